This design comes from an exercise in tuning for small area on the open sky130 flow, not from production work.
In this exercise RTL edits were held to simulation tests only and were not proved equivalent to the original.
The runs stand in the order in which they began. Some may have run side by side, so a run need not build on the results above it, and the first need not be the original design.
The series may have gaps, and a smaller design here may also do less where the tests do not look.
The clock cells of runs 6 and 7 come from the design's own scripts or RTL, not from TritonCTS.
No driver is modelled on the clock port, so clock power and skew are understated where the tree is cut down; a real chip needs a root buffer or a tree.
Power is estimated from default activity; no workload was simulated.

### flow/run.sh
#!/bin/bash
# synth_recipe.tcl (not shown) runs the flow's synth.tcl, then flattens the netlist and writes it again
# the make line also repeats each setting of config.mk as NAME=value (left out here)
make -C /OpenROAD-flow-scripts/flow DESIGN_CONFIG=/design/flow/config.mk WORK_HOME=/design/flow/orfs CLKGATE_MAP_FILE= SYNTH_SCRIPT=/design/flow/synth_recipe.tcl finish
### flow/config.mk
export PLATFORM = sky130hd
export DESIGN_NAME = instrument_main
export DESIGN_NICKNAME = instrument_main
export VERILOG_FILES = /design/flow/design.v
export SDC_FILE = /design/flow/constraint.sdc
export NUM_CORES = 4
export LEC_CHECK = 0
export CAP_MARGIN = 20
export CORE_MARGIN = 2
export CORE_UTILIZATION = 40
export SLEW_MARGIN = 20
### flow/constraint.sdc
create_clock -name core_clock -period 10.0 [get_ports {clk}]
set_input_delay 2.0000 -clock core_clock [delete_from_list [all_inputs] [get_ports {clk}]]
set_output_delay 2.0000 -clock core_clock [all_outputs]
set_load 0.01 [all_outputs]
### flow/design.v
module async_receiver(clk, rst, RxD, RxD_data_ready, RxD_data, RxD_endofpacket, RxD_idle);
input clk, rst, RxD;
output RxD_data_ready;   
output [7:0] RxD_data;
parameter ClkFrequency = 50000000;  
parameter Baud = 115200;
output RxD_endofpacket;   
output RxD_idle;   
parameter Baud8 = Baud*8;
parameter Baud8GeneratorAccWidth = 16;
wire [Baud8GeneratorAccWidth:0] Baud8GeneratorInc = ((Baud8<<(Baud8GeneratorAccWidth-7))+(ClkFrequency>>8))/(ClkFrequency>>7);
reg [Baud8GeneratorAccWidth:0] Baud8GeneratorAcc;
always @(posedge clk) if(rst) Baud8GeneratorAcc <= 0; else Baud8GeneratorAcc <= Baud8GeneratorAcc[Baud8GeneratorAccWidth-1:0] + Baud8GeneratorInc;
wire Baud8Tick = Baud8GeneratorAcc[Baud8GeneratorAccWidth];
reg [1:0] RxD_sync_inv;
always @(posedge clk) if(rst) RxD_sync_inv <= 2'b00; else if(Baud8Tick) RxD_sync_inv <= {RxD_sync_inv[0], ~RxD};
reg [1:0] RxD_cnt_inv;
reg RxD_bit_inv;
always @(posedge clk)
if(rst)
begin
	RxD_cnt_inv <= 2'b00;
	RxD_bit_inv <= 1'b0;
end
else
if(Baud8Tick)
begin
	if( RxD_sync_inv[1] && RxD_cnt_inv!=2'b11) RxD_cnt_inv <= RxD_cnt_inv + 2'h1;
	else 
	if(~RxD_sync_inv[1] && RxD_cnt_inv!=2'b00) RxD_cnt_inv <= RxD_cnt_inv - 2'h1;
	if(RxD_cnt_inv==2'b00) RxD_bit_inv <= 1'b0;
	else
	if(RxD_cnt_inv==2'b11) RxD_bit_inv <= 1'b1;
end
reg [3:0] state;
reg [3:0] bit_spacing;
wire next_bit = (bit_spacing==4'd10);
always @(posedge clk)
if(rst)
	bit_spacing <= 4'b0000;
else
if(state==0)
	bit_spacing <= 4'b0000;
else
if(Baud8Tick)
	bit_spacing <= {bit_spacing[2:0] + 4'b0001} | {bit_spacing[3], 3'b000};
always @(posedge clk)
if(rst)
	state <= 4'b0000;
else
if(Baud8Tick)
case(state)
	4'b0000: if(RxD_bit_inv) state <= 4'b1000;   
	4'b1000: if(next_bit) state <= 4'b1001;   
	4'b1001: if(next_bit) state <= 4'b1010;   
	4'b1010: if(next_bit) state <= 4'b1011;   
	4'b1011: if(next_bit) state <= 4'b1100;   
	4'b1100: if(next_bit) state <= 4'b1101;   
	4'b1101: if(next_bit) state <= 4'b1110;   
	4'b1110: if(next_bit) state <= 4'b1111;   
	4'b1111: if(next_bit) state <= 4'b0001;   
	4'b0001: if(next_bit) state <= 4'b0000;   
	default: state <= 4'b0000;
endcase
reg [7:0] RxD_data;
always @(posedge clk)
if(rst) RxD_data <= 8'h00; else
if(Baud8Tick && next_bit && state[3]) RxD_data <= {~RxD_bit_inv, RxD_data[7:1]};
reg RxD_data_ready, RxD_data_error;
always @(posedge clk)
if(rst)
begin
	RxD_data_ready <= 1'b0;
	RxD_data_error <= 1'b0;
end
else
begin
	RxD_data_ready <= (Baud8Tick && next_bit && state==4'b0001 && ~RxD_bit_inv);   
	RxD_data_error <= (Baud8Tick && next_bit && state==4'b0001 &&  RxD_bit_inv);   
end
reg [4:0] gap_count;
always @(posedge clk) if (rst) gap_count<=5'h00; else if (state!=0) gap_count<=5'h00; else if(Baud8Tick & ~gap_count[4]) gap_count <= gap_count + 5'h01;
assign RxD_idle = gap_count[4];
reg RxD_endofpacket; always @(posedge clk) if (rst) RxD_endofpacket <= 1'b0; else RxD_endofpacket <= Baud8Tick & (gap_count==5'h0F);
endmodule
`timescale 1ns / 1ps
module strum_bar(
    input clk,
    input rst,
    input [2:0] inst,
    output reg strum_b,
    output reg strum_g,
	 output reg drum_foot
    );
reg [29:0] slw_clk_0;
reg [29:0] slw_clk_1;
reg [29:0] slw_clk_foot;
always@(posedge clk)
if (rst)
begin
	strum_g <= 0;
	strum_b <= 0;
	drum_foot <= 0;
	slw_clk_0 = 0;
	slw_clk_1 = 0;
	slw_clk_foot = 0;
end
else
begin
	if(strum_g != inst[0])	
	begin	
		if(slw_clk_0 < 1)   
			slw_clk_0 = slw_clk_0 + 1; 
		else
			begin
				strum_g <= inst[0];
				slw_clk_0 = 0;
			end
	end
	if(strum_b != inst[1])
	begin
		if(slw_clk_1 < 1)
			slw_clk_1 = slw_clk_1 + 1;
		else
			begin
				strum_b <= inst[1];
				slw_clk_1 = 0;
			end
	end
	if(drum_foot != inst[2])
	begin
		if(slw_clk_foot <= 1)   
			slw_clk_foot = slw_clk_foot + 1; 
		else
			begin
				drum_foot <= inst[2];
				slw_clk_foot = 0;
			end
	end
end
endmodule
`timescale 1ns / 1ps
module LCD(
    input clk,
    input rst,
	 input [3:0] an0,
	 input [3:0] an1,
	 input [3:0] an2,
	 input [3:0] an3,
    output reg [7:0] CATHODE,
    output reg [3:0] ANODE
    );
reg [29:0] slw_clk;
reg [1:0] i;
always@(posedge clk)
if (rst)
begin
	slw_clk = 0;
	i = 0;
	CATHODE = 0;
	ANODE = 0;
end
else
begin
	if(slw_clk <= 50000)
	   slw_clk = slw_clk + 1;
	else
	   begin
		slw_clk = 0;
		case(i)
		2'b0:ANODE = 4'b0111;
		2'b1:ANODE = 4'b1011;
		2'b10:ANODE = 4'b1101;
		2'b11:ANODE = 4'b1110;
		endcase
		case(i)
		2'b0:begin
			  case(an0)
			  4'h0:CATHODE = 8'b11000000; 
			  4'h1:CATHODE = 8'b10000111; 
			  4'h2:CATHODE = 8'b10100100; 
			  4'h3:CATHODE = 8'b10110000; 
			  4'h4:CATHODE = 8'b10001100; 
			  endcase
			  end
		2'b1:begin
			  case(an1)
			  4'h0:CATHODE = 8'b11000000; 
			  4'h1:CATHODE = 8'b11111001; 
			  4'h2:CATHODE = 8'b10000110; 
			  4'h3:CATHODE = 8'b11000111; 
			  4'h4:CATHODE = 8'b11000111; 
			  endcase
			  end	
		2'b10:begin
			  case(an2)
			  4'h0:CATHODE = 8'b11000000; 
			  4'h1:CATHODE = 8'b11111001; 
			  4'h2:CATHODE = 8'b10001000; 
			  4'h3:CATHODE = 8'b10010010; 
			  4'h4:CATHODE = 8'b10011001; 
			  endcase
			  end
		2'b11:begin
			  case(an3)
			  4'h0:CATHODE = 8'b11000000; 
			  4'h1:CATHODE = 8'b10010001; 
			  4'h2:CATHODE = 8'b10100100; 
			  4'h3:CATHODE = 8'b10110000; 
			  4'h4:CATHODE = 8'b10000111; 
			  endcase
			  end
		endcase
		i = i + 1;
		end
end
endmodule
`timescale 1ns / 1ps
module instrument_main(
    input clk,
    input rst,
	 input [2:0] btn,
	 input RxD,
	 input [7:0] sw,
    output reg [4:0] bass,
    output reg [3:0] drum,
	 output reg [4:0] guitar,
	 output strum_g,
	 output strum_b,
	 output drum_foot,
	 output reg [7:0] leds,
	 output [7:0] CATHODE,
	 output [3:0] ANODE
    );
wire RxD_data_ready;
wire [7:0] RxD_data;
reg [2:0] inst;
reg [3:0] state_LED;
reg [29:0] slw_clk;
reg [29:0] slw_clk_foot;
reg leds_on;
reg [3:0] an0;
reg [3:0] an1;
reg [3:0] an2;
reg [3:0] an3;
async_receiver receiver(.clk(clk),.rst(rst),.RxD(RxD), .RxD_data_ready(RxD_data_ready), .RxD_data(RxD_data));
strum_bar strum(.clk(clk),.rst(rst),.inst(inst),.strum_b(strum_b),.strum_g(strum_g),.drum_foot(drum_foot));
LCD display(.clk(clk),.rst(rst),.an0(an0),.an1(an1),.an2(an2),.an3(an3),.CATHODE(CATHODE),.ANODE(ANODE));
always@(posedge clk)
if (rst)
begin
	slw_clk = 0;
	leds_on = 0;
	state_LED = 0;
	inst <= 0;
	bass = 0;
	drum = 0;
	guitar = 0;
	leds = 0;
	an0 <= 0;
	an1 <= 0;
	an2 <= 0;
	an3 <= 0;
end
else
begin
	if(slw_clk <= 2700000)
		slw_clk = slw_clk + 1;
	else
		begin
		slw_clk = 0;
		leds_on = ~leds_on;
		state_LED = state_LED + 1;
		end
	if (sw[7] == 1)
	begin
		leds[7] = 0;
		an0 <= 1;
		an1 <= 2;
		an2 <= 3;
		an3 <= 4;
		case(btn)
		3'b100:	begin
					bass = sw[4:0];
					if(sw[4:0] > 0)
						inst[1] <= 1;
					else
						inst[1] <= 0;
					end
		3'b010:	begin
					drum = sw[4:1];
					inst[2] <= sw[5];
					end
		3'b001:	begin
					guitar = sw[4:0];
					if(sw[4:0] > 0)
						inst[0] <= 1;
					else
						inst[0] <= 0;
					end
		default: begin
					bass = 0;
					inst <= 0;
					drum = 0;
					guitar = 0;
					end
		endcase
	end
	else
	begin
		an0 <= 4;
		an1 <= 3;
		an2 <= 2;
		an3 <= 1;
		if (RxD_data_ready)
		begin 
			leds[7] = ~leds[7];
			case(RxD_data[2:0])
			3'b001:	begin 
						bass = RxD_data[7:3];
						if(RxD_data[7:3] > 0)
							inst[1] <= 1;
						else
							inst[1] <= 0;
						end 
			3'b010:	begin
							drum = RxD_data[6:3]; 
							if(RxD_data[7] == 1)  
								inst[2] <= 1;
							else
								inst[2] <= 0;
						end
			3'b100:	begin 
						guitar = RxD_data[7:3];
						if(RxD_data[7:3] > 0)
							inst[0] <= 1;
						else
							inst[0] <= 0;
						end 
			endcase
		end 
	end
	leds[6:0] = 0;
	case(btn)
	3'b100:begin
			 leds[4:0] = bass;
			 leds[5] = strum_b;
			 leds[6] = 0;
			 end
	3'b010:begin
			 leds[4:1] = drum;
			 leds[5] = drum_foot;
			 leds[6] = 0;
			 end
	3'b001:begin
			 leds[4:0] = guitar;
			 leds[5] = strum_g;
			 leds[6] = 0;
			 end
	default:
		    begin
			 if(leds_on == 1)
			 begin
				case(state_LED)
				4'h0:	begin
						leds[6:0] = 7'b1000000;
						end
				4'h1:	begin
						leds[6:0] = 7'b1100000;
						end
				4'h2:	begin
						leds[6:0] = 7'b0110000;
						end
				4'h3:	begin
						leds[6:0] = 7'b0011000;
						end
				4'h4:	begin
						leds[6:0] = 7'b0001100;
						end
				4'h5:	begin
						leds[6:0] = 7'b0000110;
						end
				4'h6:	begin
						leds[6:0] = 7'b0000011;
						end
				4'h7:	begin
						leds[6:0] = 7'b0000001;
						end
				4'h8:	begin
						leds[6:0] = 7'b0000000;
						end
				4'h9:	begin
						leds[6:0] = 7'b0000001;
						end
				4'hA:	begin
						leds[6:0] = 7'b0000011;
						end
				4'hB:	begin
						leds[6:0] = 7'b0000110;
						end
				4'hC:	begin
						leds[6:0] = 7'b0001100;
						end
				4'hD:	begin
						leds[6:0] = 7'b0011000;
						end
				4'hE:	begin
						leds[6:0] = 7'b0110000;
						end
				4'hF:	begin
						leds[6:0] = 7'b1100000;
						end
				endcase
			end
			end
	endcase
end
endmodule
==> results of run 1 <==
## registers in the layout (all words and copies together) (netlist names), 14 cells and up
name and count:
display.slw_clk 30, slw_clk 30, strum.slw_clk_foot 30, strum.slw_clk_1 30, receiver.Baud8GeneratorAcc 14, strum.slw_clk_0 30
## power groups by stage
stage | sequential (mW) | combinational (mW) | clock [mW]
6_report | 0.983 | 0.133 | 1.00
5_1_grt | 0.986 | 0.150 | 1.07
4_1_cts | 0.983 | 0.134 | 1.03
3_5_place_dp | 1.00 | 0.133 | 0
3_3_place_gp | 1.00 | 0.132 | 0
2_1_floorplan | 1.00 | 0.0883 | 0
## area by class of cell
class | count | area [um2] | share of cell area (%)
Clock inverter | 12 | 146 | 1.20
Sequential cell | 236 | 4720 | 38.7
Tap cell | 335 | 419 | 3.44
Timing Repair Buffer | 55 | 531 | 4.35
Multi-Input combinational cell | 899 | 5480 | 44.9
Clock buffer | 37 | 773 | 6.34
Inverter | 33 | 124 | 1.02
## per-stage QoR
| step | power (mW) | area, um2 | utilization (%) | hold WS (ns) | instances |
|---|---|---|---|---|---|
| 2_1_floorplan | 1.09 | 10500 | - | 0.426 | 1213 |
| 3_3_place_gp | 1.13 | 11300 | 43.6 | 0.442 | 1558 |
| 3_5_place_dp | 1.14 | 11300 | 43.6 | 0.449 | 1558 |
| 4_1_cts | 2.15 | 12200 | 47.2 | 0.462 | 1607 |
| 5_1_grt | 2.21 | 12200 | 47.2 | 0.494 | 1607 |
| 6_report | 2.12 | 12200 | 47.2 | 0.458 | 1607 |
## logic make-up (layout without fill, tap and decap cells)
| logic type | Yosys count | after routing |
|---|---|---|
| flops | 236 | 236 |
| simple gates | 523 | 523 |
| compound gates | 208 | 208 |
| buf+inv | 78 | 137 |
| mux | 27 | 27 |
| fa+ha+maj | 35 | 35 |
| xor+xnor | 84 | 84 |
| other cells | 1 | 22 |
## worst max-delay path, stage by stage
cell and delay, ns:
clkdlybuf4s50_1 0.85, nor3b_2 0.62, buf_4 0.30, nand2_1 0.06, o21ai_0 0.07, mux2i_1 0.12, o2bb2a_1 0.31, o32a_1 0.22
o22ai_1 0.17
## path summary, 6_finish.rpt
check / startpoint / end / slack (ns) / cells after the start
worst max-delay path: btn[1] / leds[2] / 5.71 / 9
worst min-delay path: receiver.Baud8GeneratorAcc[3] / receiver.Baud8GeneratorAcc[3] / 0.46 / 1
worst max register to register: slw_clk[17] / leds[3] / 7.15 / 11
worst min register to register: receiver.Baud8GeneratorAcc[3] / receiver.Baud8GeneratorAcc[3] / 0.46 / 1
## cell usage after synthesis (all sizes together), types with 4 or more instances
master	n	area share (%)
a221oi	6	0.56
xor2	46	3.9
nand4	25	1.5
nor2b	8	0.48
and4	11	0.92
dfxtp	236	45
clkbuf	39	1.6
nand2	77	2.8
inv	33	1.2
nand3	41	2.0
a22oi	11	0.79
ha	35	4.2
o211ai	5	0.36
nor3	22	1.1
mux2i	20	2.0
nor4b	5	0.48
a41oi	6	0.50
nor4	32	2.1
or4	4	0.36
mux2	7	0.75
nor2	224	8.0
o21ai	36	1.8
o22ai	4	0.24
xnor2	38	3.2
a21oi	68	3.3
and3	33	2.0
a211oi	9	0.65
buf	6	0.34
nand2b	8	0.48
and2	14	0.84
nor3b	4	0.34
a31oi	24	1.5
a22o	6	0.50
## per-layer routing
metal,vias up,GRT usage [%],part of all wire [%],wire length [um]
li1,4296,-,-,-
met3,25,2.50,3.9,858
met2,124,27.2,46,10100
met5,-,0,0,0
met1,3907,21.6,49,10700
met4,0,3.76,1.4,312
==> metrics.md, run 1 <==
| Metric | Value |
|---|---|
| Status | finished clean |
| Via density | 5.20 |
| Syn Inst Count | 1192 |
| Crit end category | flop |
| Part of the power in registers | 46.4% |
| Post-CTS Hold Buffers | 0 |
| PortBufs | 49 |
| Post-synth EDFFs | 0 |
| Max IR drop VDD | 0.129 mV |
| Synthesized flop and latch total | 236 |
| Nets@finish | 1301 |
| CTS tree | yes |
| Longest Clk Path Bufs | 3 |
| Slew of the pin with the lowest slew margin | 1.06 ns |
| Clk root buf | clkbuf_16 |
| YS warnings | 4 |
| Fill cell count | 2542 |
| Avg WL per Cell | 13.7 um |
| Via Count | 8352 |
| CP required | 10.44 ns |
| Vias in the first global route | 7615 |
| Starting density of the core | 40.4% |
| GPL Wtd Cong | 0.788 |
| Hold Fails Final Rpt | 0 |
| Gr ovfl total | 0 |
| Final worst slack | 5.71 ns |
| Remaining DRCs | 0 |
| Final WL | 22000 um |
| Most frequent cells in the layout | 236 x dfxtp_1, 224 x nor2_1, 76 x nand2_1 |
| Total track usage | 16.1% |
| Leakage power | 4.50 nW |
| Sw Share | 22.7% |
| Clk Latency, worst-skew pair | 0.52 ns |
| Sw power | 480 uW |
| Internal power | 1.64 mW |
| Clk slew on worst S/H paths | 0.06 ns |
| Power Dens Cells | 174 nW/um2 |
| Layout area overhead | 16.7% |
| Diode count | 0 |
| I/O pin count | 51 |
| Max Freq | 233 MHz |
| Postcts setup bufs | 0 |
| CP max FO | 15 |
| First-pass DRT Iterations | 5 |
| Detail Route Antenna Nets | 0 |
| Compound-gate portion of the synthesized area | 13.1% |
| First-pass GRT wire length | 36600 um |
| Largest net degree at the start of global routing | 74 |
| Clk sinks | 236 |
| FFs w/ async S/R, synth | 0% |
| Share of cells above drive strength 1 | 7.00% |
| Mean Syn Cell Area | 8.76 um2 |
| H-tree levels | 1 |
| Post-Synth Simple-Gate Area | 24.5% |
| Slew Limit Fails | 0 |
| RSZ-0062 raised after global routing | false |
| Core footprint | 25800 um2 |
| Synthesized cell area | 10400 um2 |
| Headroom to the max-slew limit | 29.1% |
| Post-CTS Resized | 0 |
| DP Worst Slack | 5.19 ns |
| Mux share of post-synthesis cell area | 2.71% |
| Adder-cell share of the synthesized area | 4.19% |
| Setup Skew | 0.0125 ns |
| Worst Hold Class | flop to flop |
| Initial antenna violation count | 0 |
| Synth Area in XOR/XNOR | 7.12% |
| Final setup TNS | 0 ns |
| # rows | 59 |
| Power share of the clock group | 47.3% |
| Width of the die | 166 um |
| Startpoint Class | input pin |
| Max-cap viol count | 0 |
| Die Area | 27400 um2 |
| Minimum clock period | 4.29 ns |
| Final Setup Violations | 0 |
| TritonCTS Buffers | 27 |
| Combinational power share | 6.3% |
| Final period util | 42.9% |
| Commonest non-fill, non-tap cell in the layout | dfxtp_1 |
| CP arrival | 4.73 ns |
| CP Class | input pin to flop |
| Sequential area share after synthesis | 45.2% |
| Hpwl dp | 14900 um |
| Ys flop type | dfxtp_1 |
| Unique masters post-synth | 77 |
| Die Ht | 166 um |
| Largest family of logic cells by synthesized area | simple AND/OR/NAND/NOR gates |
| 1st-iter DRT viols | 548 |
==> run 2: changes to the inputs <==
==> flow/design.v (replaced) <==
module async_receiver(clk, rst, RxD, RxD_data_ready, RxD_data);
input clk, rst, RxD;
output RxD_data_ready;    
output [7:0] RxD_data;
reg [12:0] acc;
reg tick;
always @(posedge clk)
if (rst) {tick, acc} <= 14'd0;
else {tick, acc} <= {1'b0, acc} + 14'd151;
reg [1:0] sync_inv;
reg [1:0] cnt_inv;
reg bit_inv;
always @(posedge clk)
if (rst) begin
	sync_inv <= 2'b00;
	cnt_inv <= 2'b00;
	bit_inv <= 1'b0;
end else if (tick) begin
	sync_inv <= {sync_inv[0], ~RxD};
	if ( sync_inv[1] && cnt_inv != 2'b11) cnt_inv <= cnt_inv + 2'h1;
	else if (~sync_inv[1] && cnt_inv != 2'b00) cnt_inv <= cnt_inv - 2'h1;
	if (cnt_inv == 2'b00) bit_inv <= 1'b0;
	else if (cnt_inv == 2'b11) bit_inv <= 1'b1;
end
reg [6:0] pos;
wire sample = tick && (pos[2:0] == 3'b111) && (pos[6:3] != 4'd0);
wire stop_sample = sample && pos[6] && pos[3];
assign RxD_data_ready = pos[6] && pos[4];
always @(posedge clk)
if (rst)
	pos <= 7'd0;
else if (RxD_data_ready)
	pos <= 7'd0;
else if (tick) begin
	if (pos == 7'd0)
		pos <= bit_inv ? 7'd5 : 7'd0;
	else if (stop_sample && bit_inv)
		pos <= 7'd0;
	else
		pos <= pos + 7'd1;
end
reg [7:0] RxD_data;
always @(posedge clk)
if (sample && !stop_sample) RxD_data <= {~bit_inv, RxD_data[7:1]};
endmodule
module strum_bar(
    input clk,
    input rst,
    input [2:0] inst,
    output reg strum_b,
    output reg strum_g,
    output reg drum_foot
    );
reg cnt_0;
reg cnt_1;
reg [1:0] cnt_foot;
wire diff_g = strum_g != inst[0];
wire diff_b = strum_b != inst[1];
wire diff_f = drum_foot != inst[2];
always @(posedge clk)
if (rst) begin
	strum_g <= 1'b0;
	strum_b <= 1'b0;
	drum_foot <= 1'b0;
	cnt_0 <= 1'b0;
	cnt_1 <= 1'b0;
	cnt_foot <= 2'd0;
end else begin
	if (diff_g) begin
		cnt_0 <= ~cnt_0;
		if (cnt_0) strum_g <= inst[0];
	end
	if (diff_b) begin
		cnt_1 <= ~cnt_1;
		if (cnt_1) strum_b <= inst[1];
	end
	if (diff_f) begin
		if (cnt_foot[1]) begin
			drum_foot <= inst[2];
			cnt_foot <= 2'd0;
		end else
			cnt_foot <= cnt_foot + 2'd1;
	end
end
endmodule
module LCD(
    input clk,
    input rst,
    input mode,
    output reg [7:0] CATHODE,
    output reg [3:0] ANODE
    );
reg [15:0] lf;
wire step = (lf == 16'h521E);
always @(posedge clk)
if (rst || step) lf <= 16'd0;
else lf <= {lf[14:0], ~(lf[15] ^ lf[14] ^ lf[12] ^ lf[3])};
reg started;     
reg [1:0] i;     
reg mode_lat;    
always @(posedge clk)
if (rst) begin
	started <= 1'b0;
	i <= 2'd0;
end else if (step) begin
	started <= 1'b1;
	i <= i + 2'd1;
end
always @(posedge clk)
if (step) mode_lat <= mode;
wire [1:0] d = i - 2'd1;    
always @(*) begin
	ANODE = 4'b0000;
	CATHODE = 8'b00000000;
	if (started) begin
		case (d)
		2'd0: ANODE = 4'b0111;
		2'd1: ANODE = 4'b1011;
		2'd2: ANODE = 4'b1101;
		default: ANODE = 4'b1110;
		endcase
		case ({mode_lat, d})
		3'b100: CATHODE = 8'b10000111;  
		3'b101: CATHODE = 8'b10000110;  
		3'b110: CATHODE = 8'b10010010;  
		3'b111: CATHODE = 8'b10000111;  
		3'b000: CATHODE = 8'b10001100;  
		3'b001: CATHODE = 8'b11000111;  
		3'b010: CATHODE = 8'b10001000;  
		default: CATHODE = 8'b10010001;  
		endcase
	end
end
endmodule
module instrument_main(
    input clk,
    input rst,
    input [2:0] btn,
    input RxD,
    input [7:0] sw,
    output reg [4:0] bass,
    output reg [3:0] drum,
    output reg [4:0] guitar,
    output strum_g,
    output strum_b,
    output drum_foot,
    output [7:0] leds,
    output [7:0] CATHODE,
    output [3:0] ANODE
    );
wire RxD_data_ready;
wire [7:0] RxD_data;
reg foot_req;    
reg mode_q;      
wire [2:0] inst = {foot_req, |bass, |guitar};
reg led7;
reg [6:0] led_low;
assign leds = {led7, led_low};
async_receiver receiver(.clk(clk), .rst(rst), .RxD(RxD), .RxD_data_ready(RxD_data_ready), .RxD_data(RxD_data));
strum_bar strum(.clk(clk), .rst(rst), .inst(inst), .strum_b(strum_b), .strum_g(strum_g), .drum_foot(drum_foot));
LCD display(.clk(clk), .rst(rst), .mode(mode_q), .CATHODE(CATHODE), .ANODE(ANODE));
reg [21:0] lf;
wire step = (lf == 22'h29E031);
always @(posedge clk)
if (rst || step) lf <= 22'd0;
else lf <= {lf[20:0], ~(lf[21] ^ lf[20])};
reg [3:0] state_LED;    
always @(posedge clk)
if (rst) state_LED <= 4'd0;
else if (step) state_LED <= state_LED + 4'd1;
always @(posedge clk)
mode_q <= sw[7];
wire b_bass   = btn == 3'b100;
wire b_drum   = btn == 3'b010;
wire b_guitar = btn == 3'b001;
wire b_none   = !(b_bass || b_drum || b_guitar);
wire manual = sw[7];
wire rx_bass   = RxD_data_ready && RxD_data[2:0] == 3'b001;
wire rx_drum   = RxD_data_ready && RxD_data[2:0] == 3'b010;
wire rx_guitar = RxD_data_ready && RxD_data[2:0] == 3'b100;
always @(posedge clk)
if (rst) begin
	bass <= 5'd0;
	drum <= 4'd0;
	guitar <= 5'd0;
	foot_req <= 1'b0;
	led7 <= 1'b0;
end else if (manual) begin
	led7 <= 1'b0;
	if (b_bass) bass <= sw[4:0];
	if (b_drum) begin
		drum <= sw[4:1];
		foot_req <= sw[5];
	end
	if (b_guitar) guitar <= sw[4:0];
	if (b_none) begin
		bass <= 5'd0;
		drum <= 4'd0;
		guitar <= 5'd0;
		foot_req <= 1'b0;
	end
end else begin
	if (RxD_data_ready) led7 <= ~led7;
	if (rx_bass) bass <= RxD_data[7:3];
	if (rx_drum) begin
		drum <= RxD_data[6:3];
		foot_req <= RxD_data[7];
	end
	if (rx_guitar) guitar <= RxD_data[7:3];
end
localparam SEL_NONE = 2'd0, SEL_BASS = 2'd1, SEL_DRUM = 2'd2, SEL_GUITAR = 2'd3;
reg [1:0] sel;
reg sel_strum;
always @(posedge clk)
if (rst) begin
	sel <= SEL_NONE;
	sel_strum <= 1'b0;
end else begin
	sel <= b_bass ? SEL_BASS : b_drum ? SEL_DRUM : b_guitar ? SEL_GUITAR : SEL_NONE;
	sel_strum <= (b_bass && strum_b) || (b_drum && drum_foot) || (b_guitar && strum_g);
end
wire [1:0] pos = state_LED[3] ? ~state_LED[2:1] : state_LED[2:1];
always @(*) begin
	case (sel)
	SEL_BASS:   led_low = {1'b0, sel_strum, bass};
	SEL_DRUM:   led_low = {1'b0, sel_strum, drum, 1'b0};
	SEL_GUITAR: led_low = {1'b0, sel_strum, guitar};
	default:
		if (!state_LED[0]) led_low = 7'b0000000;
		else case (pos)
		2'd0: led_low = 7'b1100000;
		2'd1: led_low = 7'b0011000;
		2'd2: led_low = 7'b0000110;
		default: led_low = 7'b0000001;
		endcase
	endcase
end
endmodule
==> run 2 against run 1 <==
Effect of this change:
- clock power decreased by 64%
- fmax increased by 0.55%
- critical path depth decreased by 5
- final cell count decreased by 57%
- power decreased by 56%
- die area decreased by 54%
- setup slack improved by 0.024 ns
- first-iteration DRC count decreased by 73%
- largest cell class is now flip-flops and latches
==> metrics.md, run 2 <==
| Metric | Value |
|---|---|
| Status | finished clean |
| Postcts setup bufs | 0 |
| Worst hold slack | 0.427 ns |
| Clk root buf | clkbuf_16 |
| CP max FO | 11 |
| Via density | 5.12 |
| Crit end category | output pin |
| Hpwl dp | 6400 um |
| Count leader, synth | dfxtp_1 |
| Via Count | 3507 |
| Clk Latency, worst-skew pair | 0.34 ns |
| PortBufs | 48 |
| Largest net degree at the start of global routing | 66 |
| CP required | 8.00 ns |
| Number of flip-flops in the largest register | 22 |
| Diode count | 0 |
| CTS tree | yes |
| Gr ovfl total | 0 |
| Commonest non-fill, non-tap cell in the layout | dfxtp_1 |
| Synth area leaders | dfxtp_1 42%, edfxtp_1 5.8%, ha_1 4.6% |
| Critical path's largest stage delay | 0.55 ns |
| # rows | 39 |
| TritonCTS Buffers | 9 |
| Synthesized flop and latch total | 107 |
| Final period util | 42.6% |
| Final instance area | 5530 um2 |
| Worst path slowest cell | clkdlybuf4s50_1 |
| Setup Skew | 0.00726 ns |
| Syn Inst Count | 502 |
| Post-synth EDFFs | 9 |
| Initial antenna violation count | 0 |
| Unique masters post-synth | 51 |
| RSZ-0062 raised after global routing | false |
| Worst Hold Class | flop to flop |
| GPL Wtd Cong | 0.830 |
| Max Freq | 235 MHz |
| Share of cells above drive strength 1 | 4.24% |
| First-pass DRT Iterations | 4 |
| Width of the die | 112 um |
| Die Area | 12500 um2 |
| Power Dens Cells | 169 nW/um2 |
| Startpoint Class | flop |
| Layout area overhead | 18.6% |
| H-tree levels | 3 |
| R2R depth | 4 |
| Detail Route Antenna Nets | 0 |
| YS warnings | 4 |
| Sequential area share after synthesis | 47.9% |
| Ys flop type | dfxtp_1 |
| Synthesized cell area | 4660 um2 |
| Slew Limit Fails | 0 |
| Post-CTS Hold Buffers | 0 |
| Area after DPL | 5220 um2 |
| Final WL | 8770 um |
| Nets@finish | 568 |
| Area leader, netlist | dfxtp_1 |
| Min-Delay Path Depth | 0 |
| Max IR drop VDD | 0.107 mV |
| Die Ht | 112 um |
| Final design utilization | 48.5% |
| Longest Clk Path Bufs | 2 |
| Total track usage | 14.6% |
| Minimum clock period | 4.26 ns |
| I/O pin count | 51 |
| Clk slew on worst S/H paths | 0.07 ns |
| Leakage power | 2.01 nW |
| Vias in the first global route | 3341 |
| Mean Syn Cell Area | 9.29 um2 |
| CP arrival | 2.26 ns |
| Fill cell count | 1110 |
| Starting density of the core | 40.9% |
| Post-CTS Resized | 0 |
| Path length in cells of the critical path | 4 |
| Headroom to the max-slew limit | 37.0% |
| CP Class | flop to output pin |
| FFs w/ async S/R, synth | 0% |
| Worst path buffer plus inverter count | 1 |
| Core footprint | 11400 um2 |
| Top post-synthesis cells by count | 98 x dfxtp_1, 43 x nor2_1, 40 x a21oi_1 |
| Max-cap viol count | 0 |
| Family with the most delay on the worst path | buffers and inverters |
| Largest Register | lf |
| Final Setup Violations | 0 |
| Slew of the pin with the lowest slew margin | 0.945 ns |
| Remaining DRCs | 0 |
| Final setup TNS | 0 ns |
| Most frequent cells in the layout | 98 x dfxtp_1, 47 x clkdlybuf4s50_1, 43 x nor2_1 |
| Hold Fails Final Rpt | 0 |
| Critical-path cell list | or3b_2 -> a21oi_1 -> a221o_1 -> clkdlybuf4s50_1 |
| Avg WL per Cell | 12.8 um |
| 1st-iter DRT viols | 149 |
| Post-synth top area share | 42.1% |
| First-pass GRT wire length | 15200 um |
| Clk sinks | 107 |
==> run 2: cells by family (layout without fill, tap and decap cells) <==
group                      after synthesis  count (layout)  synth area share (%)
adders and majority gates               17              17                  4.56
AOI/OAI and AO/OA                      106             106                  14.5
xor gates and xnor gates                20              20                  3.76
muxes                                   10              10                  2.20
buffers and inverters                   56              96                  4.77
other                                    1               1                0.0804
DFF                                    107             107                  47.9
and+or+nand+nor                        185             185                  22.3
==> run 2: cell type report <==
type / count / area (um2) / area share, %
clock buffers: 10 / 229 / 4.14
clock inverters: 6 / 80.1 / 1.45
inverters: 31 / 116 / 2.10
multi-input cells: 339 / 2210 / 40.0
flip-flops and latches: 107 / 2230 / 40.3
well taps: 143 / 179 / 3.23
repair buffers: 49 / 483 / 8.73
==> run 2: power breakdown <==
group / switching [mW] / leakage, nW / internal, mW / total (mW)
sequential: 0.0214 / 0.879 / 0.452 / 0.473
combinational: 0.0476 / 0.985 / 0.0508 / 0.0984
clock: 0.146 / 0.149 / 0.217 / 0.363
==> run 2: path summary, 6_finish.rpt <==
path / startpoint / to / slack, ns
setup / recovery: state_LED[1] / leds[3] / 5.74
hold / removal: mode_q / display.mode_lat / 0.43
setup reg to reg: lf[1] / state_LED[3] / 7.92
hold reg to reg: mode_q / display.mode_lat / 0.43
==> run 2: metal layers <==
layer	track usage (%)	vias up	part of all wire [%]
met5	0	-	0
met4	4.31	0	1.4
met3	3.76	9	4.8
met2	24.2	60	46
met1	19.0	1606	48
li1	-	1832	-
==> run 2: through the flow <==
step           cells  worst slack, ns  power (mW)
4_1_cts          685             5.74       0.945
2_1_floorplan    502             6.59       0.544
3_5_place_dp     669             5.79       0.582
6_report         685             5.74       0.935
5_1_grt          685             5.54       0.977
3_3_place_gp     669             5.84       0.579
==> run 3: changes to the inputs <==
--- a/flow/design.v
+++ b/flow/design.v
@@ -5,7 +5,22 @@
 reg [12:0] acc;
 reg tick;
+wire [13:0] c;    
+assign c[0] = 1'b0;
+assign c[1] = acc[0];
+assign c[2] = acc[1] | c[1];
+assign c[3] = acc[2] | c[2];
+assign c[4] = acc[3] & c[3];
+assign c[5] = acc[4] | c[4];
+assign c[6] = acc[5] & c[5];
+assign c[7] = acc[6] & c[6];
+assign c[8] = acc[7] | c[7];
+genvar g;
+generate for (g = 8; g < 13; g = g + 1) begin : inc
+	assign c[g+1] = acc[g] & c[g];
+end endgenerate
+wire [12:0] acc_next = acc ^ c[12:0] ^ 13'b0_0000_1001_0111;
 always @(posedge clk)
 if (rst) {tick, acc} <= 14'd0;
-else {tick, acc} <= {1'b0, acc} + 14'd151;
+else {tick, acc} <= {c[13], acc_next};
 reg [1:0] sync_inv;
 reg [1:0] cnt_inv;
@@ -27,4 +42,10 @@
 wire stop_sample = sample && pos[6] && pos[3];
 assign RxD_data_ready = pos[6] && pos[4];
+wire [7:0] pc;    
+assign pc[0] = 1'b1;
+generate for (g = 0; g < 7; g = g + 1) begin : pinc
+	assign pc[g+1] = &pos[g:0];
+end endgenerate
+wire [6:0] pos_inc = pos ^ pc[6:0];
 always @(posedge clk)
 if (rst)
@@ -38,5 +59,5 @@
 		pos <= 7'd0;
 	else
-		pos <= pos + 7'd1;
+		pos <= pos_inc;
 end
 reg [7:0] RxD_data;
@@ -52,10 +73,10 @@
     output reg drum_foot
     );
-reg cnt_0;
-reg cnt_1;
-reg [1:0] cnt_foot;
-wire diff_g = strum_g != inst[0];
-wire diff_b = strum_b != inst[1];
-wire diff_f = drum_foot != inst[2];
+reg c_g;
+reg c_b;
+reg [1:0] c_f;
+function maj(input a, input b, input c);
+	maj = (a & b) | (a & c) | (b & c);
+endfunction
 always @(posedge clk)
 if (rst) begin
@@ -63,23 +84,15 @@
 	strum_b <= 1'b0;
 	drum_foot <= 1'b0;
-	cnt_0 <= 1'b0;
-	cnt_1 <= 1'b0;
-	cnt_foot <= 2'd0;
+	c_g <= 1'b0;
+	c_b <= 1'b0;
+	c_f <= 2'b00;
 end else begin
-	if (diff_g) begin
-		cnt_0 <= ~cnt_0;
-		if (cnt_0) strum_g <= inst[0];
-	end
-	if (diff_b) begin
-		cnt_1 <= ~cnt_1;
-		if (cnt_1) strum_b <= inst[1];
-	end
-	if (diff_f) begin
-		if (cnt_foot[1]) begin
-			drum_foot <= inst[2];
-			cnt_foot <= 2'd0;
-		end else
-			cnt_foot <= cnt_foot + 2'd1;
-	end
+	strum_g <= maj(strum_g, c_g, inst[0]);
+	c_g <= maj(c_g, inst[0], ~strum_g);
+	strum_b <= maj(strum_b, c_b, inst[1]);
+	c_b <= maj(c_b, inst[1], ~strum_b);
+	drum_foot <= maj(drum_foot, c_f[1], inst[2]);
+	c_f[1] <= maj(c_f[1], c_f[0], inst[2]);
+	c_f[0] <= maj(c_f[0], inst[2], ~drum_foot);
 end
 endmodule
@@ -91,41 +104,42 @@
     output reg [3:0] ANODE
     );
-reg [15:0] lf;
-wire step = (lf == 16'h521E);
-always @(posedge clk)
-if (rst || step) lf <= 16'd0;
-else lf <= {lf[14:0], ~(lf[15] ^ lf[14] ^ lf[12] ^ lf[3])};
+localparam [15:0] POL = 16'hAAAA;
+reg [15:0] lf_q;
+wire [15:0] lf = lf_q ^ POL;
+wire step = (lf == 16'h142C);
+wire [15:0] lf_next = (rst || step) ? 16'd0 : {lf[14:0], ~(lf[15] ^ lf[6])};
+always @(posedge clk)
+lf_q <= lf_next ^ POL;
 reg started;     
-reg [1:0] i;     
+reg [1:0] dg;    
 reg mode_lat;    
 always @(posedge clk)
 if (rst) begin
 	started <= 1'b0;
-	i <= 2'd0;
+	dg <= 2'b10;
 end else if (step) begin
 	started <= 1'b1;
-	i <= i + 2'd1;
+	dg <= {dg[0], ~dg[1]};
 end
 always @(posedge clk)
 if (step) mode_lat <= mode;
-wire [1:0] d = i - 2'd1;    
 always @(*) begin
 	ANODE = 4'b0000;
 	CATHODE = 8'b00000000;
 	if (started) begin
-		case (d)
-		2'd0: ANODE = 4'b0111;
-		2'd1: ANODE = 4'b1011;
-		2'd2: ANODE = 4'b1101;
+		case (dg)
+		2'b00: ANODE = 4'b0111;
+		2'b01: ANODE = 4'b1011;
+		2'b11: ANODE = 4'b1101;
 		default: ANODE = 4'b1110;
 		endcase
-		case ({mode_lat, d})
+		case ({mode_lat, dg})
 		3'b100: CATHODE = 8'b10000111;  
 		3'b101: CATHODE = 8'b10000110;  
-		3'b110: CATHODE = 8'b10010010;  
-		3'b111: CATHODE = 8'b10000111;  
+		3'b111: CATHODE = 8'b10010010;  
+		3'b110: CATHODE = 8'b10000111;  
 		3'b000: CATHODE = 8'b10001100;  
 		3'b001: CATHODE = 8'b11000111;  
-		3'b010: CATHODE = 8'b10001000;  
+		3'b011: CATHODE = 8'b10001000;  
 		default: CATHODE = 8'b10010001;  
 		endcase
@@ -160,9 +174,10 @@
 strum_bar strum(.clk(clk), .rst(rst), .inst(inst), .strum_b(strum_b), .strum_g(strum_g), .drum_foot(drum_foot));
 LCD display(.clk(clk), .rst(rst), .mode(mode_q), .CATHODE(CATHODE), .ANODE(ANODE));
-reg [21:0] lf;
+localparam [21:0] POL = 22'h2AAAAA;
+reg [21:0] lf_q;
+wire [21:0] lf = lf_q ^ POL;
 wire step = (lf == 22'h29E031);
 always @(posedge clk)
-if (rst || step) lf <= 22'd0;
-else lf <= {lf[20:0], ~(lf[21] ^ lf[20])};
+lf_q <= ((rst || step) ? 22'd0 : {lf[20:0], ~(lf[21] ^ lf[20])}) ^ POL;
 reg [3:0] state_LED;    
 always @(posedge clk)
@@ -179,34 +194,22 @@
 wire rx_drum   = RxD_data_ready && RxD_data[2:0] == 3'b010;
 wire rx_guitar = RxD_data_ready && RxD_data[2:0] == 3'b100;
-always @(posedge clk)
-if (rst) begin
-	bass <= 5'd0;
-	drum <= 4'd0;
-	guitar <= 5'd0;
-	foot_req <= 1'b0;
-	led7 <= 1'b0;
-end else if (manual) begin
-	led7 <= 1'b0;
-	if (b_bass) bass <= sw[4:0];
-	if (b_drum) begin
-		drum <= sw[4:1];
-		foot_req <= sw[5];
+wire clr = rst || (manual && b_none);
+wire [4:0] v5 = clr ? 5'd0 : manual ? sw[4:0] : RxD_data[7:3];
+wire [3:0] v4 = clr ? 4'd0 : manual ? sw[4:1] : RxD_data[6:3];
+wire vf = clr ? 1'b0 : manual ? sw[5] : RxD_data[7];
+wire ld_bass   = clr || (manual ? b_bass : rx_bass);
+wire ld_drum   = clr || (manual ? b_drum : rx_drum);
+wire ld_guitar = clr || (manual ? b_guitar : rx_guitar);
+always @(posedge clk) begin
+	if (ld_bass) bass <= v5;
+	if (ld_drum) begin
+		drum <= v4;
+		foot_req <= vf;
 	end
-	if (b_guitar) guitar <= sw[4:0];
-	if (b_none) begin
-		bass <= 5'd0;
-		drum <= 4'd0;
-		guitar <= 5'd0;
-		foot_req <= 1'b0;
-	end
-end else begin
-	if (RxD_data_ready) led7 <= ~led7;
-	if (rx_bass) bass <= RxD_data[7:3];
-	if (rx_drum) begin
-		drum <= RxD_data[6:3];
-		foot_req <= RxD_data[7];
-	end
-	if (rx_guitar) guitar <= RxD_data[7:3];
-end
+	if (ld_guitar) guitar <= v5;
+end
+always @(posedge clk)
+if (rst || manual) led7 <= 1'b0;
+else if (RxD_data_ready) led7 <= ~led7;
 localparam SEL_NONE = 2'd0, SEL_BASS = 2'd1, SEL_DRUM = 2'd2, SEL_GUITAR = 2'd3;
 reg [1:0] sel;
==> flow/flow/run.sh (new file) <==
#!/bin/bash
# Own layout flow: the standard ORFS flow (standard.sh: the standard
# synthesis, floorplan, power grid and tap cells unchanged) with two settings
# changed through ORFS's own variables:
#  - every input and output port still gets a buffer, but the smallest one
#    (buf_1) instead of the resizer's default pick (clkdlybuf4s50_1);
#  - the clock tree uses clkbuf_8 buffers and no dummy loads.
# make's full output goes to flow_make.log here; ORFS writes each step's log
# under orfs/logs/.
set -euo pipefail
export BUFFER_PORTS_ARGS="-buffer_cell sky130_fd_sc_hd__buf_1"
export CTS_ARGS="-sink_clustering_enable -repair_clock_nets -dont_use_dummy_load -buf_list sky130_fd_sc_hd__clkbuf_8"
bash standard.sh finish > flow_make.log 2>&1
==> flow/standard.sh (new file) <==
#!/bin/bash
# synth_recipe.tcl (not shown) runs the flow's synth.tcl, then flattens the netlist and writes it again
# the make line also repeats each setting of config.mk as NAME=value (left out here)
make -C /OpenROAD-flow-scripts/flow DESIGN_CONFIG=/design/flow/config.mk WORK_HOME=/design/flow/orfs CLKGATE_MAP_FILE= SYNTH_SCRIPT=/design/flow/synth_recipe.tcl "${@:-finish}"
removed: flow/run.sh
==> run 3 against run 2 <==
Effect of this change:
- combinational power fell by 42%
- setup slack improved by 0.27 ns
- power fell by 22%
- still clean on timing, DRC and antenna
- final cell count down 13%
- clock skew increased by 0.011 ns
- critical path type unchanged
- die area down 7.0%
- critical path depth unchanged
- highest routed layer unchanged
==> metrics.md, run 3 <==
| Metric | Value |
|---|---|
| Status | finished clean |
| Width of the die | 108 um |
| Post-CTS Hold Buffers | 0 |
| Max IR drop VDD | 0.0769 mV |
| Gr ovfl total | 0 |
| Vias in the first global route | 2863 |
| First-pass GRT wire length | 12900 um |
| Via Count | 2982 |
| Max Freq | 250 MHz |
| Minimum clock period | 4.00 ns |
| Leakage power | 1.79 nW |
| Remaining DRCs | 0 |
| Count leader, synth | dfxtp_1 |
| Clk Latency, worst-skew pair | 0.36 ns |
| CP Class | flop to output pin |
| Worst flop-to-flop path startpoint | receiver.acc[0] |
| Nets@finish | 498 |
| CP arrival | 2.00 ns |
| Unique masters post-synth | 50 |
| CTS tree | yes |
| Ys flop type | dfxtp_1 |
| Headroom to the max-slew limit | 48.1% |
| FFs w/ async S/R, synth | 0% |
| Hold Fails Final Rpt | 0 |
| RSZ-0062 raised after global routing | false |
| Largest net degree at the start of global routing | 51 |
| Area leader, netlist | dfxtp_1 |
| Synth area leaders | dfxtp_1 38%, edfxtp_1 17%, ha_1 5.8% |
| Total track usage | 14.0% |
| Post-synth EDFFs | 24 |
| CP required | 8.00 ns |
| Hpwl dp | 5380 um |
| Clk root buf | clkbuf_8 |
| Post-synth top area share | 38.4% |
| GPL Wtd Cong | 0.817 |
| Most frequent cells in the layout | 83 x dfxtp_1, 54 x nor2_1, 47 x buf_1 |
| Core footprint | 10400 um2 |
| Synthesized cell area | 4320 um2 |
| Sequential area share after synthesis | 55.1% |
| Power Dens Cells | 156 nW/um2 |
| Slew of the pin with the lowest slew margin | 0.779 ns |
| Final Setup Violations | 0 |
| Postcts setup bufs | 0 |
| Detail Route Antenna Nets | 0 |
| Share of cells above drive strength 1 | 4.98% |
| Syn Inst Count | 426 |
| Min-delay src | lf_q[0] |
| CP max FO | 11 |
| Top post-synthesis cells by count | 83 x dfxtp_1, 54 x nor2_1, 38 x nand2_1 |
| Startpoint Class | flop |
| Final setup TNS | 0 ns |
| CP startpoint | state_LED[1] |
| Commonest non-fill, non-tap cell in the layout | dfxtp_1 |
| Largest Register | lf_q |
| Layout area overhead | 9.03% |
| Final period util | 40.0% |
| Die Area | 11700 um2 |
| Longest Clk Path Bufs | 2 |
| Starting density of the core | 41.5% |
| Mean Syn Cell Area | 10.2 um2 |
| # rows | 37 |
| Avg WL per Cell | 12.5 um |
| Finished Layout Cells | 598 |
| Crit end category | output pin |
| Setup Skew | 0.0182 ns |
| I/O pin count | 51 |
| Clk sinks | 107 |
| Diode count | 0 |
| YS warnings | 4 |
| Final WL | 7480 um |
| Slew Limit Fails | 0 |
| Placed cell count | 589 |
| PortBufs | 48 |
| Max-cap viol count | 0 |
| Worst Hold Class | flop to flop |
| Die Ht | 108 um |
| Number of flip-flops in the largest register | 22 |
| Initial antenna violation count | 0 |
| H-tree levels | 3 |
| Via density | 4.99 |
| First-pass DRT Iterations | 4 |
| Clk slew on worst S/H paths | 0.09 ns |
| 1st-iter DRT viols | 135 |
| TritonCTS Buffers | 9 |
| Post-CTS Resized | 0 |
| Synthesized flop and latch total | 107 |
run 3: cell count changes in the layout (fill, tap and decap cells not counted), sizes merged, moves of 15 or more:
cell,delta
clkdlybuf4s50,-47
buf,+46
and2,-29
a21oi,-16
dfxtp,-15
edfxtp,+15
nand2,+15
run 3: routing by layer:
layer  routed length [um]  vias to the layer above  global-route usage, %
li1                     -                     1517                      -
met1                 3520                     1419                   16.9
met2                 3540                       33                   23.0
met3                  259                       13                   4.16
met4                  151                        0                   6.59
met5                    0                        -                      0
run 3: stage by stage:
step	area [um2]	util, %	hold slack, ns	power (mW)	worst slack, ns
3_3_place_gp	4590	44.0	0.358	0.538	6.36
3_5_place_dp	4590	44.0	0.364	0.540	6.35
2_1_floorplan	4320	-	0.353	0.522	6.66
6_report	4710	45.3	0.370	0.734	6.00
5_1_grt	4710	45.3	0.397	0.772	5.90
4_1_cts	4710	45.2	0.380	0.746	6.00
run 3: report_power, final:
group	switching (mW)	internal, mW
combinational	0.0323	0.0249
sequential	0.0112	0.461
clock	0.124	0.0811
total	0.167	0.567
run 3: cell type report:
class,instances,area (um2)
clock buffer,9,124
fill,992,5700
inverter,24,90.1
sequential,107,2380
tap,136,170
timing repair buffer,49,189
multi-input combinational,273,1760
run 3: kinds of logic after synthesis:
kind of cell / count (synthesis) / synth area share, %
simple gates: 165 / 20.1
other cells: 1 / 0.0867
xor+xnor: 11 / 2.23
compound gates: 63 / 9.12
fa+ha+maj: 22 / 6.25
flops: 107 / 55.1
buf+inv: 46 / 4.34
mux: 11 / 2.75
run 3: final timing paths:
path	end	slack [ns]	cells after the start
setup / recovery	leds[4]	6.00	4
hold / removal	lf_q[1]	0.37	1
setup reg to reg	receiver.acc[12]	7.01	19
hold reg to reg	lf_q[1]	0.37	1
run 3: worst max-delay path, stage by stage, from the launching register on:
cell and delay, ns:
dfxtp_1 0.51, or3b_2 0.48, a21oi_1 0.34, a221o_1 0.17, buf_1 0.15
==> run 4: changes to the inputs <==
--- a/flow/design.v
+++ b/flow/design.v
@@ -212,30 +212,32 @@
 if (rst || manual) led7 <= 1'b0;
 else if (RxD_data_ready) led7 <= ~led7;
-localparam SEL_NONE = 2'd0, SEL_BASS = 2'd1, SEL_DRUM = 2'd2, SEL_GUITAR = 2'd3;
-reg [1:0] sel;
+reg sel_b, sel_d, sel_g;
 reg sel_strum;
 always @(posedge clk)
 if (rst) begin
-	sel <= SEL_NONE;
+	sel_b <= 1'b0;
+	sel_d <= 1'b0;
+	sel_g <= 1'b0;
 	sel_strum <= 1'b0;
 end else begin
-	sel <= b_bass ? SEL_BASS : b_drum ? SEL_DRUM : b_guitar ? SEL_GUITAR : SEL_NONE;
+	sel_b <= b_bass;
+	sel_d <= b_drum;
+	sel_g <= b_guitar;
 	sel_strum <= (b_bass && strum_b) || (b_drum && drum_foot) || (b_guitar && strum_g);
 end
+wire anim = !(sel_b || sel_d || sel_g) && state_LED[0];
 wire [1:0] pos = state_LED[3] ? ~state_LED[2:1] : state_LED[2:1];
+wire a0 = anim && pos == 2'd0;
+wire a1 = anim && pos == 2'd1;
+wire a2 = anim && pos == 2'd2;
+wire a3 = anim && pos == 2'd3;
 always @(*) begin
-	case (sel)
-	SEL_BASS:   led_low = {1'b0, sel_strum, bass};
-	SEL_DRUM:   led_low = {1'b0, sel_strum, drum, 1'b0};
-	SEL_GUITAR: led_low = {1'b0, sel_strum, guitar};
-	default:
-		if (!state_LED[0]) led_low = 7'b0000000;
-		else case (pos)
-		2'd0: led_low = 7'b1100000;
-		2'd1: led_low = 7'b0011000;
-		2'd2: led_low = 7'b0000110;
-		default: led_low = 7'b0000001;
-		endcase
-	endcase
-end
-endmodule
+	led_low[6] = a0;
+	led_low[5] = sel_strum | a0;
+	led_low[4] = (sel_b & bass[4]) | (sel_d & drum[3]) | (sel_g & guitar[4]) | a1;
+	led_low[3] = (sel_b & bass[3]) | (sel_d & drum[2]) | (sel_g & guitar[3]) | a1;
+	led_low[2] = (sel_b & bass[2]) | (sel_d & drum[1]) | (sel_g & guitar[2]) | a2;
+	led_low[1] = (sel_b & bass[1]) | (sel_d & drum[0]) | (sel_g & guitar[1]) | a2;
+	led_low[0] = (sel_b & bass[0]) | (sel_g & guitar[0]) | a3;
+end
+endmodule
==> flow/flow/run.sh (replaced) <==
#!/bin/bash
# Own layout flow: the standard ORFS flow (standard.sh) with these changes:
#  - synthesis: flow/synth.tcl (the standard synthesis with an area-oriented
#    combinational mapping; registers unchanged);
#  - every input and output port still gets a buffer, but the smallest one
#    (buf_1) instead of the resizer's default pick (clkdlybuf4s50_1);
#  - the clock tree uses clkbuf_8 buffers and no dummy loads.
# Floorplan, power grid, tap cells, placement, routing are the standard ones.
# make's full output goes to flow_make.log here; ORFS writes each step's log
# under orfs/logs/.
set -euo pipefail
here=$(pwd)
flowdir=$(cd "$(dirname "$0")" && pwd)
sed "s|SYNTH_SCRIPT=[^ ]*|SYNTH_SCRIPT=$flowdir/synth.tcl|" standard.sh > own_standard.sh
grep -q "SYNTH_SCRIPT=$flowdir/synth.tcl" own_standard.sh
export BUFFER_PORTS_ARGS="-buffer_cell sky130_fd_sc_hd__buf_1"
export CTS_ARGS="-sink_clustering_enable -repair_clock_nets -dont_use_dummy_load -buf_list sky130_fd_sc_hd__clkbuf_8"
bash own_standard.sh finish > "$here/flow_make.log" 2>&1
==> flow/flow/area.abc (new file) <==
strash
dch -f
map -a
strash
dch -f
map -a
strash
dch -f
map -a
topo
==> flow/flow/synth.tcl (new file) <==
# The standard synthesis (synth_recipe.tcl: ORFS's synth.tcl without Yosys's fsm
# and share passes, then flattened and renamed the same way), with two changes
# to the combinational mapping only:
#  - no extract_fa: adders stay plain logic for ABC instead of ha/fa cells;
#  - ABC maps for area (area.abc here) instead of ORFS's delay-driven script.
# Registers are mapped by the same dfflibmap step, so they keep their names
# and cell types.
set my_flow_dir [file dirname [file normalize [info script]]]
proc synth {args} { yosys synth -nofsm -noshare {*}$args }
proc extract_fa {args} { puts "bench own flow: extract_fa skipped" }
proc abc {args} {
  set i [lsearch -exact $args -script]
  if {$i >= 0} { lset args [expr {$i + 1}] [file join $::my_flow_dir area.abc] }
  puts "bench own flow: abc $args"
  yosys abc {*}$args
}
source $::env(SCRIPTS_DIR)/synth.tcl
# left out here: clear keep_hierarchy, flatten, clean up, hide names made inside functions, write 1_2_yosys.v
==> run 4 against run 3 <==
Effect of this change:
- still clean on timing, DRC and antenna
- first-iteration DRC count down 16%
- clock-buffer cell count unchanged
- die area down 9.9%
- combinational power down 26%
- critical path depth up 2
- wire length down 6.1%
- synthesized cell count up 1.6%
- clock skew up 0.023 ns
- critical path type is now input pin to flop
- largest power group unchanged
==> metrics.md, run 4 <==
| Metric | Value |
|---|---|
| Clk Latency, worst-skew pair | 0.37 ns |
| I/O pin count | 51 |
| Post-CTS Resized | 0 |
| First-pass GRT wire length | 11700 um |
| Critical-path cell list | buf_1 -> buf_4 -> clkinv_1 -> a21oi_1 -> a41oi_1 -> o21ai_0 |
| Total track usage | 14.1% |
| Gr ovfl total | 0 |
| Min-Delay Path Depth | 1 |
| CP required | 9.97 ns |
| Via Count | 2919 |
| Share of cells above drive strength 1 | 3.08% |
| Synthesized flop and latch total | 108 |
| Count leader, synth | dfxtp_1 |
| Layout area overhead | 11.4% |
| RSZ-0062 raised after global routing | false |
| Clk root buf | clkbuf_8 |
| CTS tree | yes |
| Final setup TNS | 0 ns |
| Post-CTS Hold Buffers | 0 |
| Slew Limit Fails | 0 |
| Worst Hold Class | flop to flop |
| Hold Fails Final Rpt | 0 |
| Mean Syn Cell Area | 8.96 um2 |
| Slew of the pin with the lowest slew margin | 0.981 ns |
| Synthesized cell area | 3880 um2 |
| PortBufs | 48 |
| 1st-iter DRT viols | 113 |
| Final Setup Violations | 0 |
| YS warnings | 4 |
| Remaining DRCs | 0 |
| Post-synth top area share | 43.4% |
| Largest net degree at the start of global routing | 22 |
| Max-cap viol count | 0 |
| Die Area | 10500 um2 |
| # rows | 35 |
| Placed cell count | 607 |
| Total power | 717 uW |
| Postcts setup bufs | 0 |
| Final period util | 40.8% |
| Status | finished clean |
| Longest Clk Path Bufs | 2 |
| Width of the die | 102 um |
| Worst hold slack | 0.374 ns |
| Commonest non-fill, non-tap cell in the layout | dfxtp_1 |
| Family with the most delay on the worst path | compound AO/OA/AOI/OAI gates |
| H-tree levels | 3 |
| First-pass DRT Iterations | 4 |
| Diode count | 0 |
| Worst path slowest cell | a21oi_1 |
| Die Ht | 102 um |
| Fill cell count | 913 |
| FFs w/ async S/R, synth | 0% |
| Sequential area share after synthesis | 61.9% |
| R2R depth | 6 |
| Post-synth EDFFs | 24 |
| Vias in the first global route | 2640 |
| Number of flip-flops in the largest register | 22 |
| Power Dens Cells | 166 nW/um2 |
| Startpoint Class | input pin |
| Starting density of the core | 41.6% |
| Worst path buffer plus inverter count | 3 |
| Max Freq | 245 MHz |
| Setup Skew | 0.0407 ns |
| Final WL | 7020 um |
| Crit end category | flop |
| Via density | 4.74 |
| Final worst slack | 5.92 ns |
| Syn Inst Count | 433 |
| GPL Wtd Cong | 0.796 |
| CP max FO | 21 |
| Largest Register | lf_q |
| Nets@finish | 503 |
| Headroom to the max-slew limit | 34.1% |
| Clk slew on worst S/H paths | 0.09 ns |
| Synth area leaders | dfxtp_1 43%, edfxtp_1 19%, nor2_1 6.8% |
| Critical path's largest stage delay | 0.81 ns |
| DP Worst Slack | 5.53 ns |
| Detail Route Antenna Nets | 0 |
| Avg WL per Cell | 11.4 um |
| Finished Layout Cells | 616 |
| Clk sinks | 108 |
| Top post-synthesis cells by count | 84 x dfxtp_1, 70 x nor2_1, 67 x nand2_1 |
| TritonCTS Buffers | 9 |
| Unique masters post-synth | 24 |
| Path length in cells of the critical path | 6 |
| Initial antenna violation count | 0 |
| Hpwl dp | 5220 um |
| CP arrival | 4.05 ns |
| Ys flop type | dfxtp_1 |
| Most frequent cells in the layout | 84 x dfxtp_1, 70 x nor2_1, 67 x nand2_1 |
| Area leader, netlist | dfxtp_1 |
| Leakage power | 1.52 nW |
| Max IR drop VDD | 0.0899 mV |
| Core footprint | 9330 um2 |
| Minimum clock period | 4.08 ns |
| CP Class | input pin to flop |
==> run 4: cell types whose count changed after synthesis, sizes merged, moves of 10 or more <==
cell | before | now
clkbuf | 16 | 0
ha | 20 | 0
nand3 | 4 | 14
a21oi | 24 | 41
nor2 | 54 | 70
inv | 24 | 0
nand2 | 38 | 67
nand2b | 10 | 0
nor3 | 5 | 15
clkinv | 0 | 50
o21ai | 14 | 30
nor2b | 14 | 0
==> run 4: cells by family after synthesis <==
kind of cell / count (synthesis) / share of synthesized area (%)
and+or+nand+nor: 178 / 19.0
DFF: 108 / 61.9
AOI/OAI and AO/OA: 91 / 13.1
buffers and inverters: 54 / 5.61
xor gates and xnor gates: 1 / 0.226
other: 1 / 0.0967
==> run 4: cell type report <==
type	count	area [um2]	share of cell area [%]
Clock buffer	9	124	2.87
Inverter	50	188	4.34
Multi-Input combinational cell	271	1260	29.1
Sequential cell	108	2400	55.6
Tap cell	129	161	3.73
Timing Repair Buffer	49	188	4.34
==> run 4: path summary, 6_finish.rpt <==
kind                                     from              endpoint  slack, ns
worst max-delay path                      rst               bass[2]       5.92
worst min-delay path                  lf_q[0]               lf_q[1]       0.37
worst max register to register  receiver.tick  receiver.RxD_data[0]       7.19
worst min register to register        lf_q[0]               lf_q[1]       0.37
==> run 4: per-layer routing <==
metal  track usage, %  vias up  share of wire [%]
met4             3.49        0               0.54
met2             22.5       42                 46
met1             18.7     1323                 50
met3             4.31        4                3.7
li1                 -     1550                  -
met5                0        -                  0
==> run 4: per-stage QoR <==
stage / instance area, um2 / utilization [%]
2_1_floorplan: 3880 / -
3_3_place_gp: 4200 / 45.0
3_5_place_dp: 4200 / 45.0
4_1_cts: 4320 / 46.3
5_1_grt: 4320 / 46.3
6_report: 4320 / 46.3
==> run 4: power breakdown <==
part	total, mW	switching [mW]	internal (mW)	leakage, nW
clock	0.202	0.121	0.0812	0.0647
combinational	0.0422	0.0287	0.0135	0.525
sequential	0.472	0.0107	0.461	0.926
==> run 5: changes to the inputs <==
==> flow/flow/area.abc (replaced) <==
strash
&get -n
&st
&dch
&nf -R 1000 -p -F 8 -A 8
&put
strash
&get -n
&st
&dch
&nf -R 1000 -p -F 8 -A 8
&put
strash
&get -n
&st
&dch
&nf -R 1000 -p -F 8 -A 8
&put
strash
&get -n
&st
&dch
&nf -R 1000 -p -F 8 -A 8
&put
strash
&get -n
&st
&dch
&nf -R 1000 -p -F 8 -A 8
&put
topo
==> run 5 against run 4 <==
Effect of this change:
- via count shrank 4.7%
- worst hold slack got worse by 0.011 ns
- sequential power about the same
- non-clock buffer count unchanged
- die area is 2.1% lower
- still clean
==> metrics.md, run 5 <==
| Metric | Value |
|---|---|
| Clk root buf | clkbuf_8 |
| CP max FO | 45 |
| Starting density of the core | 41.0% |
| Remaining DRCs | 0 |
| Family with the most delay on the worst path | simple AND/OR/NAND/NOR gates |
| Crit end category | flop |
| Die Ht | 101 um |
| Max IR drop VDD | 0.0882 mV |
| Detail Route Antenna Nets | 0 |
| FF-to-FF setup slack | 7.59 ns |
| Post-synth top area share | 44.3% |
| CP Class | input pin to flop |
| Path length in cells of the critical path | 6 |
| Final WL | 6860 um |
| Unique masters post-synth | 33 |
| Largest net degree at the start of global routing | 46 |
| Headroom to the max-slew limit | 41.5% |
| Worst flop-to-flop path startpoint | receiver.acc[1] |
| Power share of the clock group | 27.9% |
| Total power | 722 uW |
| Longest Clk Path Bufs | 2 |
| Mean Syn Cell Area | 10.0 um2 |
| Status | finished clean |
| Sequential area share after synthesis | 63.3% |
| Number of flip-flops in the largest register | 22 |
| Post-synth EDFFs | 24 |
| Syn Inst Count | 378 |
| Diode count | 0 |
| Total track usage | 14.4% |
| Synthesized cell area | 3790 um2 |
| Minimum clock period | 3.88 ns |
| Post-CTS Resized | 0 |
| Met3 WL post-DR | 300 um |
| Clk sinks | 108 |
| CP startpoint | rst |
| Die Area | 10300 um2 |
| Slew Limit Fails | 0 |
| Area leader, netlist | dfxtp_1 |
| Setup Skew | 0.0252 ns |
| CP arrival | 3.87 ns |
| Max-cap viol count | 0 |
| Most frequent cells in the layout | 84 x dfxtp_1, 60 x nand2_1, 56 x nor2_1 |
| Combinational power share | 6.3% |
| Final period util | 38.8% |
| Share of cells above drive strength 1 | 2.55% |
| PortBufs | 48 |
| Power Dens Cells | 170 nW/um2 |
| H-tree levels | 3 |
| First-pass GRT wire length | 11700 um |
| Internal power | 560 uW |
| Hold Fails Final Rpt | 0 |
| Worst path buffer plus inverter count | 2 |
| Postcts setup bufs | 0 |
| Gr ovfl total | 0 |
| Worst Hold Class | flop to flop |
| Synthesized flop and latch total | 108 |
| Vias in the first global route | 2590 |
| Width of the die | 101 um |
| # rows | 35 |
| Worst path slowest cell | nor4b_1 |
| CP required | 9.99 ns |
| Largest Register | lf_q |
| Count leader, synth | dfxtp_1 |
| Critical Path End | guitar[3] |
| Initial antenna violation count | 0 |
| Clk Latency, worst-skew pair | 0.35 ns |
| Avg WL per Cell | 12.2 um |
| Ys flop type | dfxtp_1 |
| YS warnings | 4 |
| Final setup TNS | 0 ns |
| Final Setup Violations | 0 |
| Nets@finish | 448 |
| Synth area leaders | dfxtp_1 44%, edfxtp_1 19%, nand2_1 5.9% |
| First-pass DRT Iterations | 5 |
| Leakage power | 1.52 nW |
| Part of the power in registers | 65.9% |
| Critical path's largest stage delay | 0.65 ns |
| Post-CTS Hold Buffers | 0 |
| R2R depth | 10 |
| Met2 Routed Length | 3070 um |
| Sw power | 162 uW |
| Max Freq | 258 MHz |
| Layout area overhead | 11.7% |
| RSZ-0062 raised after global routing | false |
| Hpwl dp | 4870 um |
| Core footprint | 9240 um2 |
| FFs w/ async S/R, synth | 0% |
| Highest metal used | met4 |
| 1st-iter DRT viols | 104 |
| Metal1 wirelength | 3340 um |
| CTS tree | yes |
| Via density | 4.96 |
| Top post-synthesis cells by count | 84 x dfxtp_1, 60 x nand2_1, 56 x nor2_1 |
| Capturing point of the worst reg2reg path | receiver.acc[12] |
| Clk slew on worst S/H paths | 0.10 ns |
| Via Count | 2783 |
| Slew of the pin with the lowest slew margin | 0.870 ns |
| TritonCTS Buffers | 9 |
| Sw Share | 22.5% |
| Commonest non-fill, non-tap cell in the layout | dfxtp_1 |
| I/O pin count | 51 |
| GPL Wtd Cong | 0.820 |
| Startpoint Class | input pin |
| Critical-path cell list | clkbuf_2 -> buf_4 -> nor4b_1 -> nor2_1 -> a21oi_1 -> o21ai_0 |
-- run 5: cell count changes in the layout (fill, tap and decap cells not counted), sizes merged, moves of 6 or more --
cell,before,now
nor3,15,24
and2,1,7
clkinv,50,4
xor2,0,6
nand2,67,60
nand3,14,3
a21oi,41,34
o21ai,30,7
nor2,70,56
a22oi,8,2
-- run 5: final cells by class --
class,count,area (um2)
Inverter,4,15.0
Clock buffer,9,124
Timing Repair Buffer,49,189
Fill cell,885,5000
Sequential cell,108,2400
Tap cell,129,161
Multi-Input combinational cell,262,1350
-- run 5: through the flow --
| stage | hold slack, ns | std cells | setup slack [ns] | instance area, um2 | util (%) |
|---|---|---|---|---|---|
| finish | 0.363 | 561 | 6.12 | 4240 | 45.8 |
| CTS | 0.370 | 561 | 6.09 | 4240 | 45.8 |
| detailed placement | 0.367 | 552 | 5.75 | 4110 | 44.5 |
| global placement | 0.359 | 552 | 5.77 | 4110 | 44.5 |
| global route | 0.380 | 561 | 5.91 | 4240 | 45.8 |
| floorplan | 0.353 | 378 | 6.72 | 3790 | - |
-- run 5: cell families (layout without fill, tap and decap cells) --
| logic type | count (synthesis) | count (layout) | share of synthesized area, % |
|---|---|---|---|
| buffers and inverters | 8 | 62 | 1.19 |
| other | 1 | 1 | 0.0989 |
| flip-flops | 108 | 108 | 63.3 |
| AND/OR/NAND/NOR | 185 | 185 | 22.4 |
| XOR/XNOR | 12 | 12 | 2.77 |
| multiplexers | 1 | 1 | 0.264 |
| AO/OA/AOI/OAI | 63 | 63 | 9.90 |
-- run 5: worst min path at each step --
stage	end	cells after the start	slack, ns	start
4_1_cts	display.lf_q[9]	1	0.37	display.lf_q[8]
5_1_grt	display.lf_q[9]	1	0.38	display.lf_q[8]
2_1_floorplan	display.lf_q[15]	1	0.35	display.lf_q[14]
3_5_place_dp	display.lf_q[5]	1	0.37	display.lf_q[4]
3_3_place_gp	lf_q[3]	1	0.36	lf_q[2]
6_report	display.lf_q[9]	1	0.36	display.lf_q[8]
-- run 5: routing by layer --
layer | global-route usage [%] | vias up
li1 | - | 1434
met3 | 4.90 | 15
met1 | 19.4 | 1281
met5 | 0 | -
met4 | 4.78 | 0
met2 | 21.8 | 53
-- run 5: power by group through the flow --
stage / combinational [mW] / sequential [mW] / clock [mW]
global route: 0.0526 / 0.478 / 0.227
finish: 0.0452 / 0.475 / 0.201
global placement: 0.0446 / 0.485 / 0
detailed placement: 0.0456 / 0.485 / 0
floorplan: 0.0260 / 0.485 / 0
CTS: 0.0459 / 0.475 / 0.210
==> run 6: changes to the inputs <==
--- a/flow/flow/run.sh
+++ b/flow/flow/run.sh
@@ -5,5 +5,7 @@
 #  - every input and output port still gets a buffer, but the smallest one
 #    (buf_1) instead of the resizer's default pick (clkdlybuf4s50_1);
-#  - the clock tree uses clkbuf_8 buffers and no dummy loads.
+#  - the clock tree: the clock port drives four clkbuf_16 buffers, each
+#    feeding one cluster of registers (flow/clock_tree.tcl, in place of
+#    TritonCTS).
 # Floorplan, power grid, tap cells, placement, routing are the standard ones.
 # make's full output goes to flow_make.log here; ORFS writes each step's log
@@ -15,4 +17,4 @@
 grep -q "SYNTH_SCRIPT=$flowdir/synth.tcl" own_standard.sh
 export BUFFER_PORTS_ARGS="-buffer_cell sky130_fd_sc_hd__buf_1"
-export CTS_ARGS="-sink_clustering_enable -repair_clock_nets -dont_use_dummy_load -buf_list sky130_fd_sc_hd__clkbuf_8"
+export PRE_CTS_TCL="$flowdir/clock_tree.tcl"
 bash own_standard.sh finish > "$here/flow_make.log" 2>&1
==> flow/flow/clock_tree.tcl (new file) <==
# Clock tree for this small design, in place of TritonCTS (sourced by ORFS's
# cts.tcl through PRE_CTS_TCL): the clock port drives four clkbuf_16 buffers
# directly, and each buffer drives the clock pins of one cluster of registers
# (k-means on the placed register locations, 50 rounds, deterministic).
# Every register gets the same one-buffer clock path; ORFS's cts.tcl then
# legalizes the buffers and runs its usual timing repair.
proc my_clock_tree {nleaf bufname} {
  set block [ord::get_db_block]
  set master [[ord::get_db] findMaster $bufname]
  set clknet [$block findNet clk]
  set sinks {}
  foreach it [$clknet getITerms] {
    set bb [[$it getInst] getBBox]
    lappend sinks [list $it [expr {([$bb xMin] + [$bb xMax]) / 2}] [expr {([$bb yMin] + [$bb yMax]) / 2}]]
  }
  set n [llength $sinks]
  set sorted [lsort -integer -index 1 $sinks]
  set cx {}
  set cy {}
  for {set k 0} {$k < $nleaf} {incr k} {
    set s [lindex $sorted [expr {int(($k + 0.5) * $n / $nleaf)}]]
    lappend cx [lindex $s 1]
    lappend cy [lindex $s 2]
  }
  for {set iter 0} {$iter < 50} {incr iter} {
    set sx [lrepeat $nleaf 0.0]
    set sy [lrepeat $nleaf 0.0]
    set cnt [lrepeat $nleaf 0]
    set assign {}
    foreach s $sinks {
      set best 0
      set bd 1e30
      for {set k 0} {$k < $nleaf} {incr k} {
        set d [expr {abs([lindex $s 1] - [lindex $cx $k]) + abs([lindex $s 2] - [lindex $cy $k])}]
        if {$d < $bd} { set bd $d; set best $k }
      }
      lappend assign $best
      lset sx $best [expr {[lindex $sx $best] + [lindex $s 1]}]
      lset sy $best [expr {[lindex $sy $best] + [lindex $s 2]}]
      lset cnt $best [expr {[lindex $cnt $best] + 1}]
    }
    for {set k 0} {$k < $nleaf} {incr k} {
      if {[lindex $cnt $k] > 0} {
        lset cx $k [expr {int([lindex $sx $k] / [lindex $cnt $k])}]
        lset cy $k [expr {int([lindex $sy $k] / [lindex $cnt $k])}]
      }
    }
  }
  puts "bench clock tree: $n sinks in $nleaf clusters of $cnt"
  for {set k 0} {$k < $nleaf} {incr k} {
    set inst [odb::dbInst_create $block $master "clkbuf_leaf_$k"]
    set net [odb::dbNet_create $block "clknet_leaf_$k"]
    $net setSigType CLOCK
    [$inst findITerm A] connect $clknet
    [$inst findITerm X] connect $net
    $inst setLocation [lindex $cx $k] [lindex $cy $k]
    $inst setPlacementStatus PLACED
    foreach s $sinks a $assign {
      if {$a == $k} {
        set it [lindex $s 0]
        $it disconnect
        $it connect $net
      }
    }
  }
}
rename clock_tree_synthesis my_unused_tritoncts
proc clock_tree_synthesis {args} {
  my_clock_tree 4 sky130_fd_sc_hd__clkbuf_16
}
==> run 6 against run 5 <==
Effect of this change:
- still clean
- sequential share of layout area up 0.32 points
- register-to-register slack about the same
- via count down 1.4%
- synthesized area unchanged
- first-iteration DRC count up 4.8%
- largest cell class unchanged
- largest power group unchanged
- highest routed layer unchanged
==> metrics.md, run 6 <==
| Metric | Value |
|---|---|
| Post-CTS Hold Buffers | 0 |
| Slew of the pin with the lowest slew margin | 0.871 ns |
| Starting density of the core | 41.0% |
| Width of the die | 101 um |
| Gr ovfl total | 0 |
| Post-CTS Resized | 0 |
| Minimum clock period | 4.05 ns |
| 1st-iter DRT viols | 109 |
| Post-synth EDFFs | 24 |
| Nets@finish | 443 |
| Hold Fails Final Rpt | 0 |
| CP required | 9.84 ns |
| Postcts setup bufs | 0 |
| Avg WL per Cell | 12.2 um |
| Vias in the first global route | 2547 |
| Diode count | 0 |
| Post-synth top area share | 44.3% |
| Startpoint Class | input pin |
| Worst Hold Class | flop to flop |
| Top post-synthesis cells by count | 84 x dfxtp_1, 60 x nand2_1, 56 x nor2_1 |
| CP max FO | 45 |
| Via Count | 2744 |
| Final period util | 40.5% |
| Detail Route Antenna Nets | 0 |
| Max-cap viol count | 0 |
| Worst hold slack | 0.387 ns |
| Commonest non-fill, non-tap cell in the layout | dfxtp_1 |
| Mean Syn Cell Area | 10.0 um2 |
| FFs w/ async S/R, synth | 0% |
| Total track usage | 13.3% |
| Layout area overhead | 11.1% |
| Leakage power | 1.50 nW |
| First-pass DRT Iterations | 4 |
| Crit end category | flop |
| Final Setup Violations | 0 |
| First-pass GRT wire length | 11600 um |
| # rows | 35 |
| RSZ-0062 raised after global routing | false |
| Final WL | 6770 um |
| Area after DPL | 4110 um2 |
| Via density | 4.94 |
| CP Class | input pin to flop |
| Status | finished clean |
| Clk Latency, worst-skew pair | 0.17 ns |
| Synth area leaders | dfxtp_1 44%, edfxtp_1 19%, nand2_1 5.9% |
| Sequential area share after synthesis | 63.3% |
| Most frequent cells in the layout | 84 x dfxtp_1, 60 x nand2_1, 56 x nor2_1 |
| Remaining DRCs | 0 |
| YS warnings | 4 |
| Power Dens Cells | 165 nW/um2 |
| CP arrival | 3.89 ns |
| Syn Inst Count | 378 |
| Headroom to the max-slew limit | 41.4% |
| Initial antenna violation count | 0 |
| Max IR drop VDD | 0.0924 mV |
| Clk slew on worst S/H paths | 0.11 ns |
| Final instance area | 4210 um2 |
| GPL Wtd Cong | 0.820 |
| Setup Skew | 0.0246 ns |
| Number of flip-flops in the largest register | 22 |
| Count leader, synth | dfxtp_1 |
| Die Ht | 101 um |
| Slew Limit Fails | 0 |
| I/O pin count | 51 |
| Die Area | 10300 um2 |
| Unique masters post-synth | 33 |
| Synthesized flop and latch total | 108 |
| Ys flop type | dfxtp_1 |
| Largest Register | lf_q |
| Area leader, netlist | dfxtp_1 |
| PortBufs | 48 |
| Hpwl dp | 4870 um |
| Max Freq | 247 MHz |
| Share of cells above drive strength 1 | 1.41% |
| Synthesized cell area | 3790 um2 |
| Final setup TNS | 0 ns |
| Core footprint | 9240 um2 |
| Largest net degree at the start of global routing | 46 |
-- run 6: where the power goes --
group	internal, mW	switching (mW)
clock	0.0737	0.103
combinational	0.0160	0.0293
sequential	0.462	0.0128
total	0.552	0.145
-- run 6: cell families after synthesis --
family                 Yosys count  synth area share, %
AO/OA/AOI/OAI                   63                 9.90
XOR/XNOR                        12                 2.77
buffers and inverters            8                 1.19
flip-flops                     108                 63.3
multiplexers                     1                0.264
other                            1               0.0989
AND/OR/NAND/NOR                185                 22.4
-- run 6: final timing paths --
kind,start,endpoint,slack (ns),cells past startpoint
hold reg to reg,display.lf_q[4],display.lf_q[5],0.39,1
setup / recovery,rst,guitar[4],5.95,6
setup reg to reg,receiver.acc[1],receiver.acc[12],7.59,10
hold / removal,display.lf_q[4],display.lf_q[5],0.39,1
-- run 6: per-stage QoR --
| stage | power (mW) | util [%] | setup WS (ns) | instances |
|---|---|---|---|---|
| after floorplan | 0.511 | - | 6.72 | 378 |
| after global placement | 0.529 | 44.5 | 5.77 | 552 |
| after detailed placement | 0.531 | 44.5 | 5.75 | 552 |
| after CTS | 0.669 | 45.6 | 5.73 | 556 |
| after global routing | 0.727 | 45.6 | 5.74 | 556 |
| final | 0.697 | 45.6 | 5.95 | 556 |
-- run 6: cell type report --
cell class	instances	area (um2)
Fill cell	884	5030
Timing Repair Buffer	49	189
Multi-Input combinational cell	262	1350
Tap cell	129	161
Buffer	4	100
Inverter	4	15.0
Sequential cell	108	2400
-- run 6: worst max-delay path: stages --
cell      delay, ns
clkbuf_2       0.08
buf_4          0.26
nor4b_1        0.66
nor2_1         0.36
a21oi_1        0.21
o21ai_0        0.31
-- run 6: routing by layer --
| metal | up-vias | wire [um] | global-route usage (%) |
|---|---|---|---|
| met5 | - | 0 | 0 |
| met4 | 0 | 89 | 2.08 |
| met3 | 8 | 256 | 1.52 |
| met2 | 46 | 3030 | 21.4 |
| met1 | 1268 | 3390 | 19.6 |
| li1 | 1422 | - | - |
==> run 7: changes to the inputs <==
--- a/flow/flow/run.sh
+++ b/flow/flow/run.sh
@@ -5,5 +5,5 @@
 #  - every input and output port still gets a buffer, but the smallest one
 #    (buf_1) instead of the resizer's default pick (clkdlybuf4s50_1);
-#  - the clock tree: the clock port drives four clkbuf_16 buffers, each
+#  - the clock tree: the clock port drives four buf_12 buffers, each
 #    feeding one cluster of registers (flow/clock_tree.tcl, in place of
 #    TritonCTS).
--- a/flow/flow/clock_tree.tcl
+++ b/flow/flow/clock_tree.tcl
@@ -1,4 +1,4 @@
 # Clock tree for this small design, in place of TritonCTS (sourced by ORFS's
-# cts.tcl through PRE_CTS_TCL): the clock port drives four clkbuf_16 buffers
+# cts.tcl through PRE_CTS_TCL): the clock port drives four buf_12 buffers
 # directly, and each buffer drives the clock pins of one cluster of registers
 # (k-means on the placed register locations, 50 rounds, deterministic).
@@ -67,4 +67,4 @@
 rename clock_tree_synthesis my_unused_tritoncts
 proc clock_tree_synthesis {args} {
-  my_clock_tree 4 sky130_fd_sc_hd__clkbuf_16
+  my_clock_tree 4 sky130_fd_sc_hd__buf_12
 }
==> run 7 against run 6 <==
Effect of this change:
- still clean
- clock skew decreased by 0.0010 ns
- sequential share of layout area increased by 0.27 points
- utilization decreased by 0.22 points
- first-iteration DRC count decreased by 0.92%
- sequential power about the same
- setup slack got worse by 0.094 ns
- critical endpoint is now guitar[1]
- highest routed layer unchanged
==> metrics.md, run 7 <==
| Metric | Value |
|---|---|
| Max-cap viol count | 0 |
| Startpoint Class | input pin |
| Family with the most delay on the worst path | simple AND/OR/NAND/NOR gates |
| Die Area | 10300 um2 |
| Hpwl dp | 4870 um |
| FFs w/ async S/R, synth | 0% |
| Commonest non-fill, non-tap cell in the layout | dfxtp_1 |
| Width of the die | 101 um |
| Die Ht | 101 um |
| Multi-input combinational cell area | 1350 um2 |
| CP Class | input pin to flop |
| Final instance area | 4190 um2 |
| Clk Latency, worst-skew pair | 0.14 ns |
| Placed cell count | 552 |
| RSZ-0062 raised after global routing | false |
| Leakage power | 1.49 nW |
| Post-CTS Resized | 0 |
| Ys flop type | dfxtp_1 |
| Share of cells above drive strength 1 | 1.41% |
| Final WL | 6790 um |
| Most frequent cells in the layout | 84 x dfxtp_1, 60 x nand2_1, 56 x nor2_1 |
| Largest net degree at the start of global routing | 46 |
| Area after DPL | 4110 um2 |
| Synthesized cell area | 3790 um2 |
| Core footprint | 9240 um2 |
| Mean Syn Cell Area | 10.0 um2 |
| Starting density of the core | 41.0% |
| Synth area leaders | dfxtp_1 44%, edfxtp_1 19%, nand2_1 5.9% |
| Area leader, netlist | dfxtp_1 |
| Final Setup Violations | 0 |
| First-pass GRT wire length | 11500 um |
| Headroom to the max-slew limit | 41.6% |
| CP max FO | 45 |
| Critical-path cell list | clkbuf_2 -> buf_4 -> nor4b_1 -> nor2_1 -> a21oi_1 -> o21ai_0 |
| Vias in the first global route | 2545 |
| Clk slew on worst S/H paths | 0.11 ns |
| Setup Skew | 0.0236 ns |
| Synthesized flop and latch total | 108 |
| Worst hold slack | 0.388 ns |
| Number of flip-flops in the largest register | 22 |
| Power Dens Cells | 164 nW/um2 |
| Largest Register | lf_q |
| Finished Layout Cells | 556 |
| Detail Route Antenna Nets | 0 |
| Worst path slowest cell | nor4b_1 |
| Post-CTS Hold Buffers | 0 |
| Final setup TNS | 0 ns |
| I/O pin count | 51 |
| Via density | 4.96 |
| Max Freq | 241 MHz |
| Fill cell count | 889 |
| Via Count | 2758 |
| Sequential area share after synthesis | 63.3% |
| Crit end category | flop |
| CP arrival | 3.95 ns |
| Avg WL per Cell | 12.2 um |
| Gr ovfl total | 0 |
| YS warnings | 4 |
| Syn Inst Count | 378 |
| Final period util | 41.4% |
| Slew of the pin with the lowest slew margin | 0.867 ns |
| Worst Hold Class | flop to flop |
| Initial antenna violation count | 0 |
| Hold Fails Final Rpt | 0 |
| Slew Limit Fails | 0 |
| Critical path's largest stage delay | 0.71 ns |
| # rows | 35 |
| Total track usage | 13.2% |
| Post-synth EDFFs | 24 |
| Nets@finish | 443 |
| CP required | 9.81 ns |
| Worst path buffer plus inverter count | 2 |
| Seq. cell area | 2400 um2 |
| Layout area overhead | 10.6% |
| Postcts setup bufs | 0 |
| First-pass DRT Iterations | 4 |
| GPL Wtd Cong | 0.820 |
| Status | finished clean |
| Diode count | 0 |
| Unique masters post-synth | 33 |
| Remaining DRCs | 0 |
| PortBufs | 48 |
| Count leader, synth | dfxtp_1 |
| Post-synth top area share | 44.3% |
| 1st-iter DRT viols | 108 |
| Top post-synthesis cells by count | 84 x dfxtp_1, 60 x nand2_1, 56 x nor2_1 |
| Minimum clock period | 4.14 ns |
| Max IR drop VDD | 0.0889 mV |
## run 7: cells by family after synthesis
kind of cell / count (synthesis) / synth area share (%)
flip-flops: 108 / 63.3
AO/OA/AOI/OAI: 63 / 9.90
multiplexers: 1 / 0.264
XOR/XNOR: 12 / 2.77
other: 1 / 0.0989
AND/OR/NAND/NOR: 185 / 22.4
buffers and inverters: 8 / 1.19
## run 7: final cells by class
class | count | share of cell area, %
Timing Repair Buffer | 49 | 4.51
Multi-Input combinational cell | 262 | 32.1
Tap cell | 129 | 3.85
Buffer | 4 | 1.91
Inverter | 4 | 0.358
Sequential cell | 108 | 57.3
## run 7: final timing paths
kind | slack (ns) | from | cells after the start | to
worst max-delay path | 5.86 | rst | 6 | guitar[1]
worst min-delay path | 0.39 | display.lf_q[4] | 1 | display.lf_q[5]
worst max register to register | 7.59 | receiver.acc[1] | 10 | receiver.acc[12]
worst min register to register | 0.39 | display.lf_q[4] | 1 | display.lf_q[5]
## run 7: metal layers
layer / GRT usage, % / share of wire [%] / vias up
met1: 19.7 / 50 / 1282
met5: 0 / 0 / -
met2: 21.3 / 45 / 43
li1: - / - / 1423
met3: 1.52 / 4.0 / 10
met4: 2.08 / 1.6 / 0
## run 7: power by group
group	switching, mW	internal, mW
sequential	0.0130	0.463
clock	0.101	0.0652
combinational	0.0293	0.0160
total	0.144	0.544
## run 7: stage by stage
| step | util [%] | total power, mW | setup WS, ns |
|---|---|---|---|
| 2_1_floorplan | - | 0.511 | 6.72 |
| 3_3_place_gp | 44.5 | 0.529 | 5.77 |
| 3_5_place_dp | 44.5 | 0.531 | 5.75 |
| 4_1_cts | 45.4 | 0.661 | 5.73 |
| 5_1_grt | 45.4 | 0.718 | 5.72 |
| 6_report | 45.4 | 0.687 | 5.86 |
## run 7: worst reg2reg max path: stages (launching register included)
cell,delay (ns)
dfxtp_1,0.34
or3_1,0.42
and2_0,0.24
o21a_1,0.23
nand2_1,0.09
nand2b_1,0.09
and2_0,0.24
and3_1,0.24
and2_0,0.20
nand2_1,0.09
nor3b_1,0.16

re-timing with driven ports:
How much do the figures lean on ideal ports? The routed layouts below were timed once more, with nothing changed but the port constraints. Step 1: set_driving_cell puts a clkbuf_16 on clk and a buf_2 on each other input, an assumption about the parent block. Step 2 adds t to the input delays and takes it off the output delays; t is the mean of the earliest and latest rising clock arrival at the registers after step 1. Input paths then give back, and output paths get back, about the clock's delay inside the block. a / b / c = ideal ports / drivers / drivers and shift; a / b = the first two.
run	t, ns	setup slack, ns	worst setup path after step 2
run 1	0.565	5.715 / 5.738 / 5.173	input to register
run 2	0.371	5.738 / 5.701 / 5.768	input to register
run 3	0.387	6.004 / 5.971 / 6.358	register to output
run 4	0.374	5.919 / 5.925 / 5.550	input to register
run 5	0.373	6.121 / 6.131 / 5.758	input to register
run 6	0.233	5.951 / 6.009 / 5.775	input to register
run 7	0.212	5.857 / 5.919 / 5.707	input to register
After both steps setup and hold are still met in every run listed. The setup slack of run 1, which loses most, moves by +0.023 ns with the drivers and by -0.542 ns with both steps.
